Source: an optimization exercise on an open RTL-to-GDS flow (aim: small area, a short achievable clock period and few clock cycles). Production flows keep margins and buffers that such runs may drop. Function was checked by simulation only, so behaviour that the tests miss may differ from the original. Order is by start time. A run may have started before the one above it ended, and the first run may already hold edits. The series may have gaps, and a smaller design here may also do less where the tests do not look. Power figures rest on the tool's default switching activity, not on a simulated workload.

$ cat design/flow/config.mk
export PLATFORM = sky130hd
export DESIGN_NAME = pipeline
export DESIGN_NICKNAME = pipeline
export VERILOG_FILES = /design/flow/design.v
export SDC_FILE = /design/flow/constraint.sdc
export NUM_CORES = 4
export LEC_CHECK = 0
export CAP_MARGIN = 20
export CORE_MARGIN = 2
export CORE_UTILIZATION = 30
export PLACE_DENSITY = 0.45
export SLEW_MARGIN = 20
$ cat design/flow/constraint.sdc
create_clock -name core_clock -period 10.0 [get_ports {clk}]
set_input_delay 2.0000 -clock core_clock [delete_from_list [all_inputs] [get_ports {clk}]]
set_output_delay 2.0000 -clock core_clock [all_outputs]
set_load 0.01 [all_outputs]
$ cat design/flow/design.v
module pipeline (
        input wire clk,
        input wire reset,
        output wire [16-2-1:0] imem_addr,
        input wire [32-1:0] imem_rdata,
        output wire [16-2-1:0] dmem_addr,
        output wire dmem_we,
        output wire [32-1:0] dmem_wdata,
        input wire [32-1:0] dmem_rdata
    );
    reg  [31:0] pc;
    reg  [31:0] rf [1:31];
    reg         m_wen;       
    reg  [4:0]  m_rd;
    reg         m_ld;        
    reg         m_st;        
    reg  [13:0] m_addr;      
    reg  [31:0] m_res;       
    assign dmem_addr  = m_addr;
    assign dmem_we    = m_st;
    assign dmem_wdata = m_res;
    wire [31:0] wb_val = m_ld ? dmem_rdata : m_res;
    always @(posedge clk)
        if (m_wen)
            rf[m_rd] <= wb_val;
    wire [31:0] inst = imem_rdata;
    assign imem_addr = pc[16-1:2];
    wire [4:0] opc = inst[6:2];
    wire [2:0] f3  = inst[14:12];
    wire [4:0] rd  = inst[11:7];
    wire [4:0] rs1 = inst[19:15];
    wire [4:0] rs2 = inst[24:20];
    wire op_r     = opc == 5'b01100;
    wire op_i     = opc == 5'b00100;
    wire op_lui   = opc == 5'b01101;
    wire op_auipc = opc == 5'b00101;
    wire op_ld    = opc == 5'b00000;
    wire op_st    = opc == 5'b01000;
    wire op_jal   = opc == 5'b11011;
    wire op_jalr  = opc == 5'b11001;
    wire op_br    = opc == 5'b11000;
    wire op_sys   = opc == 5'b11100;
    wire [31:0] imm_i = {{20{inst[31]}}, inst[31:20]};
    wire [31:0] imm_s = {{20{inst[31]}}, inst[31:25], inst[11:7]};
    wire [31:0] imm_b = {{19{inst[31]}}, inst[31], inst[7], inst[30:25], inst[11:8], 1'b0};
    wire [31:0] imm_u = {inst[31:12], 12'b0};
    wire [31:0] imm_j = {{11{inst[31]}}, inst[31], inst[19:12], inst[20], inst[30:21], 1'b0};
    wire [1023:0] rf_flat;
    assign rf_flat[31:0] = 32'b0;
    genvar gi;
    generate
        for (gi = 1; gi < 32; gi = gi + 1) begin : g_rf
            assign rf_flat[gi*32 +: 32] = rf[gi];
        end
    endgenerate
    wire [31:0] a = (m_wen && m_rd == rs1) ? wb_val : rf_flat[rs1*32 +: 32];
    wire [31:0] r2 = (m_wen && m_rd == rs2) ? wb_val : rf_flat[rs2*32 +: 32];
    wire [31:0] b = op_r || op_br ? r2 : op_st ? imm_s : imm_i;
    wire sub  = op_br || ((op_r || op_i) && f3[2:1] == 2'b01) || (op_r && f3 == 3'b000 && inst[30]);
    wire usgn = op_br ? f3[1] : f3[0];
    wire [32:0] ax = {~usgn & a[31], a};
    wire [32:0] bx = {~usgn & b[31], b} ^ {33{sub}};
    wire [32:0] sum = ax + bx + {32'b0, sub};
    wire lt = sum[32];
    wire eq = a == r2;
    wire br_taken = (f3[2] ? lt : eq) ^ f3[0];
    wire [4:0] shamt = b[4:0];
    wire [31:0] a_rev;
    generate
        for (gi = 0; gi < 32; gi = gi + 1) begin : g_rev
            assign a_rev[gi] = a[31-gi];
        end
    endgenerate
    wire [31:0] sh_in = f3[2] ? a : a_rev;
    wire signed [32:0] sh_ext = {f3[2] & inst[30] & a[31], sh_in};
    wire [32:0] sh_out = sh_ext >>> shamt;
    wire [31:0] sh_rev;
    generate
        for (gi = 0; gi < 32; gi = gi + 1) begin : g_rev2
            assign sh_rev[gi] = sh_out[31-gi];
        end
    endgenerate
    wire [31:0] mul = a * r2[4:0];
    wire [31:0] pc4   = pc + 32'd4;
    wire [31:0] pcimm = pc + (op_br ? imm_b : op_jal ? imm_j : imm_u);
    reg [31:0] alu;
    always @(*) begin
        case (f3)
            3'b000: alu = (op_r && inst[25]) ? mul : sum[31:0];
            3'b001: alu = sh_rev;
            3'b010: alu = {31'b0, lt};
            3'b011: alu = {31'b0, lt};
            3'b100: alu = a ^ b;
            3'b101: alu = sh_out[31:0];
            3'b110: alu = a | b;
            default: alu = a & b;
        endcase
    end
    reg [31:0] res;
    always @(*) begin
        if (op_r || op_i)
            res = alu;
        else if (op_lui)
            res = imm_u;
        else if (op_auipc)
            res = pcimm;
        else if (op_jal || op_jalr)
            res = pc4;
        else if (op_st)
            res = r2;
        else
            res = 32'b0;
    end
    wire wen = rd != 5'd0 && (op_r || op_i || op_lui || op_auipc || op_ld ||
                              op_jal || op_jalr || op_sys);
    wire [31:0] npc = op_jalr ? {sum[31:1], 1'b0} :
                      (op_jal || (op_br && br_taken)) ? pcimm : pc4;
    always @(posedge clk) begin
        if (reset) begin
            pc    <= 32'h200;
            m_wen <= 1'b0;
            m_ld  <= 1'b0;
            m_st  <= 1'b0;
        end else begin
            pc    <= npc;
            m_wen <= wen;
            m_ld  <= op_ld;
            m_st  <= op_st;
        end
        m_rd   <= rd;
        m_addr <= sum[16-1:2];
        m_res  <= res;
    end
endmodule
$ cat design/flow/run.sh
#!/bin/bash
# synth_recipe.tcl (not shown) runs the flow's synth.tcl, then flattens the netlist and writes it again
# the make line also repeats each setting of config.mk as NAME=value (left out here)
make -C /OpenROAD-flow-scripts/flow DESIGN_CONFIG=/design/flow/config.mk WORK_HOME=/design/flow/orfs CLKGATE_MAP_FILE= SYNTH_SCRIPT=/design/flow/synth_recipe.tcl finish
==> results of run 1 <==
-- cell families (layout without fill, tap and decap cells) --
| group | count (synthesis) | count (layout) | share of synthesized area [%] |
|---|---|---|---|
| flops | 1077 | 1077 | 47.9 |
| compound gates | 1024 | 1024 | 11.1 |
| simple gates | 1024 | 1024 | 7.09 |
| mux | 785 | 785 | 21.5 |
| buf+inv | 599 | 964 | 4.26 |
| fa+ha+maj | 250 | 250 | 5.73 |
| xor+xnor | 187 | 187 | 2.49 |
| other cells | 0 | 5 | 0 |
-- layout make-up --
| class | instances | area, um^2 | share of cell area [%] |
|---|---|---|---|
| Inverter | 236 | 890 | 1.17 |
| Timing Repair Buffer | 508 | 4390 | 5.78 |
| Tap cell | 2854 | 3570 | 4.70 |
| Antenna cell | 5 | 12.5 | 0.0165 |
| Clock inverter | 76 | 619 | 0.816 |
| Multi-Input combinational cell | 3270 | 31800 | 41.9 |
| Clock buffer | 144 | 3110 | 4.10 |
| Sequential cell | 1077 | 31500 | 41.5 |
-- synthesized netlist by cell type (26+ instances only) --
master	count
buf_1	28
ha_1	165
clkbuf_1	178
nand3_1	67
nor2_1	404
o21ai_0	185
mux2_2	110
xor2_1	73
nand2_1	255
mux2i_1	184
a211oi_1	46
xnor2_1	114
a31oi_1	33
a21o_1	70
nor3_1	81
fa_1	85
edfxtp_1	992
o22ai_1	41
a221o_1	43
dfxtp_1	85
buf_2	80
nor2b_1	26
a221oi_1	85
buf_4	41
o21a_1	27
mux4_2	484
inv_1	222
nand2b_1	32
buf_6	28
a21oi_1	227
and3_1	39
a22oi_1	46
-- worst paths after layout --
kind                       from                 end  slack [ns]  cells past startpoint
max              imem_rdata[23]   pc[18]$_SDFF_PP0_        0.98                     26
min          pc[1]$_SDFFE_PP0P_  pc[1]$_SDFFE_PP0P_        0.55                      2
max reg2reg     m_rd[2]$_DFF_P_   m_res[30]$_DFF_P_        2.15                     26
min reg2reg  pc[1]$_SDFFE_PP0P_  pc[1]$_SDFFE_PP0P_        0.55                      2
-- routing by layer --
metal  vias to the layer above  track usage (%)  share of wire, %
met4                         4             12.3               5.5
met2                      2307             41.0                46
li1                      20000                -                 -
met5                         -                0            0.0072
met1                     25400             34.0                41
met3                       547             4.27               7.2
-- power by group --
| part | switching (mW) | total (mW) | internal, mW |
|---|---|---|---|
| clock network | 1.93 | 4.31 | 2.37 |
| logic | 2.52 | 4.01 | 1.49 |
| registers | 0.0339 | 5.01 | 4.97 |
| total | 4.49 | 13.3 | 8.84 |
-- cell usage in the layout (no fill, tap or decap), types with 121 or more instances in the layout --
master and n:
edfxtp_1 992, nor2_1 366, mux2i_1 184, mux4_2 484
clkbuf_16 121, a21oi_1 226, nand2_1 255, inv_1 222
ha_1 165, buf_4 367, o21ai_0 184
-- critical path, delay by kind of cell --
family	cells	cell delay, ns
compound gates	12	3.69
buf+inv	5	1.41
simple gates	4	1.08
xor+xnor	2	0.51
fa+ha+maj	1	0.42
mux	2	0.38
-- registers in the layout, summed over array words and instances (netlist names) --
register	flops
m_ld	1
m_addr	14
rf	992
m_wen	1
m_rd	5
m_st	1
m_res	32
pc	31
==> run summary, run 1 <==
### Placed design
* count of buffers from port buffering: 124
* half-perimeter wire length of the detailed placement result: 204 mm
* last weighted congestion value of the routability-driven placer: 1.02
* pre-CTS setup slack: 0.314 ns
* area of placed instances: 0.0722 mm^2
* count of placed standard cells including taps: 7945

### Logic synthesis
* flip-flop cell with the highest count after synthesis: edfxtp_1
* Synth top area share: 45.3%
* number of enable-type register cells in the synthesized netlist: 992
* synthesized area divided by synthesized cell count: 13.3 um^2
* share of flip-flops with an asynchronous set or reset: 0%
* Netlist Area Pre-Place: 0.0657 mm^2
* Warnings, synthesis: 1
* Cells after Synth: 4946
* number of register bits inferred by synthesis: 1077
* post-synthesis cell type with the largest combined area: edfxtp_1
* Synth Net Count: 5262
* biggest area contributors in the synthesized netlist: edfxtp_1, mux4_2, ha_1
* count of different cell masters after synthesis: 102
* sequential element share of the synthesized area: 47.9%

### Layout
* final standard cell count with taps included and fillers excluded: 8170
* Final nets: 5529
* fillcell total: 21200
* share of cells above drive strength 1: 24.3%
* P&R area growth vs syn: 15.5%
* summed area of non-filler cells in the final layout: 0.0759 mm^2
* Final Core Density: 34.9%

### Global routing
* maximum number of pins on one net before global-route repair: 60
* gr usage total: 25.7%
* number of global-route vias before repair: 47500
* gr ovfl total: 0
* first-pass GRT wire length: 399 mm
* antenna violations before repair: 12

### Route
* wire per inst: 35.9 um
* vias after detailed routing: 48200
* Starting DRT DRC Count: 5755
* overall routed net length: 293 mm
* detailed-route DRC error count: 0
* Final ANT Viol Nets: 0
* via density per instance: 5.90
* Detailed Routing Iterations Pass 1: 8

### Setup path
* Max Fanout on Critical Path: 33
* Worst setup EP type: flop
* most common cell type on the critical path: buf_4
* required time of the critical path: 10.62 ns
* delay of the slowest cell on the worst path: 0.78 ns
* Critical-path top delay cell: a21oi_1
* endpoint arrival time on the critical path: 9.63 ns
* Setup CP Type: input port to flop
* Critical Path Source Type: input port

### Flow run
* count of max-cap constraint violations: 0

### Timing
* post-route fraction of the period consumed by the critical path: 90.2%
* Peak Freq: 111 MHz
* Setup violations, final: 0
* number of max-slew violations in the final report: 0
* Setup WS post-layout: 0.985 ns
* final setup skew: 0.0501 ns
* post-route minimum period: 9.02 ns
* sum of negative setup slack: 0 ns
* hold_ws: 0.547 ns
* final number of hold-violating endpoints: 0
* worst-case headroom to the max-slew limit: 18.2%
* setup repair after global routing missed its margin: false
* Slew @ Worst Pin: 1.21 ns

### Clock tree
* buffer depth of the longest clock path: 3
* clock root buffer master: clkbuf_16
* clock tree from TritonCTS: built
* Setup Fix Bufs, Post-CTS: 0
* TritonCTS sink count: 1077
* clock insertion delay at the later pin of the skew report: 0.80 ns
* TritonCTS buffer count: 120
* clk slew on worst S/H paths: 0.07 ns
* H-tree depth reported by CTS: 3
* hold_buf cts: 0
* total of cells resized after clock tree synthesis: 0

### Pwr
* post-layout power: 13.3 mW
* power density over cell area: 176 mW/mm^2
* peak supply drop: 0.134 mV
* LEAKAGE: 26.7 nW

### Floorplan
* die height: 472 um
* cell row count: 171
* floorplan core area: 0.217 mm^2
* Die Area: 0.223 mm^2
* num ports: 127
* Die X: 472 um
* initial standard-cell utilization of the core: 30.2%

### Hold path
* Hold/Removal Path Class: flop to flop

### Status
* status: finished clean

Testbench counts, summed over its fixed seeds: cycles 143,912.
==> run 2, diff against run 1 <==
==> design/flow/design.v (replaced) <==
module pipeline (
        input wire clk,
        input wire reset,
        output wire [16-2-1:0] imem_addr,
        input wire [32-1:0] imem_rdata,
        output wire [16-2-1:0] dmem_addr,
        output wire dmem_we,
        output wire [32-1:0] dmem_wdata,
        input wire [32-1:0] dmem_rdata
    );
    genvar gi;
    reg         m_wen;       
    reg  [4:0]  m_rd;
    reg         m_ld;
    reg         m_st;
    reg  [13:0] m_addr;      
    reg  [31:0] m_res;       
    assign dmem_addr  = m_addr;
    assign dmem_we    = m_st;
    assign dmem_wdata = m_res;
    wire [31:0] wb_val = m_ld ? dmem_rdata : m_res;
    wire [1023:32] rf;
    generate
        for (gi = 1; gi < 32; gi = gi + 1) begin : g_rf
            reg [31:0] r;
            always @(posedge clk)
                if (m_wen && m_rd == gi)
                    r <= wb_val;
            assign rf[gi*32 +: 32] = r;
        end
    endgenerate
    reg         x_wen, x_ld, x_st, x_br, x_jalr;    
    reg  [4:0]  x_rd;
    reg  [31:1] x_rs1oh, x_rs2oh;                   
    reg         x_fwd1, x_fwd2;                     
    reg         x_alu;       
    reg         x_sdata;     
    reg         x_isr;       
    reg         x_sub, x_usgn, x_sra, x_mul;
    reg  [2:0]  x_f3;
    reg         x_predtk;    
    reg  [31:0] x_imm;
    reg  [31:2] x_v1;        
    wire [31:0] a, r2;
    generate
        for (gi = 0; gi < 32; gi = gi + 1) begin : g_rd
            wire [31:1] c1, c2;
            genvar k;
            for (k = 1; k < 32; k = k + 1) begin : g_k
                assign c1[k] = x_rs1oh[k] & rf[k*32+gi];
                assign c2[k] = x_rs2oh[k] & rf[k*32+gi];
            end
            assign a[gi]  = (|c1) | (x_fwd1 & m_res[gi]);
            assign r2[gi] = (|c2) | (x_fwd2 & m_res[gi]);
        end
    endgenerate
    wire [31:0] b = x_isr ? r2 : x_imm;
    wire [32:0] ax = {~x_usgn & a[31], a};
    wire [32:0] bx = {~x_usgn & b[31], b} ^ {33{x_sub}};
    wire [32:0] sum;
    pfx_add #(33) u_add (.a(ax), .b(bx), .cin(x_sub), .s(sum));
    wire lt = sum[32];
    wire eq = a == r2;
    wire taken = (x_f3[2] ? lt : eq) ^ x_f3[0];
    wire [31:0] a_rev, sh_rev;
    wire [32:0] sh_out;
    generate
        for (gi = 0; gi < 32; gi = gi + 1) begin : g_rev
            assign a_rev[gi]  = a[31-gi];
            assign sh_rev[gi] = sh_out[31-gi];
        end
    endgenerate
    wire signed [32:0] sh_ext = {x_sra & a[31], x_f3[2] ? a : a_rev};
    assign sh_out = sh_ext >>> b[4:0];
    wire [31:0] pp0 = r2[0] ? a         : 32'b0;
    wire [31:0] pp1 = r2[1] ? {a[30:0], 1'b0} : 32'b0;
    wire [31:0] pp2 = r2[2] ? {a[29:0], 2'b0} : 32'b0;
    wire [31:0] pp3 = r2[3] ? {a[28:0], 3'b0} : 32'b0;
    wire [31:0] pp4 = r2[4] ? {a[27:0], 4'b0} : 32'b0;
    wire [31:0] s1 = pp0 ^ pp1 ^ pp2;
    wire [31:0] c1 = {(pp0[30:0] & pp1[30:0]) | (pp0[30:0] & pp2[30:0]) | (pp1[30:0] & pp2[30:0]), 1'b0};
    wire [31:0] s2 = s1 ^ c1 ^ pp3;
    wire [31:0] c2 = {(s1[30:0] & c1[30:0]) | (s1[30:0] & pp3[30:0]) | (c1[30:0] & pp3[30:0]), 1'b0};
    wire [31:0] s3 = s2 ^ c2 ^ pp4;
    wire [31:0] c3 = {(s2[30:0] & c2[30:0]) | (s2[30:0] & pp4[30:0]) | (c2[30:0] & pp4[30:0]), 1'b0};
    wire [31:0] mul;
    pfx_add #(32) u_mul (.a(s3), .b(c3), .cin(1'b0), .s(mul));
    reg [31:0] alu;
    always @(*) begin
        case (x_f3)
            3'b000: alu = x_mul ? mul : sum[31:0];
            3'b001: alu = sh_rev;
            3'b010: alu = {31'b0, lt};
            3'b011: alu = {31'b0, lt};
            3'b100: alu = a ^ b;
            3'b101: alu = sh_out[31:0];
            3'b110: alu = a | b;
            default: alu = a & b;
        endcase
    end
    wire [31:0] res = x_alu ? alu : x_sdata ? r2 : {x_v1, 2'b00};
    wire redirect = x_jalr || (x_br && (taken ^ x_predtk));
    wire [31:2] redirect_pc = x_jalr ? sum[31:2] : x_v1;
    reg  [31:2] pc;
    wire [31:0] inst = imem_rdata;
    assign imem_addr = pc[16-1:2];
    wire [4:0] opc = inst[6:2];
    wire [2:0] f3  = inst[14:12];
    wire [4:0] rd  = inst[11:7];
    wire [4:0] rs1 = inst[19:15];
    wire [4:0] rs2 = inst[24:20];
    wire op_r     = opc == 5'b01100;
    wire op_i     = opc == 5'b00100;
    wire op_lui   = opc == 5'b01101;
    wire op_auipc = opc == 5'b00101;
    wire op_ld    = opc == 5'b00000;
    wire op_st    = opc == 5'b01000;
    wire op_jal   = opc == 5'b11011;
    wire op_jalr  = opc == 5'b11001;
    wire op_br    = opc == 5'b11000;
    wire op_sys   = opc == 5'b11100;
    wire [31:0] imm_i = {{20{inst[31]}}, inst[31:20]};
    wire [31:0] imm_s = {{20{inst[31]}}, inst[31:25], inst[11:7]};
    wire [31:0] imm_b = {{19{inst[31]}}, inst[31], inst[7], inst[30:25], inst[11:8], 1'b0};
    wire [31:0] imm_u = {inst[31:12], 12'b0};
    wire [31:0] imm_j = {{11{inst[31]}}, inst[31], inst[19:12], inst[20], inst[30:21], 1'b0};
    wire [31:2] pc4   = pc + 30'd1;
    wire [31:2] imm_pc = !inst[2] ? imm_b[31:2] : inst[3] ? imm_j[31:2] : imm_u[31:2];
    wire [31:2] pcimm;
    pfx_add #(30) u_pcadd (.a(pc), .b(imm_pc), .cin(1'b0), .s(pcimm));
    wire predtk = op_jal || (op_br && inst[31]);
    wire use1 = !(op_lui || op_auipc || op_jal);
    wire use2 = op_r || op_st || op_br;
    wire wen  = rd != 5'd0 && (op_r || op_i || op_lui || op_auipc || op_ld ||
                               op_jal || op_jalr || op_sys);
    wire stall = x_ld && ((use1 && rs1 == x_rd) || (use2 && rs2 == x_rd));
    wire fwd1 = x_wen && use1 && rs1 == x_rd;
    wire fwd2 = x_wen && use2 && rs2 == x_rd;
    wire [31:1] rs1oh, rs2oh;
    generate
        for (gi = 1; gi < 32; gi = gi + 1) begin : g_oh
            assign rs1oh[gi] = use1 && !fwd1 && rs1 == gi;
            assign rs2oh[gi] = use2 && !fwd2 && rs2 == gi;
        end
    endgenerate
    wire [31:2] v1 = op_lui  ? imm_u[31:2] :
                     op_sys  ? 30'b0 :
                     (op_auipc || (op_br && !predtk)) ? pcimm : pc4;
    wire alu_op = op_r || op_i;
    always @(posedge clk) begin
        if (reset)
            pc <= 32'h200 >> 2;
        else if (redirect)
            pc <= redirect_pc;
        else if (!stall)
            pc <= predtk ? pcimm : pc4;
        if (reset || redirect || stall) begin
            x_wen  <= 1'b0;
            x_ld   <= 1'b0;
            x_st   <= 1'b0;
            x_br   <= 1'b0;
            x_jalr <= 1'b0;
        end else begin
            x_wen  <= wen;
            x_ld   <= op_ld;
            x_st   <= op_st;
            x_br   <= op_br;
            x_jalr <= op_jalr;
        end
        x_rd    <= rd;
        x_rs1oh <= rs1oh;
        x_rs2oh <= rs2oh;
        x_fwd1  <= fwd1;
        x_fwd2  <= fwd2;
        x_alu   <= alu_op;
        x_sdata <= op_st;
        x_isr   <= op_r || op_br;
        x_sub   <= op_br || (alu_op && f3[2:1] == 2'b01) || (op_r && f3 == 3'b000 && inst[30]);
        x_usgn  <= op_br ? f3[1] : f3[0];
        x_sra   <= f3[2] && inst[30];
        x_mul   <= op_r && inst[25];
        x_f3    <= (op_r || op_i || op_br) ? f3 : 3'b000;
        x_predtk <= predtk;
        x_imm   <= op_st ? imm_s : imm_i;
        x_v1    <= v1;
        if (reset) begin
            m_wen <= 1'b0;
            m_ld  <= 1'b0;
            m_st  <= 1'b0;
        end else begin
            m_wen <= x_wen;
            m_ld  <= x_ld;
            m_st  <= x_st;
        end
        m_rd   <= x_rd;
        m_addr <= sum[16-1:2];
        m_res  <= res;
    end
endmodule
module pfx_add #(parameter W = 32) (
        input  wire [W-1:0] a,
        input  wire [W-1:0] b,
        input  wire         cin,
        output wire [W-1:0] s
    );
    wire [W-1:0] p0 = a ^ b;
    reg  [W-1:0] g, p;
    integer i, d;
    always @(*) begin
        g = a & b;
        p = p0;
        g[0] = g[0] | (p[0] & cin);
        for (d = 1; d < W; d = d * 2)
            for (i = W - 1; i >= d; i = i - 1) begin
                g[i] = g[i] | (p[i] & g[i-d]);
                p[i] = p[i] & p[i-d];
            end
    end
    assign s = p0 ^ {g[W-2:0], cin};
endmodule
==> run 2 against run 1 <==
Against the previous run:
- hold slack worse by 0.14 ns
- clock skew is 0.018 ns higher
- clock power is 21% higher
- final cell count is 5.1% higher
- sequential cell count is 126 higher
- largest power group unchanged
- worst setup slack better by 1.2 ns
- synthesized area is 3.5% lower
- maximum frequency is 16% higher
==> run summary, run 2 <==
### Status
* status: finished clean

### Global routing
* first-pass GRT wire length: 478 mm, +20%
* maximum number of pins on one net before global-route repair: 60, unchanged
* gr usage total: 32.4%, +6.7 points
* gr ovfl total: 0, unchanged
* number of global-route vias before repair: 53800, +13%
* antenna violations before repair: 21, +9

### Route
* Detailed Routing Iterations Pass 1: 7, -1
* overall routed net length: 362 mm, +23%
* wire per inst: 42.1 um, +17%
* via density per instance: 6.65, +13%
* Final ANT Viol Nets: 0, unchanged
* Starting DRT DRC Count: 10900, +89%
* detailed-route DRC error count: 0, unchanged
* vias after detailed routing: 57100, +19%

### Pwr
* power density over cell area: 176 mW/mm^2, +0.51%
* post-layout power: 12.9 mW, -3.1%
* peak supply drop: 0.184 mV, +37%
* LEAKAGE: 24.9 nW, -6.9%

### Logic synthesis
* Netlist Area Pre-Place: 0.0635 mm^2, -3.5%
* Synth top area share: 46.9%, +1.6 points
* post-synthesis cell type with the largest combined area: edfxtp_1
* flip-flop cell with the highest count after synthesis: edfxtp_1
* cell types with the highest counts after synthesis: a22oi_1, edfxtp_1, nand2_1
* Warnings, synthesis: 4, +3
* sequential element share of the synthesized area: 53.6%, +5.7 points
* most instantiated library cell after synthesis: a22oi_1
* biggest area contributors in the synthesized netlist: edfxtp_1, a22oi_1, dfxtp_1
* share of flip-flops with an asynchronous set or reset: 0%, unchanged
* Cells after Synth: 5558, +12%
* Synth Net Count: 5871, +12%
* count of different cell masters after synthesis: 94, -7.8%
* synthesized area divided by synthesized cell count: 11.4 um^2, -14%
* number of enable-type register cells in the synthesized netlist: 992, unchanged
* number of register bits inferred by synthesis: 1203, +12%

### Placed design
* pre-CTS setup slack: 2.39 ns, +2.07 ns
* last weighted congestion value of the routability-driven placer: 0.977, -4.0%
* half-perimeter wire length of the detailed placement result: 225 mm, +10%
* count of buffers from port buffering: 124, unchanged

### Clock tree
* Setup Fix Bufs, Post-CTS: 0, unchanged
* H-tree depth reported by CTS: 4, +1
* TritonCTS buffer count: 138, +15%
* total of cells resized after clock tree synthesis: 0, unchanged
* buffer depth of the longest clock path: 3, unchanged
* clock insertion delay at the later pin of the skew report: 0.82 ns, +0.02 ns
* clock tree from TritonCTS: built
* hold_buf cts: 0, unchanged
* clk slew on worst S/H paths: 0.06 ns, about the same
* TritonCTS sink count: 1203, +12%
* clock root buffer master: clkbuf_16

### Layout
* biggest regs: g_rf.r x992, m_res x32
* Final nets: 5975, +8.1%
* most common cell after layout, fill and taps aside: a22oi_1
* Largest register FFs: 992, unchanged
* leading cell types in the layout, fill and taps excluded: a22oi_1, edfxtp_1, nand2_1
* footprint of the multi-input gates: 0.0271 mm^2, -15%
* register cell area after layout: 0.0341 mm^2, +8.3%
* largest register by flop count: g_rf.r
* share of cells above drive strength 1: 12.2%, -12 points
* Final Core Density: 34.9%, -0.060 points
* fillcell total: 20700, -2.4%
* P&R area growth vs syn: 15.4%

### Setup path
* Setup CP Type: flop to flop
* required time of the critical path: 10.72 ns, +0.10 ns
* Largest delay share family, worst path: simple AND/OR/NAND/NOR gates
* cells traversed along the worst timing path: buf_4 > a22oi_1 > nand3_1 > or4_1 > nor2_1 > nor2_1 > xor2_1 > ha_1 > nand4_1 > or3_1 > a211o_1 > nand3_1 > a21oi_1 > o21ai_0 > mux2i_1 > o21a_2 > o21a_1 > nor3_1 > a221o_1
* start of the worst register-to-register path: x_rs2oh[11]$_DFF_P_
* Worst setup EP type: flop
* Max Fanout on Critical Path: 17, -48%
* Critical Path Source Type: flop
* combined buffer and inverter count along the critical path: 1, -4
* critical path startpoint: x_rs2oh[11]$_DFF_P_
* Critical-path top delay cell: dfxtp_2
* delay of the slowest cell on the worst path: 0.98 ns, +0.20 ns
* endpoint arrival time on the critical path: 8.52 ns, -1.11 ns

### Floorplan
* floorplan core area: 0.210 mm^2, -3.4%
* die height: 464 um, -1.7%
* num ports: 127, unchanged
* Die Area: 0.215 mm^2, -3.4%
* initial standard-cell utilization of the core: 30.2%, about the same
* cell row count: 168, -1.8%
* Die X: 464 um, -1.7%

### Timing
* Slew @ Worst Pin: 1.31 ns, +0.0926 ns
* post-route minimum period: 7.79 ns, -1.22 ns
* Setup violations, final: 0, unchanged
* setup repair after global routing missed its margin: false
* Peak Freq: 128 MHz, +16%
* final number of hold-violating endpoints: 0, unchanged
* sum of negative setup slack: 0 ns, unchanged
* final setup skew: 0.0681 ns, +0.0180 ns
* Setup WS post-layout: 2.21 ns, +1.22 ns
* number of max-slew violations in the final report: 0, unchanged
* post-route fraction of the period consumed by the critical path: 77.9%, -12 points
* worst-case headroom to the max-slew limit: 12.9%, -5.3 points

### Hold path
* startpoint of the tightest hold check path: x_rd[1]$_DFF_P_
* Hold/Removal Path Class: flop to flop

### Flow run
* count of max-cap constraint violations: 0, unchanged

[run 2: cell types whose count changed after synthesis, sizes merged, moves of 61 or more]
cell / before / now
nand4: 22 / 265
mux2i: 189 / 41
nand2: 255 / 383
a22oi: 46 / 1010
mux2: 112 / 51
a221oi: 102 / 26
mux4: 484 / 20
dfxtp: 85 / 211
[run 2: stage by stage]
stage,area [um^2],instances,hold slack (ns)
6_report,73200,8589,0.407
2_1_floorplan,63500,5558,0.373
5_1_grt,73200,8579,0.415
3_5_place_dp,68600,8327,0.389
3_3_place_gp,68600,8327,0.395
4_1_cts,73200,8579,0.408
[run 2: worst paths after layout]
kind | to | slack [ns] | depth (start not counted)
worst max-delay path | pc[11]$_SDFFE_PP0P_ | 2.21 | 19
worst min-delay path | m_rd[1]$_DFF_P_ | 0.41 | 0
worst max register to register | pc[11]$_SDFFE_PP0P_ | 2.21 | 19
worst min register to register | m_rd[1]$_DFF_P_ | 0.41 | 0
[run 2: kinds of logic after synthesis]
group / share of synthesized area (%)
XOR/XNOR: 2.48
flip-flops: 53.6
multiplexers: 2.26
adder cells (fa/ha/maj): 5.90
AO/OA/AOI/OAI: 20.8
AND/OR/NAND/NOR: 10.8
buffers and inverters: 4.23
[run 2: where the power goes]
group | switching [mW] | total, mW | internal, mW | leakage [nW]
Combinational | 1.40 | 2.02 | 0.621 | 11.8
Sequential | 0.129 | 5.69 | 5.56 | 10.9
Clock | 2.24 | 5.20 | 2.96 | 2.22
[run 2: routing by layer]
layer / wire length, um / GRT usage, % / part of all wire [%]
met5: 122 / 0.201 / 0.034
met4: 25000 / 17.7 / 6.9
met3: 47800 / 10.4 / 13
met2: 153000 / 48.1 / 42
met1: 136000 / 41.5 / 38
[run 2: layout make-up]
cell class / instances / area share, %
diodes: 10 / 0.0342
clock buffers: 181 / 5.12
clock inverters: 71 / 1.15
inverters: 180 / 0.944
multi-input cells: 3767 / 37.0
flip-flops and latches: 1203 / 46.6
well taps: 2805 / 4.79
repair buffers: 372 / 4.34
[run 2: worst register-to-register path: cells and delay by family, from the launching register on]
kind / cells / cell delay, ns
muxes: 1 / 0.25
buffers and inverters: 1 / 0.76
adders and majority gates: 1 / 0.45
AOI/OAI and AO/OA: 7 / 2.39
DFF: 1 / 0.98
and+or+nand+nor: 8 / 2.82
xor gates and xnor gates: 1 / 0.11
Testbench counts for the RTL of run 2, summed over its fixed seeds: cycles 152,409.
==> run 3, diff against run 2 <==
==> design/flow/design.v (replaced) <==
module pipeline (
        input wire clk,
        input wire reset,
        output wire [16-2-1:0] imem_addr,
        input wire [32-1:0] imem_rdata,
        output wire [16-2-1:0] dmem_addr,
        output wire dmem_we,
        output wire [32-1:0] dmem_wdata,
        input wire [32-1:0] dmem_rdata
    );
    genvar gi;
    reg         m_wen;       
    reg  [4:0]  m_rd;
    reg         m_ld;
    reg         m_st;
    reg  [13:0] m_addr;      
    reg  [31:0] m_res;       
    reg         m_mul;       
    reg  [31:0] m_res2;      
    assign dmem_addr  = m_addr;
    assign dmem_we    = m_st;
    assign dmem_wdata = m_res;
    wire [31:0] mul;
    pfx_add #(32) u_mul (.a(m_res), .b(m_res2), .cin(1'b0), .s(mul));
    wire [31:0] wb_val = m_ld ? dmem_rdata : m_mul ? mul : m_res;
    wire [1023:32] rf;
    generate
        for (gi = 1; gi < 32; gi = gi + 1) begin : g_rf
            reg [31:0] r;
            always @(posedge clk)
                if (m_wen && m_rd == gi)
                    r <= wb_val;
            assign rf[gi*32 +: 32] = r;
        end
    endgenerate
    reg         x_wen, x_ld, x_st, x_br, x_jalr, x_mul;    
    reg  [4:0]  x_rd;
    reg  [31:0] x_a, x_r2;   
    reg         x_a_m, x_a_r, x_r2_m, x_r2_r, x_b_m, x_b_r, x_b_i;
    reg         x_alu;       
    reg         x_sdata;     
    reg         x_sub, x_usgn, x_sra;
    reg  [2:0]  x_f3;
    reg         x_predtk;    
    reg  [31:0] x_imm;       
    reg  [31:2] x_v1;        
    wire [31:0] a  = ({32{x_a_m}} & m_res) | ({32{x_a_r}} & x_a);
    wire [31:0] r2 = ({32{x_r2_m}} & m_res) | ({32{x_r2_r}} & x_r2);
    wire [31:0] bx = ({32{x_b_m}} & (m_res ^ {32{x_sub}})) |
                     ({32{x_b_r}} & (x_r2 ^ {32{x_sub}})) |
                     ({32{x_b_i}} & x_imm);
    wire [31:0] b  = bx;     
    wire [32:0] ax  = {~x_usgn & a[31], a};
    wire [32:0] bx1 = {x_usgn ? x_sub : bx[31], bx};
    wire [32:0] sum;
    pfx_add #(33) u_add (.a(ax), .b(bx1), .cin(x_sub), .s(sum));
    wire lt = sum[32];
    wire geu;
    pfx_carry #(32) u_cmp (.a(a), .b(~r2), .cin(1'b1), .cout(geu));
    wire br_ltu = ~geu;
    wire br_lt  = (a[31] ^ r2[31]) ? a[31] : br_ltu;
    wire br_eq  = a == r2;
    wire taken  = (x_f3[2] ? (x_f3[1] ? br_ltu : br_lt) : br_eq) ^ x_f3[0];
    wire [31:0] a_rev, sh_rev;
    wire [32:0] sh_out;
    generate
        for (gi = 0; gi < 32; gi = gi + 1) begin : g_rev
            assign a_rev[gi]  = a[31-gi];
            assign sh_rev[gi] = sh_out[31-gi];
        end
    endgenerate
    wire signed [32:0] sh_ext = {x_sra & a[31], x_f3[2] ? a : a_rev};
    assign sh_out = sh_ext >>> b[4:0];
    wire [31:0] res = x_alu ? alu : x_sdata ? r2 : {x_v1, 2'b00};
    wire [4:0] mb = r2[4:0];
    wire b_neg0 = mb[1];                     
    wire b_one0 = mb[0];
    wire b_two0 = mb[1] & ~mb[0];
    wire b_neg1 = mb[3] & ~(mb[2] & mb[1]);  
    wire b_one1 = mb[2] ^ mb[1];
    wire b_two1 = (mb[3] & ~mb[2] & ~mb[1]) | (~mb[3] & mb[2] & mb[1]);
    wire b_one2 = mb[4] ^ mb[3];             
    wire b_two2 = mb[4] & mb[3];
    wire [31:0] a2  = {a[30:0], 1'b0};
    wire [31:0] bp0 = ({32{b_one0}} & a) | ({32{b_two0}} & a2);
    wire [31:0] bp1 = ({32{b_one1}} & a) | ({32{b_two1}} & a2);
    wire [31:0] bp2 = ({32{b_one2}} & a) | ({32{b_two2}} & a2);
    wire [31:0] q0 = bp0 ^ {32{b_neg0}};
    wire [31:0] q1 = {bp1[29:0] ^ {30{b_neg1}}, 1'b0, b_neg0};
    wire [31:0] q2 = {bp2[27:0], 1'b0, b_neg1, 2'b0};
    wire [31:0] cs_s = q0 ^ q1 ^ q2;
    wire [31:0] cs_c = {(q0[30:0] & q1[30:0]) | (q0[30:0] & q2[30:0]) | (q1[30:0] & q2[30:0]), 1'b0};
    reg [31:0] alu;
    always @(*) begin
        case (x_f3)
            3'b000: alu = x_mul ? cs_s : sum[31:0];
            3'b001: alu = sh_rev;
            3'b010: alu = {31'b0, lt};
            3'b011: alu = {31'b0, lt};
            3'b100: alu = a ^ b;
            3'b101: alu = sh_out[31:0];
            3'b110: alu = a | b;
            default: alu = a & b;
        endcase
    end
    wire redirect = x_jalr || (x_br && (taken ^ x_predtk));
    wire [31:2] redirect_pc = x_jalr ? sum[31:2] : x_v1;
    reg  [31:2] pc;
    wire [31:0] inst = imem_rdata;
    assign imem_addr = pc[16-1:2];
    wire [4:0] opc = inst[6:2];
    wire [2:0] f3  = inst[14:12];
    wire [4:0] rd  = inst[11:7];
    wire [4:0] rs1 = inst[19:15];
    wire [4:0] rs2 = inst[24:20];
    wire op_r     = opc == 5'b01100;
    wire op_i     = opc == 5'b00100;
    wire op_lui   = opc == 5'b01101;
    wire op_auipc = opc == 5'b00101;
    wire op_ld    = opc == 5'b00000;
    wire op_st    = opc == 5'b01000;
    wire op_jal   = opc == 5'b11011;
    wire op_jalr  = opc == 5'b11001;
    wire op_br    = opc == 5'b11000;
    wire op_sys   = opc == 5'b11100;
    wire [31:0] imm_i = {{20{inst[31]}}, inst[31:20]};
    wire [31:0] imm_s = {{20{inst[31]}}, inst[31:25], inst[11:7]};
    wire [31:0] imm_b = {{19{inst[31]}}, inst[31], inst[7], inst[30:25], inst[11:8], 1'b0};
    wire [31:0] imm_u = {inst[31:12], 12'b0};
    wire [31:0] imm_j = {{11{inst[31]}}, inst[31], inst[19:12], inst[20], inst[30:21], 1'b0};
    wire [31:0] rv1, rv2;
    generate
        for (gi = 0; gi < 32; gi = gi + 1) begin : g_rd
            wire [31:1] c1, c2;
            genvar k;
            for (k = 1; k < 32; k = k + 1) begin : g_k
                assign c1[k] = rs1 == k && rf[k*32+gi];
                assign c2[k] = rs2 == k && rf[k*32+gi];
            end
            assign rv1[gi] = |c1;
            assign rv2[gi] = |c2;
        end
    endgenerate
    wire mf1 = m_wen && m_rd == rs1;
    wire mf2 = m_wen && m_rd == rs2;
    wire [31:0] a_f  = mf1 ? wb_val : rv1;
    wire [31:0] r2_f = mf2 ? wb_val : rv2;
    wire [31:2] pc4 = pc + 30'd1;
    wire [31:2] imm_pc = inst[2] ? imm_j[31:2] : imm_b[31:2];
    wire [31:2] pcimm;
    pfx_add #(30) u_pcadd (.a(pc), .b(imm_pc), .cin(1'b0), .s(pcimm));
    wire [31:12] auipc_hi;
    pfx_add #(20) u_auipc (.a(pc[31:12]), .b(imm_u[31:12]), .cin(1'b0), .s(auipc_hi));
    wire predtk = op_jal || (op_br && inst[31]);
    wire use1 = !(op_lui || op_auipc || op_jal);
    wire use2 = op_r || op_st || op_br;
    wire wen  = rd != 5'd0 && (op_r || op_i || op_lui || op_auipc || op_ld ||
                               op_jal || op_jalr || op_sys);
    wire stall = (x_ld || x_mul) && ((use1 && rs1 == x_rd) || (use2 && rs2 == x_rd));
    wire [31:2] v1 = op_lui   ? imm_u[31:2] :
                     op_sys   ? 30'b0 :
                     op_auipc ? {auipc_hi, pc[11:2]} :
                     (op_br && !predtk) ? pcimm : pc4;
    wire alu_op = op_r || op_i;
    wire sub  = (alu_op && f3[2:1] == 2'b01) || (op_r && f3 == 3'b000 && inst[30]);
    wire fwd1 = x_wen && rs1 == x_rd;
    wire fwd2 = x_wen && rs2 == x_rd;
    always @(posedge clk) begin
        if (reset)
            pc <= 32'h200 >> 2;
        else if (redirect)
            pc <= redirect_pc;
        else if (!stall)
            pc <= predtk ? pcimm : pc4;
        if (reset || redirect || stall) begin
            x_wen  <= 1'b0;
            x_ld   <= 1'b0;
            x_st   <= 1'b0;
            x_br   <= 1'b0;
            x_jalr <= 1'b0;
            x_mul  <= 1'b0;
        end else begin
            x_wen  <= wen;
            x_ld   <= op_ld;
            x_st   <= op_st;
            x_br   <= op_br;
            x_jalr <= op_jalr;
            x_mul  <= op_r && inst[25];
        end
        x_rd    <= rd;
        x_a     <= a_f;
        x_r2    <= r2_f;
        x_a_m   <= fwd1;
        x_a_r   <= !fwd1;
        x_r2_m  <= fwd2;
        x_r2_r  <= !fwd2;
        x_b_m   <= op_r && fwd2;
        x_b_r   <= op_r && !fwd2;
        x_b_i   <= !op_r;
        x_alu   <= alu_op;
        x_sdata <= op_st;
        x_sub   <= sub;
        x_usgn  <= f3[0];
        x_sra   <= f3[2] && inst[30];
        x_f3    <= (op_r || op_i || op_br) ? f3 : 3'b000;
        x_predtk <= predtk;
        x_imm   <= (op_st ? imm_s : imm_i) ^ {32{sub}};
        x_v1    <= v1;
        if (reset) begin
            m_wen <= 1'b0;
            m_ld  <= 1'b0;
            m_st  <= 1'b0;
        end else begin
            m_wen <= x_wen;
            m_ld  <= x_ld;
            m_st  <= x_st;
        end
        m_rd   <= x_rd;
        m_addr <= sum[16-1:2];
        m_res  <= res;
        m_mul  <= x_mul;
        m_res2 <= cs_c;
    end
endmodule
module pfx_add #(parameter W = 32) (
        input  wire [W-1:0] a,
        input  wire [W-1:0] b,
        input  wire         cin,
        output wire [W-1:0] s
    );
    wire [W-1:0] p0 = a ^ b;
    reg  [W-1:0] g, p;
    integer i, d;
    always @(*) begin
        g = a & b;
        p = p0;
        g[0] = g[0] | (p[0] & cin);
        for (d = 1; d < W; d = d * 2)
            for (i = W - 1; i >= d; i = i - 1) begin
                g[i] = g[i] | (p[i] & g[i-d]);
                p[i] = p[i] & p[i-d];
            end
    end
    assign s = p0 ^ {g[W-2:0], cin};
endmodule
module pfx_carry #(parameter W = 32) (
        input  wire [W-1:0] a,
        input  wire [W-1:0] b,
        input  wire         cin,
        output wire         cout
    );
    reg [63:0] g, p;
    integer i, n;
    always @(*) begin
        g = 64'b0;
        p = {64{1'b1}};
        g[0] = cin;
        for (i = 0; i < W; i = i + 1) begin
            g[i+1] = a[i] & b[i];
            p[i+1] = a[i] | b[i];
        end
        for (n = 32; n >= 1; n = n / 2)
            for (i = 0; i < n; i = i + 1) begin
                g[i] = g[2*i+1] | (p[2*i+1] & g[2*i]);
                p[i] = p[2*i+1] & p[2*i];
            end
    end
    assign cout = g[0];
endmodule
--- a/design/flow/config.mk
+++ b/design/flow/config.mk
@@ -7,6 +7,7 @@
 export LEC_CHECK = 0
 export CAP_MARGIN = 20
 export CORE_MARGIN = 2
-export CORE_UTILIZATION = 30
-export PLACE_DENSITY = 0.45
+export CORE_UTILIZATION = 50
+export PLACE_DENSITY = 0.6
+export SETUP_SLACK_MARGIN = 5
 export SLEW_MARGIN = 20
==> run 3 against run 2 <==
Against the previous run:
- largest cell class unchanged
- still clean
- combinational power grew 63%
- critical path depth shrank 11
- hold slack lost 0.0064 ns
- synthesized area grew 3.9%
- maximum frequency grew 48%
- critical path type is now input port to flop
==> run summary, run 3 <==
### Status
* status: finished clean

### Logic synthesis
* post-synthesis cell type with the largest combined area: edfxtp_1
* Netlist Area Pre-Place: 0.0660 mm^2, +3.9%
* cell types with the highest counts after synthesis: edfxtp_1, nor2_1, a22o_1
* sequential element share of the synthesized area: 52.7%, -0.91 points
* number of enable-type register cells in the synthesized netlist: 992, unchanged
* Cells after Synth: 5812, +4.6%
* synthesized area divided by synthesized cell count: 11.3 um^2, -0.59%
* share of flip-flops with an asynchronous set or reset: 0%, unchanged
* biggest area contributors in the synthesized netlist: edfxtp_1, dfxtp_1, a22o_1
* Warnings, synthesis: 6, +2
* number of register bits inferred by synthesis: 1240, +3.1%
* count of different cell masters after synthesis: 88, -6.4%
* Synth Net Count: 6118, +4.2%
* flip-flop cell with the highest count after synthesis: edfxtp_1
* most instantiated library cell after synthesis: edfxtp_1
* Synth top area share: 45.2%, -1.8 points

### Layout
* summed area of non-filler cells in the final layout: 0.0748 mm^2, +2.2%
* Largest register FFs: 992, unchanged
* leading cell types in the layout, fill and taps excluded: edfxtp_1, a221oi_1, a22o_1
* share of cells above drive strength 1: 12.7%, +0.46 points
* fillcell total: 11000, -47%
* Final nets: 6147, +2.9%
* most common cell after layout, fill and taps aside: edfxtp_1
* P&R area growth vs syn: 13.4%
* largest register by flop count: g_rf.r

### Placed design
* last weighted congestion value of the routability-driven placer: 1.03, +5.8%
* area of placed instances: 0.0699 mm^2, +1.9%
* half-perimeter wire length of the detailed placement result: 207 mm, -8.0%
* count of buffers from port buffering: 124, unchanged

### Route
* via density per instance: 7.81, +18%
* detailed-route DRC error count: 0, unchanged
* vias after detailed routing: 60200, +5.3%
* Starting DRT DRC Count: 11300, +3.8%
* wire per inst: 44.0 um, +4.6%
* overall routed net length: 339 mm, -6.3%
* Final ANT Viol Nets: 0, unchanged
* Detailed Routing Iterations Pass 1: 11, +4

### Pwr
* power density over cell area: 191 mW/mm^2, +8.2%
* share of total power in the clock network: 35.1%, -5.2 points
* part of the power in registers: 41.9%, -2.2 points
* Switching Power: 4.60 mW, +22%
* combinational cell fraction of total power: 23.0%, +7.4 points
* post-layout power: 14.3 mW, +11%
* net switching share of the total power: 32.3%, +3.1 points
* peak supply drop: 0.189 mV, +2.6%
* Int Power: 9.67 mW, +5.7%
* LEAKAGE: 26.5 nW, +6.5%

### Setup path
* Critical Path Source Type: input port
* endpoint arrival time on the critical path: 5.90 ns, -2.62 ns
* Largest delay share family, worst path: simple AND/OR/NAND/NOR gates
* Worst setup EP type: flop
* instance count on the critical path: 8, -11
* required time of the critical path: 10.63 ns, -0.09 ns
* Setup CP Type: input port to flop
* critical path startpoint: imem_rdata[19]
* Max Fanout on Critical Path: 21, +4
* Critical-path top delay cell: nor2_4
* r2r endpoint: x_br$_SDFF_PP0_
* depth of the worst register-to-register path: 13, -6
* last element of the critical path: x_a[4]$_DFF_P_
* combined buffer and inverter count along the critical path: 2, +1
* start of the worst register-to-register path: x_a_m$_DFF_P_
* worst-case register-to-register setup slack: 4.91 ns, +2.70 ns
* cells traversed along the worst timing path: clkdlybuf4s50_1 > or2_2 > nor2_4 > buf_4 > a221oi_1 > nand4_1 > nor3_1 > a21oi_1
* delay of the slowest cell on the worst path: 0.78 ns, -0.20 ns

### Floorplan
* cell row count: 133, -21%
* Die X: 367 um, -21%
* num ports: 127, unchanged
* Die Area: 0.135 mm^2, -37%
* floorplan core area: 0.131 mm^2, -38%
* initial standard-cell utilization of the core: 50.3%, +20 points
* die height: 367 um, -21%

### Timing
* post-route fraction of the period consumed by the critical path: 52.7%, -25 points
* Peak Freq: 190 MHz, +48%
* final setup skew: 0.0521 ns, -0.0160 ns
* setup repair after global routing missed its margin: true
* number of max-slew violations in the final report: 0, unchanged
* worst-case headroom to the max-slew limit: 15.4%, +2.6 points
* post-route minimum period: 5.27 ns, -2.52 ns
* final number of hold-violating endpoints: 0, unchanged
* Setup violations, final: 0, unchanged
* Slew @ Worst Pin: 1.27 ns, -0.0386 ns
* sum of negative setup slack: 0 ns, unchanged

### Clock tree
* TritonCTS buffer count: 132, -4.3%
* buffer depth of the longest clock path: 3, unchanged
* clk slew on worst S/H paths: 0.07 ns, about the same
* H-tree depth reported by CTS: 4, unchanged
* clock root buffer master: clkbuf_16
* TritonCTS sink count: 1240, +3.1%
* clock tree from TritonCTS: built
* hold_buf cts: 0, unchanged
* clock insertion delay at the later pin of the skew report: 0.82 ns, about the same

### Global routing
* first-pass GRT wire length: 457 mm, -4.6%
* maximum number of pins on one net before global-route repair: 66, +10%
* number of global-route vias before repair: 55900, +3.9%
* gr ovfl total: 0, unchanged
* antenna violations before repair: 12, -43%
* gr usage total: 48.8%, +16 points

### Flow run
* count of max-cap constraint violations: 0, unchanged

### Hold path
* Hold/Removal Path Class: flop to flop

-- run 3: cell count changes in the layout (fill, tap and decap cells not counted), sizes merged, moves of 56 or more --
cell    delta
a21oi    +180
a221oi   +386
a222oi    +63
a22o     +399
a22oi    -745
fa        -56
nand2    -116
nand4    -121
nor3      +59
-- run 3: how the worst min path moves through the flow --
stage,from,slack [ns],endpoint,cells after the start
after floorplan,x_mul$_SDFF_PP0_,0.33,m_mul$_DFF_P_,0
after global placement,x_rd[2]$_DFF_P_,0.39,m_rd[2]$_DFF_P_,0
after detailed placement,x_rd[0]$_DFF_P_,0.39,m_rd[0]$_DFF_P_,0
after CTS,x_rd[0]$_DFF_P_,0.40,m_rd[0]$_DFF_P_,0
after global routing,x_rd[0]$_DFF_P_,0.41,m_rd[0]$_DFF_P_,0
final,x_rd[0]$_DFF_P_,0.40,m_rd[0]$_DFF_P_,0
-- run 3: power groups by stage --
stage | logic, mW | clock network (mW) | registers [mW]
after CTS | 3.08 | 4.98 | 5.97
after global placement | 3.04 | 0 | 6.07
after global routing | 3.36 | 5.18 | 5.98
final | 3.29 | 5.01 | 5.98
after floorplan | 1.69 | 0 | 6.02
after detailed placement | 3.05 | 0 | 6.07
-- run 3: routing by layer --
metal  routed length [um]  share of wire (%)  global-route usage, %  vias up
met3                50100                 15                   18.5     1783
met4                34500                 10                   38.0       10
met5                  222              0.066                  0.321        -
met1               113000                 33                   58.1    29000
li1                     -                  -                      -    23400
met2               141000                 42                   70.9     5963
-- run 3: cell families after synthesis --
kind of cell / synth area share [%]
simple gates: 8.63
flops: 52.7
xor+xnor: 2.54
buf+inv: 4.13
mux: 2.71
fa+ha+maj: 4.92
compound gates: 24.4
-- run 3: worst reg2reg max path: cells and delay by family, from the launching register on --
family / cells / cell delay (ns)
simple gates: 6 / 2.12
compound gates: 3 / 1.10
fa+ha+maj: 1 / 0.40
buf+inv: 3 / 1.05
flops: 1 / 0.31
-- run 3: metrics by stage --
stage	hold WS [ns]	setup WS, ns	utilization [%]	instances
6_report	0.401	4.73	57.0	7697
5_1_grt	0.408	4.83	57.0	7691
4_1_cts	0.398	5.01	56.8	7681
3_5_place_dp	0.386	3.38	53.3	7445
3_3_place_gp	0.388	3.42	53.3	7443
2_1_floorplan	0.329	5.00	-	5812
-- run 3: repair_timing --
item | CTS | global route
gates resized for setup | 69 | 73
pin swaps | 5 | 12
cloned | 0 | 1
buffers inserted | 9 | 7
endpoints found under the setup margin | 140 | 159
-- run 3: layout make-up --
class                   count  area [um^2]  share of cell area, %
clock buffers             162         3650                   4.89
clock inverters            65          679                  0.908
flip-flops and latches   1240        34800                   46.5
inverters                 170          638                  0.853
multi-input cells        3927        29700                   39.7
well taps                1755         2200                   2.94
repair buffers            370         3150                   4.22
diodes                      8         20.0                 0.0268
Testbench counts for the RTL of run 3, summed over its fixed seeds: cycles 152,448.
==> run 4, diff against run 3 <==
--- a/design/flow/design.v
+++ b/design/flow/design.v
@@ -33,7 +33,14 @@
             assign rf[gi*32 +: 32] = r;
         end
     endgenerate
-    reg         x_wen, x_ld, x_st, x_br, x_jalr, x_mul;    
+    reg         x_valid;     
+    reg         xr_wen, xr_ld, xr_st, xr_br, xr_jalr, xr_mul;
+    wire        x_wen  = x_valid & xr_wen;
+    wire        x_ld   = x_valid & xr_ld;
+    wire        x_st   = x_valid & xr_st;
+    wire        x_br   = x_valid & xr_br;
+    wire        x_jalr = x_valid & xr_jalr;
+    wire        x_mul  = x_valid & xr_mul;
     reg  [4:0]  x_rd;
     reg  [31:0] x_a, x_r2;   
     reg         x_a_m, x_a_r, x_r2_m, x_r2_r, x_b_m, x_b_r, x_b_i;
@@ -42,13 +49,13 @@
     reg         x_sub, x_usgn, x_sra;
     reg  [2:0]  x_f3;
     reg         x_predtk;    
-    reg  [31:0] x_imm;       
+    reg  [11:0] x_imm;       
     reg  [31:2] x_v1;        
     wire [31:0] a  = ({32{x_a_m}} & m_res) | ({32{x_a_r}} & x_a);
     wire [31:0] r2 = ({32{x_r2_m}} & m_res) | ({32{x_r2_r}} & x_r2);
     wire [31:0] bx = ({32{x_b_m}} & (m_res ^ {32{x_sub}})) |
                      ({32{x_b_r}} & (x_r2 ^ {32{x_sub}})) |
-                     ({32{x_b_i}} & x_imm);
+                     ({32{x_b_i}} & {{20{x_imm[11]}}, x_imm});
     wire [31:0] b  = bx;     
     wire [32:0] ax  = {~x_usgn & a[31], a};
     wire [32:0] bx1 = {x_usgn ? x_sub : bx[31], bx};
@@ -70,7 +77,9 @@
         end
     endgenerate
     wire signed [32:0] sh_ext = {x_sra & a[31], x_f3[2] ? a : a_rev};
-    assign sh_out = sh_ext >>> b[4:0];
+    wire [4:0] shamt = ({5{x_b_m}} & m_res[4:0]) | ({5{x_b_r}} & x_r2[4:0]) |
+                       ({5{x_b_i}} & x_imm[4:0]);
+    assign sh_out = sh_ext >>> shamt;
     wire [31:0] res = x_alu ? alu : x_sdata ? r2 : {x_v1, 2'b00};
     wire [4:0] mb = r2[4:0];
     wire b_neg0 = mb[1];                     
@@ -93,7 +102,7 @@
     reg [31:0] alu;
     always @(*) begin
         case (x_f3)
-            3'b000: alu = x_mul ? cs_s : sum[31:0];
+            3'b000: alu = xr_mul ? cs_s : sum[31:0];
             3'b001: alu = sh_rev;
             3'b010: alu = {31'b0, lt};
             3'b011: alu = {31'b0, lt};
@@ -105,7 +114,9 @@
     end
     wire redirect = x_jalr || (x_br && (taken ^ x_predtk));
     wire [31:2] redirect_pc = x_jalr ? sum[31:2] : x_v1;
-    reg  [31:2] pc;
+    reg  [31:2] pc_pred, pc_redir;
+    reg         use_redir;
+    wire [31:2] pc = use_redir ? pc_redir : pc_pred;
     wire [31:0] inst = imem_rdata;
     assign imem_addr = pc[16-1:2];
     wire [4:0] opc = inst[6:2];
@@ -167,26 +178,20 @@
     wire fwd2 = x_wen && rs2 == x_rd;
     always @(posedge clk) begin
         if (reset)
-            pc <= 32'h200 >> 2;
-        else if (redirect)
-            pc <= redirect_pc;
-        else if (!stall)
-            pc <= predtk ? pcimm : pc4;
-        if (reset || redirect || stall) begin
-            x_wen  <= 1'b0;
-            x_ld   <= 1'b0;
-            x_st   <= 1'b0;
-            x_br   <= 1'b0;
-            x_jalr <= 1'b0;
-            x_mul  <= 1'b0;
-        end else begin
-            x_wen  <= wen;
-            x_ld   <= op_ld;
-            x_st   <= op_st;
-            x_br   <= op_br;
-            x_jalr <= op_jalr;
-            x_mul  <= op_r && inst[25];
-        end
+            pc_pred <= 32'h200 >> 2;
+        else if (stall)
+            pc_pred <= pc;
+        else
+            pc_pred <= predtk ? pcimm : pc4;
+        pc_redir  <= redirect_pc;
+        use_redir <= !reset && redirect;
+        x_valid <= !reset && !redirect && !stall;
+        xr_wen  <= wen;
+        xr_ld   <= op_ld;
+        xr_st   <= op_st;
+        xr_br   <= op_br;
+        xr_jalr <= op_jalr;
+        xr_mul  <= op_r && inst[25];
         x_rd    <= rd;
         x_a     <= a_f;
         x_r2    <= r2_f;
@@ -204,7 +209,7 @@
         x_sra   <= f3[2] && inst[30];
         x_f3    <= (op_r || op_i || op_br) ? f3 : 3'b000;
         x_predtk <= predtk;
-        x_imm   <= (op_st ? imm_s : imm_i) ^ {32{sub}};
+        x_imm   <= (op_st ? imm_s[11:0] : imm_i[11:0]) ^ {12{sub}};
         x_v1    <= v1;
         if (reset) begin
             m_wen <= 1'b0;
==> design/flow/flow/run.sh (new file) <==
#!/bin/bash
# The standard flow: the standard flow's synthesis unchanged, then the layout with the
# port buffers made of buf_4 cells and the resizer asked for more setup slack.
set -euo pipefail
bash standard.sh synth > synth.log 2>&1
export BUFFER_PORTS_ARGS="-buffer_cell sky130_fd_sc_hd__buf_4"
bash standard.sh SETUP_SLACK_MARGIN=6 finish > layout.log 2>&1
==> design/flow/standard.sh (new file) <==
#!/bin/bash
# synth_recipe.tcl (not shown) runs the flow's synth.tcl, then flattens the netlist and writes it again
# the make line also repeats each setting of config.mk as NAME=value (left out here)
make -C /OpenROAD-flow-scripts/flow DESIGN_CONFIG=/design/flow/config.mk WORK_HOME=/design/flow/orfs CLKGATE_MAP_FILE= SYNTH_SCRIPT=/design/flow/synth_recipe.tcl "${@:-finish}"
--- a/design/flow/config.mk
+++ b/design/flow/config.mk
@@ -8,6 +8,7 @@
 export CAP_MARGIN = 20
 export CORE_MARGIN = 2
 export CORE_UTILIZATION = 50
+export CTS_BUF_LIST = sky130_fd_sc_hd__clkbuf_8
 export PLACE_DENSITY = 0.6
-export SETUP_SLACK_MARGIN = 5
 export SLEW_MARGIN = 20
+export TNS_END_PERCENT = 20
removed: design/flow/run.sh
==> run 4 against run 3 <==
Against the previous run:
- via count increased by 2.5%
- total power decreased by 0.96%
- wire length increased by 1.6%
- non-clock buffer count increased by 21
- clock power decreased by 7.2%
- critical path depth increased by 1
- utilization increased by 0.72 points
- combinational power increased by 4%
- largest power group unchanged
- maximum frequency increased by 21%
- final cell count increased by 4.3%
==> run summary, run 4 <==
### Status
* status: finished clean

### Layout
* share of cells above drive strength 1: 17.9%, +5.3 points
* largest register by flop count: g_rf.r
* P&R area growth vs syn: 15.0%
* leading cell types in the layout, fill and taps excluded: edfxtp_1, a22o_1, a221oi_1
* Final nets: 6390, +4.0%
* Largest register FFs: 992, unchanged
* most common cell after layout, fill and taps aside: edfxtp_1

### Logic synthesis
* Netlist Area Pre-Place: 0.0669 mm^2, +1.4%
* cell types with the highest counts after synthesis: edfxtp_1, a22o_1, a221oi_1
* number of register bits inferred by synthesis: 1271, +2.5%
* number of enable-type register cells in the synthesized netlist: 992, unchanged
* sequential element share of the synthesized area: 52.9%, +0.20 points
* most instantiated library cell after synthesis: edfxtp_1
* share of flip-flops with an asynchronous set or reset: 0%, unchanged
* biggest area contributors in the synthesized netlist: edfxtp_1, dfxtp_1, a22o_1
* flip-flop cell with the highest count after synthesis: edfxtp_1
* Warnings, synthesis: 6, unchanged
* synthesized area divided by synthesized cell count: 11.3 um^2, -0.51%
* count of different cell masters after synthesis: 95, +8.0%
* post-synthesis cell type with the largest combined area: edfxtp_1
* Synth top area share: 44.5%, -0.63 points
* Synth Net Count: 6229, +1.8%
* Cells after Synth: 5924, +1.9%

### Setup path
* required time of the critical path: 10.80 ns, +0.17 ns
* Max Fanout on Critical Path: 22, +4.8%
* start of the worst register-to-register path: m_res[15]$_DFF_P_
* endpoint arrival time on the critical path: 5.14 ns, -0.76 ns
* Critical Path Source Type: input port
* critical path startpoint: imem_rdata[20]
* depth of the worst register-to-register path: 9, -4
* Setup CP Type: input port to flop
* r2r endpoint: g_rf[13].r[22]$_DFFE_PP_
* last element of the critical path: x_r2[3]$_DFF_P_
* worst-case register-to-register setup slack: 5.76 ns, +0.85 ns
* Worst setup EP type: flop

### Global routing
* first-pass GRT wire length: 459 mm, +0.55%
* gr ovfl total: 0, unchanged
* maximum number of pins on one net before global-route repair: 73, +11%
* antenna violations before repair: 7, -5
* gr usage total: 48.6%, -0.14 points
* number of global-route vias before repair: 57000, +2.0%

### Clock tree
* clock tree from TritonCTS: built
* clock root buffer master: clkbuf_8
* clk slew on worst S/H paths: 0.06 ns, about the same
* H-tree depth reported by CTS: 4, unchanged
* clock insertion delay at the later pin of the skew report: 1.03 ns, +0.21 ns
* TritonCTS sink count: 1271, +2.5%
* buffer depth of the longest clock path: 3, unchanged
* TritonCTS buffer count: 204, +55%

### Pwr
* LEAKAGE: 27.7 nW, +4.5%
* peak supply drop: 0.145 mV, -23%
* post-layout power: 14.1 mW, -0.96%
* power density over cell area: 184 mW/mm^2, -3.7%

### Route
* Final ANT Viol Nets: 0, unchanged
* via density per instance: 7.68, -1.7%
* Detailed Routing Iterations Pass 1: 13, +2
* detailed-route DRC error count: 0, unchanged
* Starting DRT DRC Count: 12300, +9.4%
* vias after detailed routing: 61700, +2.5%
* overall routed net length: 344 mm, +1.6%
* wire per inst: 42.9 um, -2.6%

### Timing
* Peak Freq: 230 MHz, +21%
* Setup violations, final: 0, unchanged
* final number of hold-violating endpoints: 0, unchanged
* post-route minimum period: 4.34 ns, -0.926 ns
* setup repair after global routing missed its margin: true
* worst-case headroom to the max-slew limit: 4.70%, -11 points
* sum of negative setup slack: 0 ns, unchanged
* Setup WS post-layout: 5.66 ns, +0.926 ns
* Slew @ Worst Pin: 1.43 ns, +0.161 ns
* post-route fraction of the period consumed by the critical path: 43.4%, -9.3 points
* final setup skew: 0.118 ns, +0.0655 ns
* number of max-slew violations in the final report: 0, unchanged

### Placed design
* pre-CTS setup slack: 4.51 ns, +1.13 ns
* half-perimeter wire length of the detailed placement result: 202 mm, -2.3%
* last weighted congestion value of the routability-driven placer: 1.07, +3.5%
* count of buffers from port buffering: 124, unchanged

### Flow run
* count of max-cap constraint violations: 0, unchanged

### Floorplan
* Die X: 370 um, +0.69%
* Die Area: 0.137 mm^2, +1.4%
* num ports: 127, unchanged
* cell row count: 134, +0.75%
* floorplan core area: 0.133 mm^2, +1.5%
* die height: 370 um, +0.69%
* initial standard-cell utilization of the core: 50.2%, -0.056 points

### Hold path
* startpoint of the tightest hold check path: x_rd[4]$_DFF_P_
* Hold/Removal Path Class: flop to flop

[run 4: cell count changes after synthesis, moves of 22 or more]
cell and delta:
o221a_2 -25, xor2_1 +36, a31oi_1 +25, nand3_1 +30, a211oi_1 +22, nor2_1 -32
o21ai_0 +29, nand2_1 +78, dfxtp_1 +31, a21oi_1 -41, o22ai_1 -44
[run 4: worst min-delay path by stage]
stage / endpoint / slack, ns / cells past startpoint
3_5_place_dp: m_rd[4]$_DFF_P_ / 0.38 / 0
4_1_cts: m_rd[4]$_DFF_P_ / 0.40 / 0
3_3_place_gp: m_rd[4]$_DFF_P_ / 0.39 / 0
5_1_grt: m_rd[4]$_DFF_P_ / 0.39 / 0
6_report: m_rd[4]$_DFF_P_ / 0.40 / 0
2_1_floorplan: m_rd[0]$_DFF_P_ / 0.37 / 0
[run 4: worst max-delay path, cell delays in order]
cell and delay, ns:
buf_4 0.18, nand2b_2 0.42, nor2_4 0.71, buf_4 0.68
a22o_1 0.26, a221oi_1 0.06, nand4_1 0.16, nor3_1 0.06
a21oi_1 0.56
[run 4: cell type report]
cell class,instances,area (um^2)
antenna,6,15.0
clock inverter,164,1220
clock buffer,212,2920
inverter,196,820
multi-input combinational,4006,30900
fill,11300,56200
tap,1768,2210
sequential,1271,35400
timing repair buffer,391,3260
timing repair inverter,15,110
[run 4: through the flow]
step           utilization (%)  hold slack, ns  instances  instance area [um^2]
2_1_floorplan                -           0.373       5924                 67100
3_3_place_gp              53.1           0.394       7562                 70700
3_5_place_dp              53.1           0.385       7562                 70700
4_1_cts                   56.8           0.397       7967                 75600
5_1_grt                   57.8           0.394       8025                 76900
6_report                  57.8           0.397       8029                 76900
[run 4: cells by family (layout without fill, tap and decap cells)]
kind of cell / Yosys count / in the layout / synth area share (%)
compound gates: 2096 / 2097 / 23.4
simple gates: 1279 / 1279 / 8.95
flops: 1271 / 1271 / 52.9
buf+inv: 648 / 978 / 3.84
xor+xnor: 243 / 243 / 3.18
fa+ha+maj: 240 / 240 / 4.84
mux: 147 / 147 / 2.86
other cells: 0 / 6 / 0
[run 4: layer usage]
metal,part of all wire [%],track usage [%],wire length [um],up-vias
met1,33,58.7,114000,29500
met5,0.11,0.140,373,-
met2,40,69.1,139000,6212
li1,-,-,-,23900
met3,16,20.3,55200,1988
met4,10,36.4,35800,13
[run 4: power breakdown]
| part | internal, mW | switching, mW | total (mW) |
|---|---|---|---|
| clock network | 2.32 | 2.33 | 4.65 |
| logic | 1.12 | 2.29 | 3.41 |
| registers | 5.93 | 0.151 | 6.08 |
[run 4: timing repair]
item | CTS | global route
setup buffers | 22 | 42
gates resized for setup | 128 | 167
endpoints found under the setup margin | 740 | 762
pin swaps | 8 | 22
gates cloned | 7 | 13
hold buffers | 0 | 0
Testbench counts for the RTL of run 4, summed over its fixed seeds: cycles 152,448.
==> run 5, diff against run 4 <==
--- a/design/flow/config.mk
+++ b/design/flow/config.mk
@@ -7,8 +7,8 @@
 export LEC_CHECK = 0
 export CAP_MARGIN = 20
 export CORE_MARGIN = 2
-export CORE_UTILIZATION = 50
+export CORE_UTILIZATION = 58
 export CTS_BUF_LIST = sky130_fd_sc_hd__clkbuf_8
-export PLACE_DENSITY = 0.6
+export PLACE_DENSITY = 0.68
 export SLEW_MARGIN = 20
 export TNS_END_PERCENT = 20
==> run 5 against run 4 <==
Against the previous run:
- first-iteration DRC count increased by 9.9%
- clock-buffer cell count decreased by 5
- global-route usage is 6.2 points higher
- synthesized cell count stayed put
- maximum frequency decreased by 2.1%
- still clean
- clock skew down 0.053 ns
- total power is 1.1% lower
- largest cell class unchanged
- design area fell by 1.3%
- via count up 1.9%
- combinational power is 3% lower
- wire length decreased by 3.3%
- sequential cell count did not move
==> run summary, run 5 <==
### Route
* vias after detailed routing: 62900, +1.9%
* Starting DRT DRC Count: 13500, +9.9%
* via density per instance: 8.13, +5.9%
* wire per inst: 43.1 um, +0.44%
* detailed-route DRC error count: 0, unchanged
* Detailed Routing Iterations Pass 1: 14, +1
* Final ANT Viol Nets: 0, unchanged
* overall routed net length: 333 mm, -3.3%

### Layout
* final standard cell count with taps included and fillers excluded: 7729, -3.7%
* largest register by flop count: g_rf.r
* Final nets: 6350, -0.63%
* leading cell types in the layout, fill and taps excluded: edfxtp_1, a22o_1, a221oi_1
* Largest register FFs: 992, unchanged
* share of cells above drive strength 1: 17.2%, -0.78 points
* summed area of non-filler cells in the final layout: 0.0759 mm^2, -1.3%
* most common cell after layout, fill and taps aside: edfxtp_1
* P&R area growth vs syn: 13.4%

### Timing
* Peak Freq: 225 MHz, -2.1%
* Setup WS post-layout: 5.56 ns, -0.0940 ns
* Setup violations, final: 0, unchanged
* final setup skew: 0.0642 ns, -0.0534 ns
* setup repair after global routing missed its margin: true
* post-route fraction of the period consumed by the critical path: 44.4%, +0.94 points
* sum of negative setup slack: 0 ns, unchanged
* Slew @ Worst Pin: 1.19 ns, -0.241 ns
* final number of hold-violating endpoints: 0, unchanged
* worst-case headroom to the max-slew limit: 20.4%, +16 points
* post-route minimum period: 4.44 ns, +0.0940 ns
* number of max-slew violations in the final report: 0, unchanged

### Floorplan
* num ports: 127, unchanged
* initial standard-cell utilization of the core: 58.5%, +8.3 points
* die height: 344 um, -7.1%
* Die Area: 0.118 mm^2, -14%
* cell row count: 124, -7.5%
* floorplan core area: 0.114 mm^2, -14%
* Die X: 344 um, -7.1%

### Placed design
* count of buffers from port buffering: 124, unchanged
* last weighted congestion value of the routability-driven placer: 1.07, +0.26%
* pre-CTS setup slack: 4.56 ns, +0.0433 ns
* half-perimeter wire length of the detailed placement result: 193 mm, -4.8%
* count of placed standard cells including taps: 7298, -3.5%
* area of placed instances: 0.0703 mm^2, -0.57%

### Clock tree
* clock tree from TritonCTS: built
* hold_buf cts: 0, unchanged
* TritonCTS buffer count: 197, -3.4%
* clk slew on worst S/H paths: 0.07 ns, about the same
* clock root buffer master: clkbuf_8
* H-tree depth reported by CTS: 4, unchanged
* buffer depth of the longest clock path: 3, unchanged
* TritonCTS sink count: 1271, unchanged
* clock insertion delay at the later pin of the skew report: 0.96 ns, -0.07 ns

### Logic synthesis
* number of enable-type register cells in the synthesized netlist: 992, unchanged
* Cells after Synth: 5924, unchanged
* cell types with the highest counts after synthesis: edfxtp_1, a22o_1, a221oi_1
* share of flip-flops with an asynchronous set or reset: 0%, unchanged
* most instantiated library cell after synthesis: edfxtp_1
* number of register bits inferred by synthesis: 1271, unchanged
* biggest area contributors in the synthesized netlist: edfxtp_1, dfxtp_1, a22o_1
* flip-flop cell with the highest count after synthesis: edfxtp_1
* Warnings, synthesis: 6, unchanged
* post-synthesis cell type with the largest combined area: edfxtp_1
* Synth Net Count: 6229, unchanged
* Netlist Area Pre-Place: 0.0669 mm^2, unchanged
* count of different cell masters after synthesis: 95, unchanged
* synthesized area divided by synthesized cell count: 11.3 um^2, unchanged
* Synth top area share: 44.5%, unchanged
* sequential element share of the synthesized area: 52.9%, unchanged

### Pwr
* peak supply drop: 0.158 mV, +8.3%
* LEAKAGE: 27.4 nW, -0.95%
* power density over cell area: 184 mW/mm^2, +0.19%

### Hold path
* Hold/Removal Path Class: flop to flop

### Global routing
* first-pass GRT wire length: 448 mm, -2.5%
* antenna violations before repair: 17, +10
* number of global-route vias before repair: 58300, +2.4%
* maximum number of pins on one net before global-route repair: 65, -11%
* gr ovfl total: 0, unchanged
* gr usage total: 54.8%, +6.2 points

### Setup path
* Critical Path Source Type: input port
* endpoint arrival time on the critical path: 5.21 ns, +0.07 ns
* Setup CP Type: input port to flop
* Worst setup EP type: flop
* required time of the critical path: 10.77 ns, -0.03 ns
* Max Fanout on Critical Path: 23, +4.5%

### Flow run
* count of max-cap constraint violations: 0, unchanged

### Status
* status: finished clean

run 5: final timing paths:
kind,endpoint,cells after the start,start,slack [ns]
max reg2reg,g_rf[10].r[13]$_DFFE_PP_,12,m_res[1]$_DFF_P_,5.72
max,x_r2[18]$_DFF_P_,9,imem_rdata[21],5.56
min,m_rd[0]$_DFF_P_,0,x_rd[0]$_DFF_P_,0.40
min reg2reg,m_rd[0]$_DFF_P_,0,x_rd[0]$_DFF_P_,0.40
run 5: repair_timing:
| action | CTS | global route |
|---|---|---|
| pin swaps | 5 | 23 |
| setup buffers | 24 | 19 |
| gates resized for setup | 139 | 101 |
| cloned | 9 | 6 |
| endpoints found under the setup margin | 729 | 727 |
run 5: per-stage QoR:
stage / utilization [%] / hold WS (ns) / total power [mW]
floorplan: - / 0.373 / 7.82
global route: 66.3 / 0.416 / 14.2
CTS: 65.7 / 0.407 / 13.6
detailed placement: 61.5 / 0.390 / 9.17
finish: 66.4 / 0.404 / 14.0
global placement: 61.5 / 0.386 / 9.15
run 5: logic make-up after synthesis:
| kind of cell | after synthesis | share of synthesized area, % |
|---|---|---|
| AOI/OAI and AO/OA | 2096 | 23.4 |
| and+or+nand+nor | 1279 | 8.95 |
| DFF | 1271 | 52.9 |
| buffers and inverters | 648 | 3.84 |
| xor gates and xnor gates | 243 | 3.18 |
| adders and majority gates | 240 | 4.84 |
| muxes | 147 | 2.86 |
run 5: power breakdown:
part	switching, mW	internal, mW
clock	2.28	2.27
sequential	0.171	5.93
combinational	2.25	1.08
run 5: worst max-delay path, cell delays in order:
cell	delay, ns
buf_4	0.19
or3b_2	0.59
nor2_4	0.51
buf_4	0.69
a22o_1	0.27
a221oi_1	0.06
nand4_1	0.17
nor3_1	0.08
a21oi_1	0.60
run 5: routing by layer:
metal  track usage (%)  wire length, um
met5              3.13              731
met4              45.8            39600
met3              28.0            60300
met2              75.4           130000
met1              63.1           102000
run 5: area by class of cell:
class,count,area [um^2]
Fill cell,8605,38500
Inverter,196,796
Multi-Input combinational cell,4005,30600
Clock inverter,153,1170
Timing Repair inverter,8,60.1
Clock buffer,207,2850
Antenna cell,11,27.5
Timing Repair Buffer,366,3090
Tap cell,1512,1890
Sequential cell,1271,35400
==> run 6, diff against run 5 <==
--- a/design/flow/design.v
+++ b/design/flow/design.v
@@ -22,7 +22,7 @@
     assign dmem_wdata = m_res;
     wire [31:0] mul;
     pfx_add #(32) u_mul (.a(m_res), .b(m_res2), .cin(1'b0), .s(mul));
-    wire [31:0] wb_val = m_ld ? dmem_rdata : m_mul ? mul : m_res;
+    wire [31:0] wb_val = m_mul ? mul : m_ld ? dmem_rdata : m_res;
     wire [1023:32] rf;
     generate
         for (gi = 1; gi < 32; gi = gi + 1) begin : g_rf
@@ -117,8 +117,9 @@
     reg  [31:2] pc_pred, pc_redir;
     reg         use_redir;
     wire [31:2] pc = use_redir ? pc_redir : pc_pred;
+    reg  [15:2] ia;
     wire [31:0] inst = imem_rdata;
-    assign imem_addr = pc[16-1:2];
+    assign imem_addr = ia;
     wire [4:0] opc = inst[6:2];
     wire [2:0] f3  = inst[14:12];
     wire [4:0] rd  = inst[11:7];
@@ -184,6 +185,14 @@
         else
             pc_pred <= predtk ? pcimm : pc4;
         pc_redir  <= redirect_pc;
+        if (reset)
+            ia <= 32'h200 >> 2;
+        else if (redirect)
+            ia <= redirect_pc[15:2];
+        else if (predtk && !stall)
+            ia <= pcimm[15:2];
+        else
+            ia <= stall ? pc[15:2] : pc4[15:2];
         use_redir <= !reset && redirect;
         x_valid <= !reset && !redirect && !stall;
         xr_wen  <= wen;
--- a/design/flow/config.mk
+++ b/design/flow/config.mk
@@ -7,8 +7,8 @@
 export LEC_CHECK = 0
 export CAP_MARGIN = 20
 export CORE_MARGIN = 2
-export CORE_UTILIZATION = 58
+export CORE_UTILIZATION = 50
 export CTS_BUF_LIST = sky130_fd_sc_hd__clkbuf_8
-export PLACE_DENSITY = 0.68
+export PLACE_DENSITY = 0.6
 export SLEW_MARGIN = 20
 export TNS_END_PERCENT = 20
==> run 6 against run 5 <==
Against the previous run:
- hold slack worse by 0.00064 ns
- utilization down 8.4 points
- worst setup slack worse by 0.17 ns
- combinational power about the same
- clock power up 12%
- first-iteration DRC count down 13%
- synthesized cell count up 0.41%
- wire length up 2.4%
- total power up 3.9%
- critical endpoint is now x_a[25]$_DFF_P_
- largest cell class unchanged
==> run summary, run 6 <==
### Status
* status: finished clean

### Timing
* Setup WS post-layout: 5.39 ns, -0.170 ns
* number of max-slew violations in the final report: 0, unchanged
* worst-case headroom to the max-slew limit: 11.9%, -8.5 points
* final number of hold-violating endpoints: 0, unchanged
* Setup violations, final: 0, unchanged
* setup repair after global routing missed its margin: true
* hold_ws: 0.403 ns, -0.000639 ns
* sum of negative setup slack: 0 ns, unchanged
* Slew @ Worst Pin: 1.31 ns, +0.123 ns
* final setup skew: 0.0747 ns, +0.0106 ns
* post-route minimum period: 4.61 ns, +0.170 ns
* Peak Freq: 217 MHz, -3.7%
* post-route fraction of the period consumed by the critical path: 46.1%, +1.7 points

### Setup path
* critical path startpoint: imem_rdata[16]
* cells traversed along the worst timing path: buf_4 > nand3_1 > nor2_4 > buf_4 > a22o_1 > a221oi_1 > nand4_1 > nor3_1 > a21oi_1
* Setup CP Type: input port to flop
* Critical-path top delay cell: nor2_4
* Critical Path Source Type: input port
* required time of the critical path: 10.81 ns, +0.04 ns
* Worst setup EP type: flop
* Max Fanout on Critical Path: 20, -13%
* most common cell type on the critical path: buf_4
* endpoint arrival time on the critical path: 5.42 ns, +0.21 ns
* start of the worst register-to-register path: m_res[1]$_DFF_P_
* delay of the slowest cell on the worst path: 0.99 ns, +0.30 ns

### Placed design
* count of buffers from port buffering: 124, unchanged
* pre-CTS setup slack: 3.84 ns, -0.722 ns
* area of placed instances: 0.0710 mm^2, +1.1%
* last weighted congestion value of the routability-driven placer: 0.990, -7.7%
* half-perimeter wire length of the detailed placement result: 202 mm, +4.6%

### Route
* vias after detailed routing: 61200, -2.6%
* Detailed Routing Iterations Pass 1: 14, unchanged
* via density per instance: 7.61, -6.4%
* detailed-route DRC error count: 0, unchanged
* wire per inst: 42.4 um, -1.6%
* overall routed net length: 341 mm, +2.4%
* Starting DRT DRC Count: 11700, -13%
* Final ANT Viol Nets: 0, unchanged

### Layout
* most common cell after layout, fill and taps aside: edfxtp_1
* share of cells above drive strength 1: 17.5%, +0.39 points
* Final Core Density: 58.0%, -8.4 points
* Largest register FFs: 992, unchanged
* Final nets: 6392, +0.66%
* footprint of the multi-input gates: 0.0309 mm^2, +1.1%
* P&R area growth vs syn: 15.0%
* fillcell total: 11300, +31%
* register cell area after layout: 0.0357 mm^2, +0.72%
* summed area of non-filler cells in the final layout: 0.0774 mm^2, +2.0%
* leading cell types in the layout, fill and taps excluded: edfxtp_1, a22o_1, a221oi_1
* largest register by flop count: g_rf.r

### Hold path
* startpoint of the tightest hold check path: x_rd[2]$_DFF_P_
* Hold/Removal Path Class: flop to flop

### Clock tree
* buffer depth of the longest clock path: 3, unchanged
* clock insertion delay at the later pin of the skew report: 1.02 ns, +0.06 ns
* H-tree depth reported by CTS: 4, unchanged
* TritonCTS buffer count: 211, +7.1%
* TritonCTS sink count: 1285, +1.1%
* clock tree from TritonCTS: built
* clock root buffer master: clkbuf_8
* clk slew on worst S/H paths: 0.07 ns, about the same

### Logic synthesis
* share of flip-flops with an asynchronous set or reset: 0%, unchanged
* Cells after Synth: 5948, +0.41%
* count of different cell masters after synthesis: 91, -4.2%
* Warnings, synthesis: 6, unchanged
* number of enable-type register cells in the synthesized netlist: 992, unchanged
* post-synthesis cell type with the largest combined area: edfxtp_1
* cell types with the highest counts after synthesis: edfxtp_1, a22o_1, nor2_1
* synthesized area divided by synthesized cell count: 11.3 um^2, +0.21%
* Synth top area share: 44.3%, -0.27 points
* number of register bits inferred by synthesis: 1285, +1.1%
* Synth Net Count: 6254, +0.40%
* Netlist Area Pre-Place: 0.0673 mm^2, +0.62%
* most instantiated library cell after synthesis: edfxtp_1
* sequential element share of the synthesized area: 53.0%, +0.093 points
* biggest area contributors in the synthesized netlist: edfxtp_1, dfxtp_1, a22o_1
* flip-flop cell with the highest count after synthesis: edfxtp_1

### Floorplan
* num ports: 127, unchanged
* die height: 371 um, +7.9%
* floorplan core area: 0.133 mm^2, +17%
* initial standard-cell utilization of the core: 50.4%, -8.1 points
* Die X: 371 um, +7.9%
* Die Area: 0.138 mm^2, +17%
* cell row count: 134, +8.1%

### Global routing
* gr ovfl total: 0, unchanged
* gr usage total: 48.2%, -6.7 points
* antenna violations before repair: 15, -2
* number of global-route vias before repair: 56900, -2.5%
* first-pass GRT wire length: 458 mm, +2.4%
* maximum number of pins on one net before global-route repair: 64, -1.5%

### Pwr
* LEAKAGE: 28.2 nW, +2.9%
* power density over cell area: 188 mW/mm^2, +1.8%
* peak supply drop: 0.163 mV, +3.7%

### Flow run
* count of max-cap constraint violations: 0, unchanged

-- run 6: cell count changes after synthesis, sizes merged, moves of 12 or more --
cell    previous run  this run
o21a              25        13
xnor2            135       119
a21o              47        63
xor2             108       132
a211oi            69        55
inv              191       175
a31oi             43        22
mux2i             74        91
nand2            345       315
and3              25        12
dfxtp            279       293
-- run 6: what timing repair did --
item | 4_1_cts | 5_1_grt
gates cloned | 5 | 6
hold buffers | 0 | 0
setup buffers | 31 | 27
pin swaps | 26 | 43
endpoints found under the setup margin | 486 | 426
resized for setup | 129 | 86
-- run 6: through the flow --
stage | instances | power (mW)
3_5_place_dp | 7571 | 9.17
4_1_cts | 8002 | 14.3
6_report | 8043 | 14.5
2_1_floorplan | 5948 | 7.82
3_3_place_gp | 7571 | 9.17
5_1_grt | 8038 | 14.8
-- run 6: worst paths after layout --
kind	endpoint	slack, ns	cells past startpoint
hold / removal	m_rd[2]$_DFF_P_	0.40	0
setup / recovery	x_a[25]$_DFF_P_	5.39	9
setup reg to reg	g_rf[10].r[13]$_DFFE_PP_	5.60	12
hold reg to reg	m_rd[2]$_DFF_P_	0.40	0
-- run 6: layout make-up --
type                    count  area share, %
multi-input cells        4021           40.0
repair inverters            5         0.0453
clock buffers             236           4.20
clock inverters           159           1.79
well taps                1768           2.86
flip-flops and latches   1285           46.1
repair buffers            383           4.12
inverters                 179          0.915
diodes                      7         0.0226
-- run 6: kinds of logic after synthesis --
group,Yosys count,synth area share [%]
AO/OA/AOI/OAI,2080,23.1
flip-flops,1285,53.0
AND/OR/NAND/NOR,1277,8.88
buffers and inverters,642,3.69
XOR/XNOR,251,3.27
adder cells (fa/ha/maj),241,4.82
multiplexers,172,3.24
-- run 6: critical path, delay by kind of cell --
family | cells | cell delay, ns
AND/OR/NAND/NOR | 4 | 1.61
AO/OA/AOI/OAI | 3 | 0.85
buffers and inverters | 2 | 0.89
-- run 6: report_power, final --
part,internal (mW),switching (mW),leakage [nW]
clock network,2.70,2.38,2.54
logic,1.10,2.19,14.2
registers,5.98,0.162,11.5
total,9.78,4.74,28.2
-- run 6: layer usage --
| layer | wire, um | vias to the layer above | share of wire, % | track usage, % |
|---|---|---|---|---|
| met5 | 370 | - | 0.11 | 1.36 |
| li1 | - | 24000 | - | - |
| met4 | 32300 | 25 | 9.5 | 35.1 |
| met3 | 50900 | 1691 | 15 | 18.4 |
| met1 | 116000 | 29700 | 34 | 59.0 |
| met2 | 141000 | 5896 | 41 | 69.0 |
Testbench counts for the RTL of run 6, summed over its fixed seeds: cycles 152,448.
==> run 7, diff against run 6 <==
--- a/design/flow/design.v
+++ b/design/flow/design.v
@@ -22,7 +22,7 @@
     assign dmem_wdata = m_res;
     wire [31:0] mul;
     pfx_add #(32) u_mul (.a(m_res), .b(m_res2), .cin(1'b0), .s(mul));
-    wire [31:0] wb_val = m_mul ? mul : m_ld ? dmem_rdata : m_res;
+    wire [31:0] wb_val = m_ld ? dmem_rdata : m_mul ? mul : m_res;
     wire [1023:32] rf;
     generate
         for (gi = 1; gi < 32; gi = gi + 1) begin : g_rf
@@ -117,9 +117,8 @@
     reg  [31:2] pc_pred, pc_redir;
     reg         use_redir;
     wire [31:2] pc = use_redir ? pc_redir : pc_pred;
-    reg  [15:2] ia;
     wire [31:0] inst = imem_rdata;
-    assign imem_addr = ia;
+    assign imem_addr = pc[16-1:2];
     wire [4:0] opc = inst[6:2];
     wire [2:0] f3  = inst[14:12];
     wire [4:0] rd  = inst[11:7];
@@ -185,14 +184,6 @@
         else
             pc_pred <= predtk ? pcimm : pc4;
         pc_redir  <= redirect_pc;
-        if (reset)
-            ia <= 32'h200 >> 2;
-        else if (redirect)
-            ia <= redirect_pc[15:2];
-        else if (predtk && !stall)
-            ia <= pcimm[15:2];
-        else
-            ia <= stall ? pc[15:2] : pc4[15:2];
         use_redir <= !reset && redirect;
         x_valid <= !reset && !redirect && !stall;
         xr_wen  <= wen;
--- a/design/flow/config.mk
+++ b/design/flow/config.mk
@@ -5,6 +5,7 @@
 export SDC_FILE = /design/flow/constraint.sdc
 export NUM_CORES = 4
 export LEC_CHECK = 0
+export ABC_AREA = 1
 export CAP_MARGIN = 20
 export CORE_MARGIN = 2
 export CORE_UTILIZATION = 50
==> run 7 against run 6 <==
Against the previous run:
- critical path type unchanged
- clock power is 6.7% lower
- still clean on timing, DRC and antenna
- clock skew is 0.037 ns higher
- die area is 4.3% higher
- sequential cell count is 14 lower
- final cell count is 28% higher
- wire length is 1.7% lower
- combinational power is 5% higher
- critical path depth is 2 higher
- critical endpoint is now x_r2[26]$_DFF_P_
- sequential share of layout area is 1.8 points lower
==> run summary, run 7 <==
### Status
* status: finished clean

### Global routing
* number of global-route vias before repair: 61500, +8.1%
* antenna violations before repair: 18, +3
* first-pass GRT wire length: 457 mm, -0.39%
* gr ovfl total: 0, unchanged
* gr usage total: 45.5%, -2.6 points
* maximum number of pins on one net before global-route repair: 58, -9.4%

### Logic synthesis
* flip-flop cell with the highest count after synthesis: edfxtp_1
* Synth Net Count: 8295, +33%
* sequential element share of the synthesized area: 50.4%, -2.6 points
* share of flip-flops with an asynchronous set or reset: 0%, unchanged
* Synth top area share: 42.4%, -1.8 points
* Netlist Area Pre-Place: 0.0702 mm^2, +4.4%
* count of different cell masters after synthesis: 68, -25%
* Warnings, synthesis: 6, unchanged
* most instantiated library cell after synthesis: nand2_1
* post-synthesis cell type with the largest combined area: edfxtp_1
* number of register bits inferred by synthesis: 1271, -1.1%
* cell types with the highest counts after synthesis: nand2_1, inv_1, edfxtp_1
* biggest area contributors in the synthesized netlist: edfxtp_1, nand2_1, dfxtp_1
* Cells after Synth: 7990, +34%
* synthesized area divided by synthesized cell count: 8.79 um^2, -22%
* number of enable-type register cells in the synthesized netlist: 992, unchanged

### Floorplan
* initial standard-cell utilization of the core: 50.3%, -0.091 points
* floorplan core area: 0.140 mm^2, +4.6%
* Die Area: 0.143 mm^2, +4.3%
* die height: 379 um, +2.1%
* Die X: 379 um, +2.1%
* cell row count: 137, +2.2%
* num ports: 127, unchanged

### Clock tree
* buffer depth of the longest clock path: 3, unchanged
* TritonCTS buffer count: 207, -1.9%
* clk slew on worst S/H paths: 0.06 ns, about the same
* clock insertion delay at the later pin of the skew report: 1.02 ns, about the same
* TritonCTS sink count: 1271, -1.1%
* H-tree depth reported by CTS: 4, unchanged
* clock tree from TritonCTS: built
* clock root buffer master: clkbuf_8

### Layout
* Final Core Density: 57.3%, -0.69 points
* leading cell types in the layout, fill and taps excluded: nand2_1, inv_1, edfxtp_1
* largest register by flop count: g_rf.r
* Final nets: 8500, +33%
* summed area of non-filler cells in the final layout: 0.0799 mm^2, +3.3%
* Largest register FFs: 992, unchanged
* most common cell after layout, fill and taps aside: nand2_1
* P&R area growth vs syn: 13.8%
* share of cells above drive strength 1: 11.9%, -5.7 points

### Setup path
* start of the worst register-to-register path: x_a_m$_DFF_P_
* endpoint arrival time on the critical path: 5.02 ns, -0.40 ns
* Worst setup EP type: flop
* critical path startpoint: imem_rdata[21]
* Critical Path Source Type: input port
* Setup CP Type: input port to flop
* Max Fanout on Critical Path: 16, -20%
* required time of the critical path: 10.75 ns, -0.06 ns

### Placed design
* last weighted congestion value of the routability-driven placer: 1.04, +5.5%
* pre-CTS setup slack: 3.99 ns, +0.154 ns
* area of placed instances: 0.0738 mm^2, +3.9%
* count of buffers from port buffering: 124, unchanged
* half-perimeter wire length of the detailed placement result: 227 mm, +13%

### Timing
* Peak Freq: 234 MHz, +8.0%
* post-route minimum period: 4.26 ns, -0.342 ns
* post-route fraction of the period consumed by the critical path: 42.6%, -3.4 points
* final number of hold-violating endpoints: 0, unchanged
* Setup WS post-layout: 5.74 ns, +0.342 ns
* number of max-slew violations in the final report: 0, unchanged
* sum of negative setup slack: 0 ns, unchanged
* final setup skew: 0.111 ns, +0.0366 ns
* worst-case headroom to the max-slew limit: 16.6%, +4.7 points
* Slew @ Worst Pin: 1.24 ns, -0.0730 ns
* hold_ws: 0.407 ns, +0.00372 ns
* Setup violations, final: 0, unchanged
* setup repair after global routing missed its margin: true

### Route
* Final ANT Viol Nets: 0, unchanged
* Detailed Routing Iterations Pass 1: 9, -5
* wire per inst: 32.6 um, -23%
* via density per instance: 6.56, -14%
* detailed-route DRC error count: 0, unchanged
* Starting DRT DRC Count: 10300, -13%
* overall routed net length: 335 mm, -1.7%
* vias after detailed routing: 67300, +9.9%

### Pwr
* net switching share of the total power: 34.8%, +2.2 points
* part of the power in registers: 43.0%, +0.7 points
* LEAKAGE: 32.3 nW, +14%
* power density over cell area: 180 mW/mm^2, -4.3%
* share of total power in the clock network: 33.1%, -2.0 points
* Switching Power: 4.99 mW, +5.4%
* combinational cell fraction of total power: 24.0%, +1.4 points
* peak supply drop: 0.173 mV, +6.1%
* Int Power: 9.36 mW, -4.3%

### Flow run
* count of max-cap constraint violations: 0, unchanged

### Hold path
* startpoint of the tightest hold check path: x_rd[1]$_DFF_P_
* Hold/Removal Path Class: flop to flop

## run 7: through the flow
stage / power [mW] / std cells
floorplan: 7.91 / 7990
detailed placement: 9.41 / 9794
finish: 14.4 / 10300
CTS: 14.1 / 10200
global placement: 9.41 / 9794
global route: 14.7 / 10300
## run 7: timing repair
action	CTS	global route
cloned	5	3
buffers inserted	25	32
pin swaps	8	18
endpoints found under the hold margin	0	0
gates resized for setup	159	161
endpoints found under the setup margin	157	142
hold buffers	0	0
## run 7: kinds of logic after synthesis
family / after synthesis / synth area share (%)
flops: 1271 / 50.4
mux: 7 / 0.105
compound gates: 1850 / 16.9
buf+inv: 1490 / 8.08
simple gates: 2971 / 17.9
xor+xnor: 162 / 2.02
fa+ha+maj: 239 / 4.59
## run 7: layout make-up
cell class,count,area [um^2]
fill,12600,59600
sequential,1271,35400
multi-input combinational,5230,30400
inverter,1109,4310
clock buffer,224,3080
timing repair buffer,373,3080
tap,1876,2350
clock inverter,168,1230
antenna,11,27.5
timing repair inverter,3,22.5
## run 7: power groups by stage
stage / clock network [mW] / registers [mW] / logic (mW)
finish: 4.75 / 6.16 / 3.44
global route: 4.96 / 6.16 / 3.56
CTS: 4.74 / 6.15 / 3.24
detailed placement: 0 / 6.25 / 3.16
global placement: 0 / 6.25 / 3.15
floorplan: 0 / 6.16 / 1.75
## run 7: worst max-delay path: stages
cell	delay, ns
buf_4	0.17
inv_2	0.15
nor2_1	0.13
nand3_1	0.10
buf_4	0.32
clkinv_1	0.34
buf_4	0.35
a221oi_1	0.37
nand4_1	0.19
nor4_2	0.71
a31oi_1	0.14
## run 7: worst paths after layout
| kind | endpoint | slack, ns | depth (start not counted) |
|---|---|---|---|
| worst min register to register | m_rd[1]$_DFF_P_ | 0.41 | 0 |
| worst min-delay path | m_rd[1]$_DFF_P_ | 0.41 | 0 |
| worst max-delay path | x_r2[26]$_DFF_P_ | 5.74 | 11 |
| worst max register to register | m_res[12]$_DFF_P_ | 5.80 | 13 |
## run 7: per-layer routing
metal,up-vias,wire (um),GRT usage (%)
met2,5234,143000,67.8
met3,1292,42300,12.1
met1,32100,117000,55.9
met4,10,32700,36.2
li1,28600,-,-
met5,-,55,0.172
Testbench counts for the RTL of run 7, summed over its fixed seeds: cycles 152,448.
==> run 8, diff against run 7 <==
--- a/design/flow/config.mk
+++ b/design/flow/config.mk
@@ -5,11 +5,10 @@
 export SDC_FILE = /design/flow/constraint.sdc
 export NUM_CORES = 4
 export LEC_CHECK = 0
-export ABC_AREA = 1
 export CAP_MARGIN = 20
 export CORE_MARGIN = 2
 export CORE_UTILIZATION = 50
 export CTS_BUF_LIST = sky130_fd_sc_hd__clkbuf_8
 export PLACE_DENSITY = 0.6
 export SLEW_MARGIN = 20
-export TNS_END_PERCENT = 20
+export TNS_END_PERCENT = 10
==> run 8 against run 7 <==
Against the previous run:
- total power is 1.2% lower
- non-clock buffer count shrank 8
- hold slack better by 0.0033 ns
- die area decreased by 4.7%
- sequential power shrank 1%
- maximum frequency is 6.8% lower
- utilization is 0.077 points lower
- via count decreased by 8.1%
- wire length is 2.8% higher
==> run summary, run 8 <==
### Layout
* Largest register FFs: 992, unchanged
* P&R area growth vs syn: 13.9%, about the same
* most common cell after layout, fill and taps aside: edfxtp_1
* leading cell types in the layout, fill and taps excluded: edfxtp_1, a22o_1, a221oi_1
* share of cells above drive strength 1: 16.9%, +5.0 points
* Final Core Density: 57.2%, -0.077 points
* Final nets: 6362, -25%
* largest register by flop count: g_rf.r
* final standard cell count with taps included and fillers excluded: 8004, -22%
* fillcell total: 11400, -10%

### Logic synthesis
* share of flip-flops with an asynchronous set or reset: 0%, unchanged
* Cells after Synth: 5924, -26%
* adder-cell share of the synthesized area: 4.84%, +0.25 points
* mux contribution to synthesized area: 2.86%, +2.8 points
* flip-flop cell with the highest count after synthesis: edfxtp_1
* count of different cell masters after synthesis: 95, +40%
* synthesized-area fraction occupied by ao, oa, aoi and oai cells: 23.4%, +6.5 points
* dominant combinational cell family by area after synthesis: compound AO/OA/AOI/OAI gates
* Warnings, synthesis: 6, unchanged
* Netlist Area Pre-Place: 0.0669 mm^2, -4.8%
* number of register bits inferred by synthesis: 1271, unchanged
* number of enable-type register cells in the synthesized netlist: 992, unchanged
* post-synthesis xor/xnor area fraction: 3.18%, +1.2 points
* Synth Net Count: 6229, -25%
* cell types with the highest counts after synthesis: edfxtp_1, a22o_1, a221oi_1
* Synth top area share: 44.5%, +2.1 points
* most instantiated library cell after synthesis: edfxtp_1
* sequential element share of the synthesized area: 52.9%, +2.5 points
* post-synthesis cell type with the largest combined area: edfxtp_1
* simple logic cell fraction of the synthesized area: 8.95%, -9.0 points
* synthesized area divided by synthesized cell count: 11.3 um^2, +28%
* biggest area contributors in the synthesized netlist: edfxtp_1, dfxtp_1, a22o_1

### Timing
* post-route minimum period: 4.57 ns, +0.309 ns
* post-route fraction of the period consumed by the critical path: 45.7%, +3.1 points
* sum of negative setup slack: 0 ns, unchanged
* worst-case headroom to the max-slew limit: 17.3%, +0.71 points
* final number of hold-violating endpoints: 0, unchanged
* Peak Freq: 219 MHz, -6.8%
* number of max-slew violations in the final report: 0, unchanged
* hold_ws: 0.410 ns, +0.00328 ns
* final setup skew: 0.0879 ns, -0.0235 ns
* Setup violations, final: 0, unchanged
* setup repair after global routing missed its margin: true
* Slew @ Worst Pin: 1.24 ns, -0.000558 ns

### Setup path
* start of the worst register-to-register path: x_a_r$_DFF_P_
* Max Fanout on Critical Path: 17, +1
* worst-case register-to-register setup slack: 5.72 ns, -0.08 ns
* Critical Path Source Type: input port
* r2r endpoint: m_res[26]$_DFF_P_
* depth of the worst register-to-register path: 11, -2
* Worst setup EP type: flop
* Setup CP Type: input port to flop
* required time of the critical path: 10.76 ns, about the same
* endpoint arrival time on the critical path: 5.33 ns, +0.31 ns

### Flow run
* count of max-cap constraint violations: 0, unchanged

### Clock tree
* TritonCTS sink count: 1271, unchanged
* H-tree depth reported by CTS: 4, unchanged
* buffer depth of the longest clock path: 3, unchanged
* clk slew on worst S/H paths: 0.06 ns, about the same
* TritonCTS buffer count: 204, -1.4%
* clock root buffer master: clkbuf_8
* clock insertion delay at the later pin of the skew report: 1.00 ns, -0.02 ns
* clock tree from TritonCTS: built
* hold_buf cts: 0, unchanged

### Global routing
* antenna violations before repair: 14, -4
* first-pass GRT wire length: 464 mm, +1.7%
* gr ovfl total: 0, unchanged
* maximum number of pins on one net before global-route repair: 59, +1.7%
* gr usage total: 49.1%, +3.5 points
* number of global-route vias before repair: 57300, -6.7%

### Route
* Final ANT Viol Nets: 0, unchanged
* Starting DRT DRC Count: 12400, +21%
* vias after detailed routing: 61900, -8.1%
* via density per instance: 7.73, +18%
* overall routed net length: 344 mm, +2.8%
* detailed-route DRC error count: 0, unchanged
* Detailed Routing Iterations Pass 1: 12, +3
* wire per inst: 43.0 um, +32%

### Placed design
* half-perimeter wire length of the detailed placement result: 206 mm, -9.5%
* count of buffers from port buffering: 124, unchanged
* last weighted congestion value of the routability-driven placer: 1.09, +4.5%
* count of placed standard cells including taps: 7565, -23%

### Hold path
* hold-critical path depth: 0, unchanged
* endpoint of the worst hold-timing path: m_rd[4]$_DFF_P_
* Hold/Removal Path Class: flop to flop
* startpoint of the tightest hold check path: x_rd[4]$_DFF_P_

### Floorplan
* Die X: 370 um, -2.4%
* initial standard-cell utilization of the core: 50.2%, -0.091 points
* floorplan core area: 0.133 mm^2, -4.6%
* num ports: 127, unchanged
* cell row count: 134, -2.2%
* Die Area: 0.137 mm^2, -4.7%
* die height: 370 um, -2.4%

### Pwr
* post-layout power: 14.2 mW, -1.2%
* peak supply drop: 0.138 mV, -20%
* LEAKAGE: 27.4 nW, -15%
* power density over cell area: 186 mW/mm^2, +3.7%

### Status
* status: finished clean

## run 8: cell types whose count changed in the layout (fill, tap and decap cells not counted), moves of 67 or more
cell,delta
a221oi_1,+161
a222oi_1,+67
a22o_1,+360
a22oi_1,+235
inv_1,-900
nand2_1,-1321
nand3_1,-305
nor2_1,-111
o21ai_0,-160
o22ai_1,-464
xnor2_1,+97
## run 8: through the flow
step | setup slack (ns) | area [um^2]
final | 5.43 | 76200
after global routing | 5.64 | 76100
after CTS | 5.57 | 75700
after detailed placement | 4.33 | 70700
after global placement | 4.39 | 70700
after floorplan | 5.36 | 67100
## run 8: layer usage
layer  wire, um  GRT usage [%]  part of all wire, %  vias to the layer above
met2     140000           69.5                   41                     6337
li1           -              -                    -                    23900
met1     115000           58.6                   33                    29700
met5        572           2.03                 0.17                        -
met4      35500           38.6                   10                       18
met3      53200           20.4                   15                     2017
## run 8: layout make-up
type / count / area (um^2) / area share, %
repair buffers: 365 / 2930 / 3.85
clock inverters: 151 / 1250 / 1.65
multi-input cells: 4005 / 30400 / 39.9
well taps: 1768 / 2210 / 2.90
diodes: 14 / 35.0 / 0.0460
repair inverters: 14 / 105 / 0.138
clock buffers: 220 / 3030 / 3.98
flip-flops and latches: 1271 / 35400 / 46.5
inverters: 196 / 803 / 1.05
## run 8: where the power goes
part	switching [mW]	internal (mW)	leakage, nW
Sequential	0.155	5.93	11.4
Clock	2.32	2.51	2.35
Combinational	2.20	1.06	13.7
## run 8: worst max-delay path by stage
| stage | start | endpoint | slack [ns] |
|---|---|---|---|
| 2_1_floorplan | imem_rdata[2] | x_v1[31]$_DFF_P_ | 5.36 |
| 3_3_place_gp | x_sub$_DFF_P_ | m_res[26]$_DFF_P_ | 4.39 |
| 3_5_place_dp | x_sub$_DFF_P_ | m_res[26]$_DFF_P_ | 4.33 |
| 4_1_cts | m_res[3]$_DFF_P_ | g_rf[11].r[10]$_DFFE_PP_ | 5.57 |
| 5_1_grt | m_res[3]$_DFF_P_ | g_rf[21].r[14]$_DFFE_PP_ | 5.64 |
| 6_report | imem_rdata[18] | x_a[13]$_DFF_P_ | 5.43 |
## run 8: critical path, cell delays in order
cell and delay (ns):
buf_4 0.17, nand2_1 0.57, nor2_4 0.39, buf_4 0.42, a22o_1 0.29, a221oi_1 0.22, nand4_1 0.13, nor3_1 0.97
a21oi_1 0.15
## run 8: what timing repair did
| item | 4_1_cts | 5_1_grt |
|---|---|---|
| pin swaps | 10 | 2 |
| setup endpoints to repair | 744 | 790 |
| buffers inserted | 21 | 12 |
| gates cloned | 5 | 11 |
| resized for setup | 116 | 58 |
| hold endpoints to repair | 0 | 0 |
## run 8: kinds of logic after synthesis
logic type,count (synthesis)
flops,1271
compound gates,2096
fa+ha+maj,240
xor+xnor,243
mux,147
buf+inv,648
simple gates,1279

==> port drivers added, routing unchanged <==
How much do the figures lean on ideal ports? The routed layouts below were timed once more, with nothing changed but the port constraints. Step 1 sets driving cells, clkbuf_16 on the clock port and buf_2 on the other inputs (assumed; they add their load-dependent delay and slew). Step 2 times the ports against the registers' clock, not the clock port: input delays grow and output delays shrink by t, the midpoint of the rising clock arrivals with the driver on. a / b / c = no drivers / after step 1 / after step 2; a / b = the first two.
run	t, ns	slack for setup (ns)	slew at the worst register clock pin (ns)
run 1	0.857	0.985 / 1.033 / 0.176	0.07 / 0.07
run 2	0.871	2.207 / 2.207 / 2.207	0.07 / 0.07
run 3	0.875	4.732 / 4.788 / 3.914	0.08 / 0.08
run 4	1.048	5.658 / 5.710 / 4.661	0.08 / 0.08
run 5	1.012	5.564 / 5.615 / 4.603	0.08 / 0.08
run 6	1.054	5.393 / 5.444 / 4.390	0.08 / 0.08
run 7	1.051	5.735 / 5.772 / 4.749	0.08 / 0.08
run 8	1.028	5.426 / 5.474 / 4.446	0.10 / 0.10
After both steps every run listed still meets setup and hold. The setup slack of run 6, which loses most, moves by +0.051 ns with the drivers and by -1.003 ns with both steps.
